This design comes from an exercise in tuning for small area on the open sky130 flow, not from production work.
At most, simulation tests tie the RTL to the original design; equivalence was not proved.
The runs stand in the order in which they began. Some may have run side by side, so a run need not build on the results above it, and the first need not be the original design.
The series may have gaps, and a smaller design here may also do less where the tests do not look.
For runs 1, 4 and 5, only the layout was checked, not whether the RTL still works.
Power figures rest on the tool's default switching activity, not on a simulated workload.

==> design.v <==
module conv1 (
input clock,
input reset,
input vld_in,
input [5:0][15:0] in,
output vld_out,
output [63:0][15:0] out
);
reg [4:0] vld_reg;
wire [4:0] resets;
reg [3:0] rst_reg;
assign resets = { rst_reg, reset };
assign vld_out = vld_reg[4];
always @( posedge clock ) begin
vld_reg <= reset ? 5'b0 : { vld_reg[3:0], vld_in };
rst_reg <= resets[3:0];
end
reg [15:0] tree_0;
always @( posedge clock ) begin
tree_0 <= ( $signed( in[3] ) ) - ( $signed( in[4] ) ) - ( $signed( 16'h0 ) );
end
reg [15:0] tree_1;
always @( posedge clock ) begin
tree_1 <= ( $signed( in[1] ) ) + ( $signed( in[5] ) ) - ( $signed( 16'h0 ) );
end
reg [15:0] tree_2;
always @( posedge clock ) begin
tree_2 <= ( $signed( in[0] ) ) - ( $signed( in[5] ) ) - ( $signed( 16'h0 ) );
end
reg [15:0] tree_3;
always @( posedge clock ) begin
tree_3 <= ( $signed( in[1] ) ) - ( $signed( in[2] ) ) - ( $signed( 16'h0 ) );
end
reg [15:0] tree_4;
always @( posedge clock ) begin
tree_4 <= ( $signed( tree_0 ) ) - ( $signed( tree_2 ) ) - ( $signed( 16'h0 ) );
end
reg [15:0] tree_5;
always @( posedge clock ) begin
tree_5 <= ( $signed( in[1] ) ) - ( $signed( in[4] ) ) - ( $signed( 16'h0 ) );
end
reg [15:0] tree_6;
always @( posedge clock ) begin
tree_6 <= ( $signed( in[0] ) ) + ( $signed( in[2] ) ) - ( $signed( 16'h0 ) );
end
reg [15:0] tree_7;
always @( posedge clock ) begin
tree_7 <= ( $signed( in[4] ) ) + ( $signed( in[5] ) ) - ( $signed( 16'h0 ) );
end
reg [15:0] tree_8;
always @( posedge clock ) begin
tree_8 <= ( $signed( in[3] ) ) + ( $signed( in[5] ) ) + ( $signed( 16'h0 ) );
end
reg [15:0] tree_9;
always @( posedge clock ) begin
tree_9 <= ( $signed( tree_1 ) ) + ( $signed( 16'h0 ) ) + ( $signed( 16'h0 ) );
end
reg [15:0] tree_10;
always @( posedge clock ) begin
tree_10 <= ( $signed( in[2] ) ) - ( $signed( 16'h0 ) ) - ( $signed( 16'h0 ) );
end
reg [15:0] tree_11;
always @( posedge clock ) begin
tree_11 <= ( $signed( tree_10 ) ) + ( $signed( tree_1 ) ) - ( $signed( 16'h0 ) );
end
reg [15:0] tree_12;
always @( posedge clock ) begin
tree_12 <= ( $signed( in[3] ) ) + ( $signed( in[4] ) ) - ( $signed( 16'h0 ) );
end
reg [15:0] tree_13;
always @( posedge clock ) begin
tree_13 <= ( $signed( in[0] ) ) - ( $signed( 16'h0 ) ) - ( $signed( 16'h0 ) );
end
reg [15:0] tree_14;
always @( posedge clock ) begin
tree_14 <= ( $signed( tree_13 ) ) - ( $signed( tree_1 ) ) - ( $signed( 16'h0 ) );
end
reg [15:0] tree_15;
always @( posedge clock ) begin
tree_15 <= ( $signed( in[2] ) ) + ( $signed( 16'h0 ) ) + ( $signed( 16'h0 ) );
end
reg [15:0] tree_16;
always @( posedge clock ) begin
tree_16 <= ( $signed( tree_15 ) ) + ( $signed( tree_0 ) ) + ( $signed( 16'h0 ) );
end
reg [15:0] tree_17;
always @( posedge clock ) begin
tree_17 <=  - ( $signed( tree_16 ) ) + ( $signed( tree_14 ) ) - ( $signed( 16'h0 ) );
end
reg [15:0] tree_18;
always @( posedge clock ) begin
tree_18 <= ( $signed( tree_0 ) ) + ( $signed( tree_6 ) ) + ( $signed( 16'h0 ) );
end
reg [15:0] tree_19;
always @( posedge clock ) begin
tree_19 <= ( $signed( in[2] ) ) + ( $signed( in[4] ) ) - ( $signed( 16'h0 ) );
end
reg [15:0] tree_20;
always @( posedge clock ) begin
tree_20 <= ( $signed( in[1] ) ) - ( $signed( 16'h0 ) ) - ( $signed( 16'h0 ) );
end
reg [15:0] tree_21;
always @( posedge clock ) begin
tree_21 <= ( $signed( tree_0 ) ) + ( $signed( tree_3 ) ) - ( $signed( 16'h0 ) );
end
reg [15:0] tree_22;
always @( posedge clock ) begin
tree_22 <= ( $signed( tree_6 ) ) + ( $signed( tree_7 ) ) - ( $signed( 16'h0 ) );
end
reg [15:0] tree_23;
always @( posedge clock ) begin
tree_23 <= ( $signed( in[3] ) ) + ( $signed( 16'h0 ) ) + ( $signed( 16'h0 ) );
end
reg [15:0] tree_24;
always @( posedge clock ) begin
tree_24 <= ( $signed( tree_23 ) ) + ( $signed( 16'h0 ) ) + ( $signed( 16'h0 ) );
end
reg [15:0] tree_25;
always @( posedge clock ) begin
tree_25 <= ( $signed( tree_24 ) ) + ( $signed( tree_14 ) ) + ( $signed( 16'h0 ) );
end
reg [15:0] tree_26;
always @( posedge clock ) begin
tree_26 <= ( $signed( in[5] ) ) + ( $signed( 16'h0 ) ) + ( $signed( 16'h0 ) );
end
reg [15:0] tree_27;
always @( posedge clock ) begin
tree_27 <= ( $signed( in[3] ) ) - ( $signed( 16'h0 ) ) - ( $signed( 16'h0 ) );
end
reg [15:0] tree_28;
always @( posedge clock ) begin
tree_28 <= ( $signed( tree_27 ) ) - ( $signed( tree_2 ) ) - ( $signed( 16'h0 ) );
end
reg [15:0] tree_29;
always @( posedge clock ) begin
tree_29 <= ( $signed( tree_0 ) ) + ( $signed( 16'h0 ) ) + ( $signed( 16'h0 ) );
end
reg [15:0] tree_30;
always @( posedge clock ) begin
tree_30 <=  - ( $signed( tree_29 ) ) + ( $signed( tree_14 ) ) - ( $signed( 16'h0 ) );
end
reg [15:0] tree_31;
always @( posedge clock ) begin
tree_31 <=  - ( $signed( in[1] ) ) + ( $signed( in[5] ) ) - ( $signed( 16'h0 ) );
end
reg [15:0] tree_32;
always @( posedge clock ) begin
tree_32 <= ( $signed( tree_2 ) ) + ( $signed( tree_5 ) ) - ( $signed( 16'h0 ) );
end
reg [15:0] tree_33;
always @( posedge clock ) begin
tree_33 <= ( $signed( in[1] ) ) - ( $signed( 16'h0 ) ) - ( $signed( 16'h0 ) );
end
reg [15:0] tree_34;
always @( posedge clock ) begin
tree_34 <= ( $signed( tree_33 ) ) + ( $signed( tree_2 ) ) - ( $signed( 16'h0 ) );
end
reg [15:0] tree_35;
always @( posedge clock ) begin
tree_35 <= ( $signed( tree_2 ) ) - ( $signed( 16'h0 ) ) - ( $signed( 16'h0 ) );
end
reg [15:0] tree_36;
always @( posedge clock ) begin
tree_36 <= ( $signed( in[2] ) ) - ( $signed( 16'h0 ) ) - ( $signed( 16'h0 ) );
end
reg [15:0] tree_37;
always @( posedge clock ) begin
tree_37 <= ( $signed( tree_36 ) ) - ( $signed( tree_12 ) ) - ( $signed( 16'h0 ) );
end
reg [15:0] tree_38;
always @( posedge clock ) begin
tree_38 <= ( $signed( in[4] ) ) + ( $signed( 16'h0 ) ) + ( $signed( 16'h0 ) );
end
reg [15:0] tree_39;
always @( posedge clock ) begin
tree_39 <= ( $signed( tree_38 ) ) + ( $signed( tree_1 ) ) + ( $signed( 16'h0 ) );
end
reg [15:0] tree_40;
always @( posedge clock ) begin
tree_40 <= ( $signed( in[5] ) ) - ( $signed( 16'h0 ) ) - ( $signed( 16'h0 ) );
end
reg [15:0] tree_41;
always @( posedge clock ) begin
tree_41 <= ( $signed( tree_40 ) ) + ( $signed( tree_0 ) ) - ( $signed( 16'h0 ) );
end
reg [15:0] tree_42;
always @( posedge clock ) begin
tree_42 <= ( $signed( tree_6 ) ) + ( $signed( 16'h0 ) ) + ( $signed( 16'h0 ) );
end
reg [15:0] tree_43;
always @( posedge clock ) begin
tree_43 <= ( $signed( tree_42 ) ) + ( $signed( tree_41 ) ) + ( $signed( 16'h0 ) );
end
reg [15:0] tree_44;
always @( posedge clock ) begin
tree_44 <= ( $signed( in[0] ) ) + ( $signed( in[3] ) ) - ( $signed( 16'h0 ) );
end
reg [15:0] tree_45;
always @( posedge clock ) begin
tree_45 <= ( $signed( in[2] ) ) - ( $signed( 16'h0 ) ) - ( $signed( 16'h0 ) );
end
reg [15:0] tree_46;
always @( posedge clock ) begin
tree_46 <= ( $signed( tree_45 ) ) - ( $signed( 16'h0 ) ) - ( $signed( 16'h0 ) );
end
reg [15:0] tree_47;
always @( posedge clock ) begin
tree_47 <= ( $signed( tree_46 ) ) + ( $signed( tree_4 ) ) - ( $signed( 16'h0 ) );
end
reg [15:0] tree_48;
always @( posedge clock ) begin
tree_48 <= ( $signed( in[1] ) ) + ( $signed( in[2] ) ) + ( $signed( 16'h0 ) );
end
reg [15:0] tree_49;
always @( posedge clock ) begin
tree_49 <= ( $signed( tree_48 ) ) + ( $signed( 16'h0 ) ) + ( $signed( 16'h0 ) );
end
reg [15:0] tree_50;
always @( posedge clock ) begin
tree_50 <=  - ( $signed( tree_49 ) ) + ( $signed( tree_28 ) ) - ( $signed( 16'h0 ) );
end
reg [15:0] tree_51;
always @( posedge clock ) begin
tree_51 <= ( $signed( tree_2 ) ) + ( $signed( 16'h0 ) ) + ( $signed( 16'h0 ) );
end
reg [15:0] tree_52;
always @( posedge clock ) begin
tree_52 <=  - ( $signed( tree_51 ) ) + ( $signed( tree_37 ) ) - ( $signed( 16'h0 ) );
end
reg [15:0] tree_53;
always @( posedge clock ) begin
tree_53 <= ( $signed( in[2] ) ) - ( $signed( 16'h0 ) ) - ( $signed( 16'h0 ) );
end
reg [15:0] tree_54;
always @( posedge clock ) begin
tree_54 <= ( $signed( tree_53 ) ) - ( $signed( 16'h0 ) ) - ( $signed( 16'h0 ) );
end
reg [15:0] tree_55;
always @( posedge clock ) begin
tree_55 <= ( $signed( tree_54 ) ) - ( $signed( tree_28 ) ) - ( $signed( 16'h0 ) );
end
reg [15:0] tree_56;
always @( posedge clock ) begin
tree_56 <= ( $signed( tree_19 ) ) + ( $signed( 16'h0 ) ) + ( $signed( 16'h0 ) );
end
reg [15:0] tree_57;
always @( posedge clock ) begin
tree_57 <= ( $signed( tree_56 ) ) + ( $signed( tree_14 ) ) + ( $signed( 16'h0 ) );
end
reg [15:0] tree_58;
always @( posedge clock ) begin
tree_58 <= ( $signed( tree_21 ) ) - ( $signed( 16'h0 ) ) - ( $signed( 16'h0 ) );
end
reg [15:0] tree_59;
always @( posedge clock ) begin
tree_59 <= ( $signed( in[3] ) ) - ( $signed( 16'h0 ) ) - ( $signed( 16'h0 ) );
end
reg [15:0] tree_60;
always @( posedge clock ) begin
tree_60 <= ( $signed( tree_59 ) ) + ( $signed( tree_1 ) ) - ( $signed( 16'h0 ) );
end
reg [15:0] tree_61;
always @( posedge clock ) begin
tree_61 <= ( $signed( tree_1 ) ) - ( $signed( 16'h0 ) ) - ( $signed( 16'h0 ) );
end
reg [15:0] tree_62;
always @( posedge clock ) begin
tree_62 <= ( $signed( tree_61 ) ) + ( $signed( tree_37 ) ) - ( $signed( 16'h0 ) );
end
reg [15:0] tree_63;
always @( posedge clock ) begin
tree_63 <= ( $signed( tree_11 ) ) - ( $signed( 16'h0 ) ) - ( $signed( 16'h0 ) );
end
reg [15:0] tree_64;
always @( posedge clock ) begin
tree_64 <= ( $signed( tree_3 ) ) - ( $signed( 16'h0 ) ) - ( $signed( 16'h0 ) );
end
reg [15:0] tree_65;
always @( posedge clock ) begin
tree_65 <= ( $signed( tree_64 ) ) - ( $signed( tree_4 ) ) - ( $signed( 16'h0 ) );
end
reg [15:0] tree_66;
always @( posedge clock ) begin
tree_66 <= ( $signed( in[2] ) ) - ( $signed( 16'h0 ) ) - ( $signed( 16'h0 ) );
end
reg [15:0] tree_67;
always @( posedge clock ) begin
tree_67 <= ( $signed( tree_66 ) ) + ( $signed( tree_12 ) ) - ( $signed( 16'h0 ) );
end
reg [15:0] tree_68;
always @( posedge clock ) begin
tree_68 <= ( $signed( in[5] ) ) - ( $signed( 16'h0 ) ) - ( $signed( 16'h0 ) );
end
reg [15:0] tree_69;
always @( posedge clock ) begin
tree_69 <= ( $signed( tree_68 ) ) - ( $signed( tree_0 ) ) - ( $signed( 16'h0 ) );
end
reg [15:0] tree_70;
always @( posedge clock ) begin
tree_70 <= ( $signed( in[2] ) ) - ( $signed( 16'h0 ) ) - ( $signed( 16'h0 ) );
end
reg [15:0] tree_71;
always @( posedge clock ) begin
tree_71 <= ( $signed( tree_70 ) ) - ( $signed( 16'h0 ) ) - ( $signed( 16'h0 ) );
end
reg [15:0] tree_72;
always @( posedge clock ) begin
tree_72 <= ( $signed( tree_71 ) ) + ( $signed( tree_41 ) ) - ( $signed( 16'h0 ) );
end
reg [15:0] tree_73;
always @( posedge clock ) begin
tree_73 <= ( $signed( tree_37 ) ) + ( $signed( 16'h0 ) ) + ( $signed( 16'h0 ) );
end
reg [15:0] tree_74;
always @( posedge clock ) begin
tree_74 <= ( $signed( tree_60 ) ) + ( $signed( 16'h0 ) ) + ( $signed( 16'h0 ) );
end
reg [15:0] tree_75;
always @( posedge clock ) begin
tree_75 <= ( $signed( tree_1 ) ) + ( $signed( tree_0 ) ) + ( $signed( 16'h0 ) );
end
reg [15:0] tree_76;
always @( posedge clock ) begin
tree_76 <=  - ( $signed( in[0] ) ) + ( $signed( in[1] ) ) - ( $signed( 16'h0 ) );
end
reg [15:0] tree_77;
always @( posedge clock ) begin
tree_77 <= ( $signed( tree_76 ) ) - ( $signed( tree_12 ) ) - ( $signed( 16'h0 ) );
end
reg [15:0] tree_78;
always @( posedge clock ) begin
tree_78 <= ( $signed( tree_2 ) ) - ( $signed( 16'h0 ) ) - ( $signed( 16'h0 ) );
end
reg [15:0] tree_79;
always @( posedge clock ) begin
tree_79 <= ( $signed( tree_78 ) ) - ( $signed( tree_67 ) ) - ( $signed( 16'h0 ) );
end
reg [15:0] tree_80;
always @( posedge clock ) begin
tree_80 <=  - ( $signed( tree_3 ) ) + ( $signed( tree_12 ) ) - ( $signed( 16'h0 ) );
end
reg [15:0] tree_81;
always @( posedge clock ) begin
tree_81 <= ( $signed( in[5] ) ) + ( $signed( 16'h0 ) ) + ( $signed( 16'h0 ) );
end
reg [15:0] tree_82;
always @( posedge clock ) begin
tree_82 <=  - ( $signed( tree_81 ) ) + ( $signed( tree_5 ) ) - ( $signed( 16'h0 ) );
end
reg [15:0] tree_83;
always @( posedge clock ) begin
tree_83 <= ( $signed( in[2] ) ) - ( $signed( 16'h0 ) ) - ( $signed( 16'h0 ) );
end
reg [15:0] tree_84;
always @( posedge clock ) begin
tree_84 <= ( $signed( tree_83 ) ) - ( $signed( tree_0 ) ) - ( $signed( 16'h0 ) );
end
reg [15:0] tree_85;
always @( posedge clock ) begin
tree_85 <= ( $signed( in[0] ) ) - ( $signed( 16'h0 ) ) - ( $signed( 16'h0 ) );
end
reg [15:0] tree_86;
always @( posedge clock ) begin
tree_86 <= ( $signed( tree_85 ) ) + ( $signed( tree_1 ) ) - ( $signed( 16'h0 ) );
end
reg [15:0] tree_87;
always @( posedge clock ) begin
tree_87 <= ( $signed( in[2] ) ) - ( $signed( 16'h0 ) ) - ( $signed( 16'h0 ) );
end
reg [15:0] tree_88;
always @( posedge clock ) begin
tree_88 <= ( $signed( tree_87 ) ) + ( $signed( tree_2 ) ) - ( $signed( 16'h0 ) );
end
reg [15:0] tree_89;
always @( posedge clock ) begin
tree_89 <= ( $signed( in[0] ) ) - ( $signed( 16'h0 ) ) - ( $signed( 16'h0 ) );
end
reg [15:0] tree_90;
always @( posedge clock ) begin
tree_90 <= ( $signed( tree_89 ) ) - ( $signed( tree_3 ) ) - ( $signed( 16'h0 ) );
end
reg [15:0] tree_91;
always @( posedge clock ) begin
tree_91 <= ( $signed( tree_4 ) ) + ( $signed( 16'h0 ) ) + ( $signed( 16'h0 ) );
end
reg [15:0] tree_92;
always @( posedge clock ) begin
tree_92 <= ( $signed( tree_5 ) ) + ( $signed( tree_6 ) ) + ( $signed( 16'h0 ) );
end
reg [15:0] tree_93;
always @( posedge clock ) begin
tree_93 <= ( $signed( in[4] ) ) - ( $signed( 16'h0 ) ) - ( $signed( 16'h0 ) );
end
reg [15:0] tree_94;
always @( posedge clock ) begin
tree_94 <= ( $signed( tree_93 ) ) - ( $signed( 16'h0 ) ) - ( $signed( 16'h0 ) );
end
reg [15:0] tree_95;
always @( posedge clock ) begin
tree_95 <= ( $signed( tree_94 ) ) - ( $signed( tree_86 ) ) - ( $signed( 16'h0 ) );
end
reg [15:0] tree_96;
always @( posedge clock ) begin
tree_96 <= ( $signed( tree_3 ) ) - ( $signed( tree_7 ) ) - ( $signed( 16'h0 ) );
end
reg [15:0] tree_97;
always @( posedge clock ) begin
tree_97 <= ( $signed( in[4] ) ) + ( $signed( 16'h0 ) ) + ( $signed( 16'h0 ) );
end
reg [15:0] tree_98;
always @( posedge clock ) begin
tree_98 <= ( $signed( tree_97 ) ) + ( $signed( 16'h0 ) ) + ( $signed( 16'h0 ) );
end
reg [15:0] tree_99;
always @( posedge clock ) begin
tree_99 <=  - ( $signed( tree_98 ) ) + ( $signed( tree_11 ) ) - ( $signed( 16'h0 ) );
end
reg [15:0] tree_100;
always @( posedge clock ) begin
tree_100 <= ( $signed( tree_2 ) ) + ( $signed( 16'h0 ) ) + ( $signed( 16'h0 ) );
end
reg [15:0] tree_101;
always @( posedge clock ) begin
tree_101 <= ( $signed( tree_100 ) ) + ( $signed( tree_84 ) ) + ( $signed( 16'h0 ) );
end
reg [15:0] tree_102;
always @( posedge clock ) begin
tree_102 <= ( $signed( tree_12 ) ) + ( $signed( 16'h0 ) ) + ( $signed( 16'h0 ) );
end
reg [15:0] tree_103;
always @( posedge clock ) begin
tree_103 <=  - ( $signed( tree_102 ) ) + ( $signed( tree_14 ) ) - ( $signed( 16'h0 ) );
end
reg [15:0] tree_104;
always @( posedge clock ) begin
tree_104 <= ( $signed( tree_14 ) ) + ( $signed( tree_84 ) ) + ( $signed( 16'h0 ) );
end
reg [15:0] tree_105;
always @( posedge clock ) begin
tree_105 <= ( $signed( tree_7 ) ) - ( $signed( 16'h0 ) ) - ( $signed( 16'h0 ) );
end
reg [15:0] tree_106;
always @( posedge clock ) begin
tree_106 <= ( $signed( tree_105 ) ) + ( $signed( tree_90 ) ) - ( $signed( 16'h0 ) );
end
reg [15:0] tree_107;
always @( posedge clock ) begin
tree_107 <= ( $signed( in[5] ) ) + ( $signed( 16'h0 ) ) + ( $signed( 16'h0 ) );
end
reg [15:0] tree_108;
always @( posedge clock ) begin
tree_108 <=  - ( $signed( tree_107 ) ) + ( $signed( tree_19 ) ) - ( $signed( 16'h0 ) );
end
reg [15:0] tree_109;
always @( posedge clock ) begin
tree_109 <= ( $signed( tree_2 ) ) + ( $signed( 16'h0 ) ) + ( $signed( 16'h0 ) );
end
reg [15:0] tree_110;
always @( posedge clock ) begin
tree_110 <= ( $signed( tree_109 ) ) + ( $signed( tree_21 ) ) + ( $signed( 16'h0 ) );
end
reg [15:0] tree_111;
always @( posedge clock ) begin
tree_111 <= ( $signed( tree_19 ) ) - ( $signed( 16'h0 ) ) - ( $signed( 16'h0 ) );
end
reg [15:0] tree_112;
always @( posedge clock ) begin
tree_112 <= ( $signed( tree_111 ) ) + ( $signed( tree_86 ) ) - ( $signed( 16'h0 ) );
end
reg [15:0] tree_113;
always @( posedge clock ) begin
tree_113 <= ( $signed( in[0] ) ) + ( $signed( 16'h0 ) ) + ( $signed( 16'h0 ) );
end
reg [15:0] tree_114;
always @( posedge clock ) begin
tree_114 <= ( $signed( tree_113 ) ) + ( $signed( 16'h0 ) ) + ( $signed( 16'h0 ) );
end
reg [15:0] tree_115;
always @( posedge clock ) begin
tree_115 <=  - ( $signed( tree_114 ) ) + ( $signed( tree_84 ) ) - ( $signed( 16'h0 ) );
end
reg [15:0] tree_116;
always @( posedge clock ) begin
tree_116 <= ( $signed( tree_28 ) ) + ( $signed( 16'h0 ) ) + ( $signed( 16'h0 ) );
end
reg [15:0] tree_117;
always @( posedge clock ) begin
tree_117 <= ( $signed( tree_12 ) ) + ( $signed( 16'h0 ) ) + ( $signed( 16'h0 ) );
end
reg [15:0] tree_118;
always @( posedge clock ) begin
tree_118 <= ( $signed( tree_117 ) ) + ( $signed( tree_90 ) ) + ( $signed( 16'h0 ) );
end
reg [15:0] tree_119;
always @( posedge clock ) begin
tree_119 <=  - ( $signed( tree_37 ) ) + ( $signed( tree_86 ) ) - ( $signed( 16'h0 ) );
end
reg [15:0] tree_120;
always @( posedge clock ) begin
tree_120 <= ( $signed( in[0] ) ) - ( $signed( in[1] ) ) - ( $signed( 16'h0 ) );
end
reg [15:0] tree_121;
always @( posedge clock ) begin
tree_121 <= ( $signed( tree_120 ) ) - ( $signed( 16'h0 ) ) - ( $signed( 16'h0 ) );
end
reg [15:0] tree_122;
always @( posedge clock ) begin
tree_122 <= ( $signed( tree_121 ) ) + ( $signed( tree_41 ) ) - ( $signed( 16'h0 ) );
end
reg [15:0] tree_123;
always @( posedge clock ) begin
tree_123 <= ( $signed( tree_3 ) ) + ( $signed( tree_44 ) ) - ( $signed( 16'h0 ) );
end
reg [15:0] tree_124;
always @( posedge clock ) begin
tree_124 <= ( $signed( tree_60 ) ) + ( $signed( 16'h0 ) ) + ( $signed( 16'h0 ) );
end
reg [15:0] tree_125;
always @( posedge clock ) begin
tree_125 <= ( $signed( tree_123 ) ) - ( $signed( 16'h0 ) ) - ( $signed( 16'h0 ) );
end
reg [15:0] tree_126;
always @( posedge clock ) begin
tree_126 <= ( $signed( tree_37 ) ) + ( $signed( tree_86 ) ) + ( $signed( 16'h0 ) );
end
reg [15:0] tree_127;
always @( posedge clock ) begin
tree_127 <= ( $signed( tree_86 ) ) - ( $signed( tree_67 ) ) - ( $signed( 16'h0 ) );
end
reg [15:0] tree_128;
always @( posedge clock ) begin
tree_128 <= ( $signed( in[1] ) ) - ( $signed( 16'h0 ) ) - ( $signed( 16'h0 ) );
end
reg [15:0] tree_129;
always @( posedge clock ) begin
tree_129 <= ( $signed( tree_128 ) ) - ( $signed( 16'h0 ) ) - ( $signed( 16'h0 ) );
end
reg [15:0] tree_130;
always @( posedge clock ) begin
tree_130 <= ( $signed( tree_129 ) ) + ( $signed( tree_88 ) ) - ( $signed( 16'h0 ) );
end
reg [15:0] tree_131;
always @( posedge clock ) begin
tree_131 <= ( $signed( in[3] ) ) + ( $signed( 16'h0 ) ) + ( $signed( 16'h0 ) );
end
reg [15:0] tree_132;
always @( posedge clock ) begin
tree_132 <= ( $signed( tree_131 ) ) + ( $signed( 16'h0 ) ) + ( $signed( 16'h0 ) );
end
reg [15:0] tree_133;
always @( posedge clock ) begin
tree_133 <= ( $signed( tree_132 ) ) + ( $signed( 16'h0 ) ) + ( $signed( 16'h0 ) );
end
reg [15:0] tree_134;
always @( posedge clock ) begin
tree_134 <= ( $signed( tree_133 ) ) + ( $signed( tree_130 ) ) + ( $signed( 16'h0 ) );
end
reg [15:0] tree_135;
always @( posedge clock ) begin
tree_135 <= ( $signed( tree_5 ) ) - ( $signed( 16'h0 ) ) - ( $signed( 16'h0 ) );
end
reg [15:0] tree_136;
always @( posedge clock ) begin
tree_136 <= ( $signed( tree_135 ) ) + ( $signed( tree_88 ) ) - ( $signed( 16'h0 ) );
end
reg [15:0] tree_137;
always @( posedge clock ) begin
tree_137 <= ( $signed( in[1] ) ) - ( $signed( 16'h0 ) ) - ( $signed( 16'h0 ) );
end
reg [15:0] tree_138;
always @( posedge clock ) begin
tree_138 <= ( $signed( tree_137 ) ) - ( $signed( 16'h0 ) ) - ( $signed( 16'h0 ) );
end
reg [15:0] tree_139;
always @( posedge clock ) begin
tree_139 <= ( $signed( tree_138 ) ) + ( $signed( tree_84 ) ) - ( $signed( 16'h0 ) );
end
reg [15:0] tree_140;
always @( posedge clock ) begin
tree_140 <= ( $signed( tree_86 ) ) + ( $signed( tree_67 ) ) - ( $signed( 16'h0 ) );
end
reg [15:0] tree_141;
always @( posedge clock ) begin
tree_141 <= ( $signed( tree_84 ) ) + ( $signed( tree_86 ) ) - ( $signed( 16'h0 ) );
end
reg [15:0] tree_142;
always @( posedge clock ) begin
tree_142 <= ( $signed( tree_88 ) ) - ( $signed( 16'h0 ) ) - ( $signed( 16'h0 ) );
end
reg [15:0] tree_143;
always @( posedge clock ) begin
tree_143 <=  - ( $signed( in[4] ) ) + ( $signed( in[5] ) ) - ( $signed( 16'h0 ) );
end
reg [15:0] tree_144;
always @( posedge clock ) begin
tree_144 <= ( $signed( tree_143 ) ) - ( $signed( 16'h0 ) ) - ( $signed( 16'h0 ) );
end
reg [15:0] tree_145;
always @( posedge clock ) begin
tree_145 <= ( $signed( tree_144 ) ) + ( $signed( tree_90 ) ) - ( $signed( 16'h0 ) );
end
reg [15:0] tree_146;
always @( posedge clock ) begin
tree_146 <= ( $signed( tree_123 ) ) - ( $signed( 16'h0 ) ) - ( $signed( 16'h0 ) );
end
reg [15:0] tree_147;
always @( posedge clock ) begin
tree_147 <= ( $signed( tree_12 ) ) + ( $signed( 16'h0 ) ) + ( $signed( 16'h0 ) );
end
reg [15:0] tree_148;
always @( posedge clock ) begin
tree_148 <= ( $signed( tree_147 ) ) + ( $signed( 16'h0 ) ) + ( $signed( 16'h0 ) );
end
reg [15:0] tree_149;
always @( posedge clock ) begin
tree_149 <= ( $signed( tree_148 ) ) + ( $signed( tree_130 ) ) + ( $signed( 16'h0 ) );
end
reg [15:0] tree_150;
always @( posedge clock ) begin
tree_150 <=  - ( $signed( tree_8 ) ) - ( $signed( 16'h0 ) ) - ( $signed( 16'h0 ) );
end
reg [15:0] tree_151;
always @( posedge clock ) begin
tree_151 <=  - ( $signed( tree_9 ) ) - ( $signed( 16'h0 ) ) - ( $signed( 16'h0 ) );
end
reg [15:0] tree_152;
always @( posedge clock ) begin
tree_152 <=  - ( $signed( tree_18 ) ) - ( $signed( 16'h0 ) ) - ( $signed( 16'h0 ) );
end
reg [15:0] tree_153;
always @( posedge clock ) begin
tree_153 <=  - ( $signed( tree_25 ) ) - ( $signed( 16'h0 ) ) - ( $signed( 16'h0 ) );
end
reg [15:0] tree_154;
always @( posedge clock ) begin
tree_154 <=  - ( $signed( tree_26 ) ) - ( $signed( 16'h0 ) ) - ( $signed( 16'h0 ) );
end
reg [15:0] tree_155;
always @( posedge clock ) begin
tree_155 <=  - ( $signed( tree_39 ) ) - ( $signed( 16'h0 ) ) - ( $signed( 16'h0 ) );
end
reg [15:0] tree_156;
always @( posedge clock ) begin
tree_156 <=  - ( $signed( tree_43 ) ) - ( $signed( 16'h0 ) ) - ( $signed( 16'h0 ) );
end
reg [15:0] tree_157;
always @( posedge clock ) begin
tree_157 <=  - ( $signed( tree_57 ) ) - ( $signed( 16'h0 ) ) - ( $signed( 16'h0 ) );
end
reg [15:0] tree_158;
always @( posedge clock ) begin
tree_158 <=  - ( $signed( tree_73 ) ) - ( $signed( 16'h0 ) ) - ( $signed( 16'h0 ) );
end
reg [15:0] tree_159;
always @( posedge clock ) begin
tree_159 <=  - ( $signed( tree_74 ) ) - ( $signed( 16'h0 ) ) - ( $signed( 16'h0 ) );
end
reg [15:0] tree_160;
always @( posedge clock ) begin
tree_160 <=  - ( $signed( tree_75 ) ) - ( $signed( 16'h0 ) ) - ( $signed( 16'h0 ) );
end
reg [15:0] tree_161;
always @( posedge clock ) begin
tree_161 <=  - ( $signed( tree_91 ) ) - ( $signed( 16'h0 ) ) - ( $signed( 16'h0 ) );
end
reg [15:0] tree_162;
always @( posedge clock ) begin
tree_162 <=  - ( $signed( tree_92 ) ) - ( $signed( 16'h0 ) ) - ( $signed( 16'h0 ) );
end
reg [15:0] tree_163;
always @( posedge clock ) begin
tree_163 <=  - ( $signed( tree_101 ) ) - ( $signed( 16'h0 ) ) - ( $signed( 16'h0 ) );
end
reg [15:0] tree_164;
always @( posedge clock ) begin
tree_164 <=  - ( $signed( tree_104 ) ) - ( $signed( 16'h0 ) ) - ( $signed( 16'h0 ) );
end
reg [15:0] tree_165;
always @( posedge clock ) begin
tree_165 <=  - ( $signed( tree_110 ) ) - ( $signed( 16'h0 ) ) - ( $signed( 16'h0 ) );
end
reg [15:0] tree_166;
always @( posedge clock ) begin
tree_166 <=  - ( $signed( tree_116 ) ) - ( $signed( 16'h0 ) ) - ( $signed( 16'h0 ) );
end
reg [15:0] tree_167;
always @( posedge clock ) begin
tree_167 <=  - ( $signed( tree_118 ) ) - ( $signed( 16'h0 ) ) - ( $signed( 16'h0 ) );
end
reg [15:0] tree_168;
always @( posedge clock ) begin
tree_168 <=  - ( $signed( tree_124 ) ) - ( $signed( 16'h0 ) ) - ( $signed( 16'h0 ) );
end
reg [15:0] tree_169;
always @( posedge clock ) begin
tree_169 <=  - ( $signed( tree_126 ) ) - ( $signed( 16'h0 ) ) - ( $signed( 16'h0 ) );
end
reg [15:0] tree_170;
always @( posedge clock ) begin
tree_170 <=  - ( $signed( tree_134 ) ) - ( $signed( 16'h0 ) ) - ( $signed( 16'h0 ) );
end
reg [15:0] tree_171;
always @( posedge clock ) begin
tree_171 <=  - ( $signed( tree_149 ) ) - ( $signed( 16'h0 ) ) - ( $signed( 16'h0 ) );
end
reg [1:0][15:0] out_0;
assign out[0] = out_0[1];
reg [1:0][15:0] out_1;
assign out[1] = out_1[1];
reg [1:0][15:0] out_2;
assign out[2] = out_2[1];
reg [15:0] out_3;
assign out[3] = out_3;
reg [1:0][15:0] out_4;
assign out[4] = out_4[1];
reg [1:0][15:0] out_5;
assign out[5] = out_5[1];
reg [2:0][15:0] out_6;
assign out[6] = out_6[2];
reg [2:0][15:0] out_7;
assign out[7] = out_7[2];
reg [1:0][15:0] out_8;
assign out[8] = out_8[1];
reg [1:0][15:0] out_9;
assign out[9] = out_9[1];
reg [15:0] out_10;
assign out[10] = out_10;
reg [1:0][15:0] out_11;
assign out[11] = out_11[1];
reg [15:0] out_12;
assign out[12] = out_12;
reg [1:0][15:0] out_13;
assign out[13] = out_13[1];
reg [1:0][15:0] out_14;
assign out[14] = out_14[1];
reg [1:0][15:0] out_15;
assign out[15] = out_15[1];
reg [2:0][15:0] out_16;
assign out[16] = out_16[2];
reg [3:0][15:0] out_17;
assign out[17] = out_17[3];
reg [15:0] out_18;
assign out[18] = out_18;
reg [2:0][15:0] out_19;
assign out[19] = out_19[2];
reg [15:0] out_20;
assign out[20] = out_20;
reg [2:0][15:0] out_21;
assign out[21] = out_21[2];
reg [1:0][15:0] out_22;
assign out[22] = out_22[1];
reg [1:0][15:0] out_23;
assign out[23] = out_23[1];
reg [15:0] out_24;
assign out[24] = out_24;
reg [1:0][15:0] out_25;
assign out[25] = out_25[1];
reg [3:0][15:0] out_26;
assign out[26] = out_26[3];
reg [2:0][15:0] out_27;
assign out[27] = out_27[2];
reg [2:0][15:0] out_28;
assign out[28] = out_28[2];
reg [15:0] out_29;
assign out[29] = out_29;
reg [2:0][15:0] out_30;
assign out[30] = out_30[2];
reg [1:0][15:0] out_31;
assign out[31] = out_31[1];
reg [1:0][15:0] out_32;
assign out[32] = out_32[1];
reg [1:0][15:0] out_33;
assign out[33] = out_33[1];
reg [15:0] out_34;
assign out[34] = out_34;
reg [1:0][15:0] out_35;
assign out[35] = out_35[1];
reg [1:0][15:0] out_36;
assign out[36] = out_36[1];
reg [1:0][15:0] out_37;
assign out[37] = out_37[1];
reg [1:0][15:0] out_38;
assign out[38] = out_38[1];
reg [1:0][15:0] out_39;
assign out[39] = out_39[1];
reg [15:0] out_40;
assign out[40] = out_40;
reg [1:0][15:0] out_41;
assign out[41] = out_41[1];
reg [15:0] out_42;
assign out[42] = out_42;
reg [1:0][15:0] out_43;
assign out[43] = out_43[1];
reg [1:0][15:0] out_44;
assign out[44] = out_44[1];
reg [1:0][15:0] out_45;
assign out[45] = out_45[1];
reg [15:0] out_46;
assign out[46] = out_46;
reg [1:0][15:0] out_47;
assign out[47] = out_47[1];
reg [1:0][15:0] out_48;
assign out[48] = out_48[1];
assign out[49] = tree_171;
assign out[50] = 16'h0;
reg [2:0][15:0] out_51;
assign out[51] = out_51[2];
assign out[52] = tree_170;
reg [1:0][15:0] out_53;
assign out[53] = out_53[1];
reg [1:0][15:0] out_54;
assign out[54] = out_54[1];
reg [15:0] out_55;
assign out[55] = out_55;
reg [15:0] out_56;
assign out[56] = out_56;
reg [1:0][15:0] out_57;
assign out[57] = out_57[1];
reg [1:0][15:0] out_58;
assign out[58] = out_58[1];
reg [1:0][15:0] out_59;
assign out[59] = out_59[1];
reg [2:0][15:0] out_60;
assign out[60] = out_60[2];
reg [1:0][15:0] out_61;
assign out[61] = out_61[1];
reg [2:0][15:0] out_62;
assign out[62] = out_62[2];
reg [2:0][15:0] out_63;
assign out[63] = out_63[2];
always @( posedge clock ) begin
out_0 <= { out_0[0:0], tree_141};
out_1 <= { out_1[0:0], tree_142};
out_2 <= { out_2[0:0], tree_145};
out_3 <= tree_161;
out_4 <= { out_4[0:0], tree_162};
out_5 <= { out_5[0:0], tree_95};
out_6 <= { out_6[1:0], tree_96};
out_7 <= { out_7[1:0], tree_150};
out_8 <= { out_8[0:0], tree_151};
out_9 <= { out_9[0:0], tree_99};
out_10 <= tree_163;
out_11 <= { out_11[0:0], tree_103};
out_12 <= tree_164;
out_13 <= { out_13[0:0], tree_106};
out_14 <= { out_14[0:0], tree_17};
out_15 <= { out_15[0:0], tree_152};
out_16 <= { out_16[1:0], tree_108};
out_17 <= { out_17[2:0], tree_20};
out_18 <= tree_165;
out_19 <= { out_19[1:0], tree_22};
out_20 <= tree_153;
out_21 <= { out_21[1:0], tree_154};
out_22 <= { out_22[0:0], tree_112};
out_23 <= { out_23[0:0], tree_115};
out_24 <= tree_166;
out_25 <= { out_25[0:0], tree_30};
out_26 <= { out_26[2:0], tree_31};
out_27 <= { out_27[1:0], tree_32};
out_28 <= { out_28[1:0], tree_34};
out_29 <= tree_167;
out_30 <= { out_30[1:0], tree_35};
out_31 <= { out_31[0:0], tree_119};
out_32 <= { out_32[0:0], tree_155};
out_33 <= { out_33[0:0], tree_122};
out_34 <= tree_156;
out_35 <= { out_35[0:0], tree_146};
out_36 <= { out_36[0:0], tree_47};
out_37 <= { out_37[0:0], tree_50};
out_38 <= { out_38[0:0], tree_52};
out_39 <= { out_39[0:0], tree_55};
out_40 <= tree_157;
out_41 <= { out_41[0:0], tree_58};
out_42 <= tree_168;
out_43 <= { out_43[0:0], tree_62};
out_44 <= { out_44[0:0], tree_125};
out_45 <= { out_45[0:0], tree_63};
out_46 <= tree_169;
out_47 <= { out_47[0:0], tree_65};
out_48 <= { out_48[0:0], tree_127};
out_51 <= { out_51[1:0], tree_69};
out_53 <= { out_53[0:0], tree_72};
out_54 <= { out_54[0:0], tree_136};
out_55 <= tree_158;
out_56 <= tree_159;
out_57 <= { out_57[0:0], tree_139};
out_58 <= { out_58[0:0], tree_160};
out_59 <= { out_59[0:0], tree_140};
out_60 <= { out_60[1:0], tree_77};
out_61 <= { out_61[0:0], tree_79};
out_62 <= { out_62[1:0], tree_80};
out_63 <= { out_63[1:0], tree_82};
end
endmodule
==> run.sh <==
#!/bin/bash
# synth_recipe.tcl (not shown) runs the flow's synth.tcl, then flattens the netlist and writes it again
# the make line also repeats each setting of config.mk as NAME=value (left out here)
make -C /OpenROAD-flow-scripts/flow DESIGN_CONFIG=/design/flow/config.mk WORK_HOME=/design/flow/orfs CLKGATE_MAP_FILE= SYNTH_SCRIPT=/design/flow/synth_recipe.tcl finish
==> config.mk <==
export PLATFORM = sky130hd
export DESIGN_NAME = conv1
export DESIGN_NICKNAME = conv1
export VERILOG_FILES = /design/flow/design.v
export SDC_FILE = /design/flow/constraint.sdc
export NUM_CORES = 8
export LEC_CHECK = 0
export CAP_MARGIN = 20
export CORE_MARGIN = 2
export CORE_UTILIZATION = 40
export SLEW_MARGIN = 20
==> constraint.sdc <==
create_clock -name core_clock -period 6.0 [get_ports {clock}]
set_input_delay 1.2000 -clock core_clock [delete_from_list [all_inputs] [get_ports {clock}]]
set_output_delay 1.2000 -clock core_clock [all_outputs]
set_load 0.01 [all_outputs]
==> results.txt, run 1 <==
Place
The congestion estimate from routability-driven global placement came to 0.942. The total of buffers placed on input and output ports is 1107. Detailed placement ended at an HPWL of 404000 um.

Logic synthesis
The post-synthesis cell type with the largest combined area is sky130_fd_sc_hd__dfxtp_1. By area, the combinational part of the netlist is dominated by adder cells. For this run, asynchronously set or reset flops after synthesis account for 0.

The multiplexer share of the synthesized area is 0.00227. Of the total synthesized cell area, the portion taken by full adders, half adders and majority gates is 0.113. The synthesized cell area is 0.147 sq mm.

The post-synthesis area per instance is 10.9 sq um. For this run, the number of Yosys warnings is 1. The number of instances in the synthesized netlist is 13600. The total of flip-flops plus latches after synthesis is 4015. The compound-cell area share of the yosys netlist is 0.110. Of the total synthesized cell area, the portion taken by XOR and XNOR cells is 0.0691. The most frequent cell after synthesis is sky130_fd_sc_hd__dfxtp_1. The count of flip-flops with a built-in enable after synthesis is 0. The leading register cell type out of synthesis is sky130_fd_sc_hd__dfxtp_1.

The portion of the post-synthesis area used by sequential elements is 0.546. The commonest cells after synthesis are sky130_fd_sc_hd__dfxtp_1, sky130_fd_sc_hd__ha_1, sky130_fd_sc_hd__inv_1. The area share of the largest cell type after synthesis is 0.546. Sorting the synthesized cells by area gives the leading types as sky130_fd_sc_hd__dfxtp_1, sky130_fd_sc_hd__ha_1, sky130_fd_sc_hd__xnor2_1.

Synthesis instantiated 82 different standard cells from the library. Of the total synthesized cell area, the portion taken by AND, OR, NAND and NOR gates is 0.0925.

Power
The worst-case IR drop observed on VDD is 0.410 mV. The share of total power dissipated in combinational logic is 0.348. For this design the ratio of total power to cell area is 644 mW/mm^2. The share of total power in the clock network is 0.238. The switching power total is 39800 uW. The net switching fraction of the power is 0.356. Summed over all cells, the static leakage comes to 0.0741 uW. The share of power burned in registers is 0.414. The internal power of the cells totals 71900 uW.

Floorplanning
Row generation in the floorplan step produced 222 rows. In this run the count of I/O pins placed on the die edge is 1124. The standard cell core area is 0.366 sq mm. The die height is 611 um. For this configuration, the core starts out at a cell density of 0.402.

The area enclosed by the die boundary is 0.373 sq mm. The floorplan step set the die width to 611 um.

Global route
The largest net degree at the start of global routing is 17. The global route total overflow is 0. The first-pass GRT wire length is 695000 um. The total track usage is 0.267. The number of global-route vias before repair is 91800. The initial antenna violation count is 169.

Drt
The final route contains 98100 vias. The initial detailed-routing violation count is 8602. The number of iterations in the first detailed-routing pass is 6. The count of antenna-violating nets left after detailed routing is 0. The routed length per placed instance is 26.4 um. The DRC violation count after routing is 0. The aggregate routed wire length is 516000 um.

The via density per instance is 5.02.

Critical path
STA classifies the critical path endpoint as a flop. The register-to-register setup slack is 2090 ps. The startpoint of the most critical register-to-register path is tree_3[0].

The critical path is of the in2reg type. The critical path data arrival time is 5020 ps. STA puts the critical path data required time at 6880 ps. The critical path starts at in[17]. The startpoint type of the worst setup path is an input port. In this run the worst path has a maximum fanout of 9. The number of cells on the worst reg-to-reg path is 11. The critical register-to-register path endpoint is tree_123[14].

Cells and area
The number of flip-flops under the largest register name is 62. The fraction of layout cells with a size suffix above 1 is 0.0627. Ranked by flip-flop count, first place goes to out_26.

After the last flow step, the layout net total stands at 15700. Counting the fill cells in the layout gives 33400. The multi-input combinational cells in the finished layout cover a total of 0.0570 sq mm.

The post-synthesis to final-layout area growth is 17.9%. The final core area utilization is 0.474. In the final layout, the registers with the most flip-flops are out_26: 62 flops, out_17: 49 flops. Across the whole layout, storage elements account for 0.0804 sq mm.

Hold path
The classification of the worst-slack hold path is reg2reg. The instance count along the most critical hold path is 0. The worst hold endpoint is out_2[24]. In this run the most critical hold path is launched from out_2[8].

Timing
The hold violation total from the final report is 0. The final total negative setup slack is 0 ps. The count of final max-slew check failures is 0. The routed design could run at a clock period as short as 4140 ps. Setup violations remaining at the end of the flow were counted as 0. For the pin with the worst max-slew slack, the measured transition is 1180 ps. Setup repair after global routing left no endpoint under its margin. Final hold analysis gives a worst-case slack of 268 ps. Dividing the final minimum period by the clock period gives 0.690. The post-route clock skew is 84.1 ps.

The upper clock frequency limit is 0.241 GHz. The normalized max-slew margin is 0.211.

CTS
The number of gates resized after CTS was 0. In this run, CTS created clock tree buffers numbering 400. The H-tree depth reported by CTS is 5. The tree is rooted in a sky130_fd_sc_hd__clkbuf_16. Counting along the longest clock path gives a buffer depth of 4. After clock tree synthesis, the clock-pin slew on the worst setup and hold paths is 60 ps. The clock net sink count is 4015. The clock latency at the later pin of the worst-skew pair is 1000 ps. The post-CTS setup repair buffer count is 0. The number of hold buffers added after CTS was 0. The TritonCTS clock tree is done.

Status
The flow ran to the end and the layout has no timing, DRC or antenna violations.

Flow run
The max-cap violation count is 0.
routing by layer:
layer | wire, um | GRT usage
met5 | 414 | 0
met4 | 32700 | 0.157
met2 | 223000 | 0.410
met1 | 223000 | 0.351
met3 | 36100 | 0.0491
area by class of cell:
class / instances / area share
well taps: 4816 / 0.0347
clock inverters: 203 / 0.0172
multi-input cells: 7721 / 0.328
clock buffers: 540 / 0.0655
inverters: 932 / 0.0202
flip-flops and latches: 4015 / 0.463
repair buffers: 1241 / 0.0698
diodes: 71 / 0.00102
power by group through the flow:
stage | registers [uW] | clock network (uW) | logic, uW
2_1_floorplan | 42400 | 0 | 26400
3_3_place_gp | 46700 | 0 | 38500
3_5_place_dp | 46700 | 0 | 38500
4_1_cts | 46400 | 27100 | 38800
5_1_grt | 47100 | 28100 | 42200
6_report | 46300 | 26600 | 38800
worst max-delay path by stage:
stage                             to  slack, ps  cells past startpoint
after floorplan           tree_7[15]       2740                     10
after global placement    tree_5[14]       1050                     10
after detailed placement  tree_5[14]       1030                     10
after CTS                 tree_5[14]       2060                     10
after global routing      tree_5[14]       1780                     10
final                     tree_5[14]       1860                     10
metrics by stage:
step / total power (uW) / cell area, sq um / instances / setup slack [ps]
2_1_floorplan: 68900 / 147000 / 13600 / 2740
3_3_place_gp: 85300 / 159000 / 18700 / 1050
3_5_place_dp: 85200 / 159000 / 18700 / 1030
4_1_cts: 112000 / 173000 / 19500 / 2060
5_1_grt: 117000 / 173000 / 19500 / 1780
6_report: 112000 / 173000 / 19500 / 1860
logic make-up (layout without fill, tap and decap cells):
group | after synthesis | in the layout
AO/OA/AOI/OAI | 2482 | 2482
adder cells (fa/ha/maj) | 1281 | 1281
other | 1 | 87
XOR/XNOR | 1162 | 1162
buffers and inverters | 1838 | 2916
multiplexers | 33 | 33
AND/OR/NAND/NOR | 2747 | 2747
flip-flops | 4015 | 4015
worst max-delay path: stages:
cell and delay (ps):
sky130_fd_sc_hd__clkdlybuf4s50_1 850, sky130_fd_sc_hd__inv_1 680, sky130_fd_sc_hd__fa_1 320, sky130_fd_sc_hd__nor2b_1 50, sky130_fd_sc_hd__o21ai_0 430, sky130_fd_sc_hd__a21boi_0 280, sky130_fd_sc_hd__o31ai_1 410, sky130_fd_sc_hd__a21oi_1 160
sky130_fd_sc_hd__or4_1 520, sky130_fd_sc_hd__o211ai_1 100
layout by cell type, fill, tap and decap left out, drive strengths merged, types with 54 or more instances in the layout:
cell	netlist	layout
clkbuf	91	540
nand2	451	451
xnor2	860	860
ha	1202	1202
clkinv	1	102
xor2	302	302
or3	72	72
buf	815	135
or4	54	54
fa	79	79
o211ai	62	62
o21bai	88	88
a21boi	62	62
nor2b	240	240
o31ai	64	64
nor4	78	78
a21oi	658	658
clkdlybuf4s50	0	1106
and3	82	82
a211oi	122	122
nor2	884	884
o21a	203	203
o21ai	591	591
inv	931	956
nor3	340	340
nand2b	175	175
a21o	170	170
diode	0	71
nand3	113	113
dfxtp	4015	4015
==> run 2, diff against run 1 <==
==> design.v (replaced) <==
module conv1 (
  input clock,
  input reset,
  input vld_in,
  input [5:0][15:0] in,
  output vld_out,
  output [63:0][15:0] out
);
  reg [1:0] vld_r;
  always @(posedge clock) vld_r <= reset ? 2'd0 : {vld_r, vld_in};
  assign vld_out = vld_r[1];
  reg [5:0][15:0] in_r;
  always @(posedge clock) in_r <= in;
  wire [15:0] x0 = in_r[0];
  wire [15:0] x1 = in_r[1];
  wire [15:0] x2 = in_r[2];
  wire [15:0] x3 = in_r[3];
  wire [15:0] x4 = in_r[4];
  wire [15:0] x5 = in_r[5];
  wire [15:0] n0 = x3 - x4;   
  wire [15:0] n1 = x5 + x3;   
  wire [15:0] n2 = x4 + x3;   
  wire [15:0] n3 = x1 - x2;   
  wire [15:0] n4 = x1 - x5;   
  wire [15:0] n5 = x5 + x1;   
  wire [15:0] n6 = x0 - x5;   
  wire [15:0] n7 = x3 + x0;   
  wire [15:0] n8 = n0 - x5;   
  wire [15:0] n9 = x2 - n2;   
  wire [15:0] n10 = x2 - n0;   
  wire [15:0] n11 = n2 + x2;   
  wire [15:0] n12 = n3 - n2;   
  wire [15:0] n13 = n0 + n3;   
  wire [15:0] n14 = n4 - x4;   
  wire [15:0] n15 = x4 + n5;   
  wire [15:0] n16 = n0 + n5;   
  wire [15:0] n17 = x3 + n5;   
  wire [15:0] n18 = x2 + n5;   
  wire [15:0] n19 = n7 - n5;   
  wire [15:0] n20 = n7 - n4;   
  wire [15:0] n21 = n6 - x3;   
  wire [15:0] n22 = n6 - n0;   
  wire [15:0] n23 = x2 + n6;   
  wire [15:0] n24 = n3 + n7;   
  wire [15:0] n25 = n4 + x0;   
  wire [15:0] n26 = n5 + x0;   
  reg [15:0] n1_s2;
  always @(posedge clock) n1_s2 <= n1;
  reg [15:0] n11_s2;
  always @(posedge clock) n11_s2 <= n11;
  wire [15:0] n27 = n11_s2 - n1_s2;   
  reg [15:0] n3_s2;
  always @(posedge clock) n3_s2 <= n3;
  reg [15:0] n16_s2;
  always @(posedge clock) n16_s2 <= n16;
  wire [15:0] n28 = n16_s2 - n3_s2;   
  reg [15:0] n13_s2;
  always @(posedge clock) n13_s2 <= n13;
  wire [15:0] n29 = n13_s2 - n1_s2;   
  reg [15:0] n2_s2;
  always @(posedge clock) n2_s2 <= n2;
  reg [15:0] n18_s2;
  always @(posedge clock) n18_s2 <= n18;
  wire [15:0] n30 = n18_s2 - n2_s2;   
  reg [15:0] n10_s2;
  always @(posedge clock) n10_s2 <= n10;
  reg [15:0] x1_s2;
  always @(posedge clock) x1_s2 <= x1;
  wire [15:0] n31 = n10_s2 + x1_s2;   
  reg [15:0] x4_s2;
  always @(posedge clock) x4_s2 <= x4;
  wire [15:0] n32 = n18_s2 - x4_s2;   
  reg [15:0] n22_s2;
  always @(posedge clock) n22_s2 <= n22;
  wire [15:0] n33 = n22_s2 - x1_s2;   
  reg [15:0] n20_s2;
  always @(posedge clock) n20_s2 <= n20;
  wire [15:0] n34 = n20_s2 - x4_s2;   
  wire [15:0] n35 = n22_s2 - n3_s2;   
  reg [15:0] n9_s2;
  always @(posedge clock) n9_s2 <= n9;
  wire [15:0] n36 = n9_s2 + n20_s2;   
  reg [15:0] n19_s2;
  always @(posedge clock) n19_s2 <= n19;
  wire [15:0] n37 = n10_s2 + n19_s2;   
  wire [15:0] n38 = n10_s2 + n20_s2;   
  reg [15:0] n12_s2;
  always @(posedge clock) n12_s2 <= n12;
  reg [15:0] x0_s2;
  always @(posedge clock) x0_s2 <= x0;
  wire [15:0] n39 = x0_s2 - n12_s2;   
  reg [15:0] n6_s2;
  always @(posedge clock) n6_s2 <= n6;
  wire [15:0] n40 = n6_s2 - n11_s2;   
  reg [15:0] x2_s2;
  always @(posedge clock) x2_s2 <= x2;
  wire [15:0] n41 = n22_s2 - x2_s2;   
  wire [15:0] n42 = x0_s2 - n10_s2;   
  wire [15:0] n43 = n6_s2 - n9_s2;   
  reg [15:0] x3_s2;
  always @(posedge clock) x3_s2 <= x3;
  reg [15:0] n23_s2;
  always @(posedge clock) n23_s2 <= n23;
  wire [15:0] n44 = n23_s2 - x3_s2;   
  reg [15:0] n0_s2;
  always @(posedge clock) n0_s2 <= n0;
  wire [15:0] n45 = n23_s2 - n0_s2;   
  reg [15:0] n26_s2;
  always @(posedge clock) n26_s2 <= n26;
  wire [15:0] n46 = n26_s2 - n11_s2;   
  wire [15:0] n47 = n3_s2 + n22_s2;   
  reg [15:0] n25_s2;
  always @(posedge clock) n25_s2 <= n25;
  wire [15:0] n48 = n25_s2 - n10_s2;   
  wire [15:0] n49 = n26_s2 - n9_s2;   
  wire [15:0] n50 = n25_s2 - x4_s2;   
  wire [15:0] n51 = n26_s2 - x4_s2;   
  wire [15:0] n52 = n9_s2 + n26_s2;   
  wire [15:0] n53 = n10_s2 + n26_s2;   
  wire [15:0] n54 = n11_s2 + n25_s2;   
  wire [15:0] n55 = n11_s2 + n26_s2;   
  wire [15:0] n56 = n33 - x2_s2;   
  wire [15:0] n57 = n40 - n3_s2;   
  wire [15:0] n58 = n39 - x2_s2;   
  wire [15:0] n59 = x1_s2 + n38;   
  wire [15:0] n60 = n28 + n6_s2;   
  wire [15:0] n61 = n28 + x0_s2;   
  wire [15:0] n62 = n10_s2 + n50;   
  wire [15:0] n63 = x2_s2 + n50;   
  wire [15:0] n64 = n16_s2 + n44;   
  wire [15:0] n65 = x3_s2 + n53;   
  wire [15:0] n66 = n54 - x4_s2;   
  assign out[0] = n53;
  assign out[1] = n23_s2;
  assign out[2] = n36;
  assign out[3] = n22_s2;
  assign out[4] = -n64;
  assign out[5] = -n51;
  assign out[6] = n29;
  assign out[7] = -n1_s2;
  reg [15:0] n5_s2;
  always @(posedge clock) n5_s2 <= n5;
  assign out[8] = -n5_s2;
  assign out[9] = n32;
  assign out[10] = -n45;
  assign out[11] = n57;
  assign out[12] = -n35;
  assign out[13] = n38;
  assign out[14] = n56;
  assign out[15] = -n60;
  assign out[16] = n27;
  assign out[17] = x1_s2;
  assign out[18] = -n48;
  assign out[19] = n59;
  assign out[20] = -n19_s2;
  reg [15:0] x5_s2;
  always @(posedge clock) x5_s2 <= x5;
  assign out[21] = -x5_s2;
  assign out[22] = n65;
  assign out[23] = -n42;
  reg [15:0] n21_s2;
  always @(posedge clock) n21_s2 <= n21;
  assign out[24] = n21_s2;
  assign out[25] = n33;
  reg [15:0] n4_s2;
  always @(posedge clock) n4_s2 <= n4;
  assign out[26] = -n4_s2;
  assign out[27] = n50;
  assign out[28] = n25_s2;
  assign out[29] = -n39;
  assign out[30] = n6_s2;
  assign out[31] = n49;
  reg [15:0] n15_s2;
  always @(posedge clock) n15_s2 <= n15;
  assign out[32] = -n15_s2;
  assign out[33] = n34;
  assign out[34] = -n61;
  reg [15:0] n24_s2;
  always @(posedge clock) n24_s2 <= n24;
  assign out[35] = n24_s2;
  assign out[36] = -n41;
  assign out[37] = -n62;
  assign out[38] = -n43;
  assign out[39] = n44;
  assign out[40] = -n37;
  assign out[41] = n13_s2;
  reg [15:0] n17_s2;
  always @(posedge clock) n17_s2 <= n17;
  assign out[42] = -n17_s2;
  assign out[43] = n30;
  assign out[44] = n24_s2;
  assign out[45] = n18_s2;
  assign out[46] = -n52;
  assign out[47] = n47;
  assign out[48] = n46;
  assign out[49] = -n54;
  assign out[50] = 16'd0;
  reg [15:0] n8_s2;
  always @(posedge clock) n8_s2 <= n8;
  assign out[51] = -n8_s2;
  assign out[52] = -n66;
  assign out[53] = n28;
  assign out[54] = n63;
  assign out[55] = -n9_s2;
  assign out[56] = -n17_s2;
  assign out[57] = n31;
  assign out[58] = -n16_s2;
  assign out[59] = n55;
  assign out[60] = -n58;
  assign out[61] = n40;
  assign out[62] = -n12_s2;
  reg [15:0] n14_s2;
  always @(posedge clock) n14_s2 <= n14;
  assign out[63] = n14_s2;
endmodule
==> run 2 against run 1 <==
Net effect:
- now fails the layout checks on setup timing
- maximum frequency decreased by 34%
- critical endpoint is now out[79]
- hold slack better by 160 ps
- non-clock buffer count up 880
==> results.txt, run 2 <==
Critical path
STA classifies the critical path startpoint as a flop. Data on the critical path is required at its endpoint by 4800 ps. Among cell families on the critical path, the largest total delay comes from compound AO/OA/AOI/OAI gates. In this run the critical register-to-register path is launched from in_r[18]. Across all register-to-register paths, the minimum setup slack is 360 ps.

The cell count of the worst reg-to-reg path is 18. The total buffers and inverters traversed by the critical path is 3. The critical path goes through inv_2 -> ha_4 -> fa_2 -> nor2b_2 -> o21ai_2 -> a21boi_2 -> o21ai_2 -> a21boi_2 -> o21ai_4 -> a21oi_4 -> nor2_2 -> xor2_2 -> ha_1 -> ha_4 -> buf_4 -> a22o_4 -> a311oi_4 -> o41ai_4 -> a21oi_2 -> xnor2_2 -> xnor2_1 -> buf_2. Data arrives at the worst endpoint at 5090 ps. The worst setup path is of the reg2out kind. For this design, the slowest cell found on the critical path is sky130_fd_sc_hd__fa_2. Following the worst setup path forward leads to its endpoint at out[79]. The depth of the critical timing path with buffers and inverters included is 22. The worst setup path is captured at a primary output. In this run the worst setup path begins at n23_s2[0]. The peak per-stage delay on the critical path is 380 ps. Along the worst path, the maximum fanout reaches 3.

The critical register-to-register path endpoint is n17_s2[15].

Global route
The first global-routing pass estimated 465000 um of wire. The number of global-route vias before repair is 65300. The initial antenna violation count is 52. For this run, the total global-route usage over all layers was measured as 0.423. Entering global routing, the biggest net connects 15 pins.

Global routing finished with a remaining overflow of 0.

Floorplanning
The die covers 0.156 sq mm. 1124 I/O pins were placed. After floorplanning, the core was sized to cover 0.152 sq mm. The die height is 395 um. In this run the core area contains 143 standard-cell rows. The width of the die is 395 um.

The effective utilization at floorplan is 0.402.

Cells and area
After filler insertion, the fill cell instance count of the layout stands at 14000. The number of nets in the layout is 10800. The fraction of layout cells with a size suffix above 1 is 0.188. Leaving out fill and tap cells, the most frequent cell in the layout is sky130_fd_sc_hd__ha_1. The area of the multi-input gates is 0.0481 sq mm. The post-synthesis to final-layout area growth is 43.6%.

The library cells used most frequently in the layout, excluding fill and tap cells, are sky130_fd_sc_hd__ha_1, sky130_fd_sc_hd__clkdlybuf4s50_1, sky130_fd_sc_hd__buf_4. The register ranked first by flip-flop count is in_r. The number of flip-flops under the largest register name is 96. Summing all flip-flop and latch instances after layout gives 0.0122 sq mm.

Logic synthesis
Counting flops with an async set or reset pin after synthesis yields a share of 0. The area share of the largest cell type after synthesis is 0.221. sky130_fd_sc_hd__ha_1 takes more of the synthesized area than any other cell.

For this run, the number of Yosys warnings is 1. The total of flip-flops plus latches after synthesis is 607. The synthesized design contains 0 enable-type register cells. The mapped netlist covers 0.0611 sq mm. The portion of the post-synthesis area used by sequential elements is 0.199. For this run, the leading register cell type out of synthesis is sky130_fd_sc_hd__dfxtp_1.

In the synthesized netlist, the number of instances is 7469. The unique cell type count in the Yosys netlist is 96. The post-synthesis area per instance is 8.18 sq um. After synthesis, the cell types taking the most area are sky130_fd_sc_hd__ha_1, sky130_fd_sc_hd__dfxtp_1, sky130_fd_sc_hd__xnor2_1. Sorting the synthesized cells by how often they occur yields sky130_fd_sc_hd__ha_1, sky130_fd_sc_hd__inv_1, sky130_fd_sc_hd__xnor2_1. In the post-synthesis netlist, the cell with the most instances is sky130_fd_sc_hd__ha_1.

Drt
In this run the remaining antenna-violating nets after routing total 0. The DRC violation count after routing is 0. The via density per instance is 5.68.

The initial detailed-routing violation count is 5848. The via count is 66400. The first detailed-routing pass took 5 iterations. The routed design has 346000 um of wire. The routed length per placed instance is 29.6 um.

CTS
The clock reaches the later pin of the worst-skew pair after 720 ps. The clock tree synthesis step divided the H-tree into 3 levels. The root buffer cell chosen for the clock tree is sky130_fd_sc_hd__clkbuf_16.

The TritonCTS buffer count is 81. The tree built by TritonCTS fans out to 607 sinks. The TritonCTS clock tree is done. Clock-pin slew was measured on the worst setup and hold paths at 60 ps. The cts-stage hold buffer count is 0. The deepest clock path buffer count is 3.

Timing
The final worst-path cycle share is 1.05. The normalized max-slew margin is 0.0923. The hold violation total from the final report was 0.

Static timing analysis puts the maximum clock frequency at 0.159 GHz. The post-route minimum period is 6290 ps. The slack of the critical path is -291 ps.

The post-route clock skew is 47.3 ps. The slew of the pin with the lowest slew margin is 1340 ps. Setup repair after global routing could not meet its margin everywhere. The count of final max-slew check failures is 0. Final hold analysis gives a worst-case slack of 429 ps. The setup violation total in the final timing report is 10.

Hold path
The worst hold path begins at in_r[90]. The worst hold path belongs to the class reg2reg.

Place
The detailed placer's ending HPWL is 301000 um. In this run the tool buffered the top-level ports with 1107 buffer cells. The final weighted congestion in routability-driven placement is 1.05.

Status
The run did not pass the layout checks because of setup timing. The flow ran to the end, but the layout failed its checks.

Flow run
The max-cap violation count is 0.
## run 2: how the worst min path moves through the flow
| stage | endpoint | slack (ps) | cells past startpoint |
|---|---|---|---|
| after floorplan | x2_s2[15] | 330 | 0 |
| final | x5_s2[10] | 430 | 0 |
| after global routing | x5_s2[14] | 450 | 0 |
| after CTS | x5_s2[14] | 430 | 0 |
| after global placement | x5_s2[14] | 410 | 0 |
| after detailed placement | x5_s2[14] | 420 | 0 |
## run 2: final cells by class
class / count / share of cell area
Multi-Input combinational cell: 5854 / 0.548
Clock inverter: 37 / 0.00518
Inverter: 921 / 0.0395
Tap cell: 2030 / 0.0290
Sequential cell: 607 / 0.139
Clock buffer: 106 / 0.0256
Timing Repair Buffer: 2121 / 0.213
Antenna cell: 11 / 0.000314
## run 2: through the flow
stage / area, sq um / cells / setup slack [ps] / TNS (ps) / utilization
after detailed placement: 81000 / 11400 / -1170 / -10310 / 0.534
after CTS: 86300 / 11600 / -488 / -2700 / 0.569
after global placement: 81000 / 11400 / -1140 / -8750 / 0.534
final: 87700 / 11700 / -291 / -1390 / 0.578
after global routing: 87700 / 11700 / -437 / -3340 / 0.578
after floorplan: 61100 / 7484 / 370 / 0 / -
## run 2: cell families after synthesis
| kind of cell | share of synthesized area |
|---|---|
| fa+ha+maj | 0.245 |
| flops | 0.199 |
| simple gates | 0.155 |
| compound gates | 0.179 |
| buf+inv | 0.0672 |
| mux | 0.00172 |
| other cells | 0.0000614 |
| xor+xnor | 0.153 |
## run 2: timing repair
item,in CTS,in global routing
gates resized for setup,692,282
endpoints found under the setup margin,163,129
cloned,0,0
buffers inserted,83,41
pin swaps,223,220
## run 2: worst reg2reg max path, delay by kind of cell (launching register included)
kind	cells	cell delay, ps
flops	1	810
buf+inv	1	420
fa+ha+maj	2	780
simple gates	2	530
xor+xnor	2	600
compound gates	11	2420
## run 2: routing by layer
layer  wire, um  up-vias  GRT usage
li1           -    30200          -
met2     160000     3364      0.719
met1     128000    32100      0.478
met5         69        -          0
met4      28700       12      0.292
met3      29500      833     0.0801
Power of run 2 is left out: the tool's default activity adds up to more than one toggle a clock period on the data nets, which glitch-free logic cannot reach.
==> run 3, diff against run 2 <==
==> design.v (replaced) <==
module conv1 (
  input clock,
  input reset,
  input vld_in,
  input [5:0][15:0] in,
  output vld_out,
  output [63:0][15:0] out
);
  reg [2:0] vld_r;
  always @(posedge clock) vld_r <= reset ? 3'd0 : {vld_r, vld_in};
  assign vld_out = vld_r[2];
  reg [5:0][15:0] in_r;
  always @(posedge clock) in_r <= in;
  wire [15:0] x0 = in_r[0];
  wire [15:0] x1 = in_r[1];
  wire [15:0] x2 = in_r[2];
  wire [15:0] x3 = in_r[3];
  wire [15:0] x4 = in_r[4];
  wire [15:0] x5 = in_r[5];
  wire [15:0] n0 = x3 - x4;   
  wire [15:0] n1 = x5 + x3;   
  wire [15:0] n2 = x4 + x3;   
  wire [15:0] n3 = x1 - x2;   
  wire [15:0] n4 = x1 - x5;   
  wire [15:0] n5 = x5 + x1;   
  wire [15:0] n6 = x0 - x5;   
  wire [15:0] n7 = x3 + x0;   
  reg [15:0] x5_s2;
  always @(posedge clock) x5_s2 <= x5;
  reg [15:0] n0_s2;
  always @(posedge clock) n0_s2 <= n0;
  wire [15:0] n8 = n0_s2 - x5_s2;   
  reg [15:0] n2_s2;
  always @(posedge clock) n2_s2 <= n2;
  reg [15:0] x2_s2;
  always @(posedge clock) x2_s2 <= x2;
  wire [15:0] n9 = x2_s2 - n2_s2;   
  wire [15:0] n10 = x2_s2 - n0_s2;   
  wire [15:0] n11 = n2_s2 + x2_s2;   
  reg [15:0] n3_s2;
  always @(posedge clock) n3_s2 <= n3;
  wire [15:0] n12 = n3_s2 - n2_s2;   
  wire [15:0] n13 = n0_s2 + n3_s2;   
  reg [15:0] x4_s2;
  always @(posedge clock) x4_s2 <= x4;
  reg [15:0] n4_s2;
  always @(posedge clock) n4_s2 <= n4;
  wire [15:0] n14 = n4_s2 - x4_s2;   
  reg [15:0] n5_s2;
  always @(posedge clock) n5_s2 <= n5;
  wire [15:0] n15 = x4_s2 + n5_s2;   
  wire [15:0] n16 = n0_s2 + n5_s2;   
  reg [15:0] x3_s2;
  always @(posedge clock) x3_s2 <= x3;
  wire [15:0] n17 = x3_s2 + n5_s2;   
  wire [15:0] n18 = x2_s2 + n5_s2;   
  reg [15:0] n7_s2;
  always @(posedge clock) n7_s2 <= n7;
  wire [15:0] n19 = n7_s2 - n5_s2;   
  wire [15:0] n20 = n7_s2 - n4_s2;   
  reg [15:0] n6_s2;
  always @(posedge clock) n6_s2 <= n6;
  wire [15:0] n21 = n6_s2 - x3_s2;   
  wire [15:0] n22 = n6_s2 - n0_s2;   
  wire [15:0] n23 = x2_s2 + n6_s2;   
  wire [15:0] n24 = n3_s2 + n7_s2;   
  reg [15:0] x0_s2;
  always @(posedge clock) x0_s2 <= x0;
  wire [15:0] n25 = n4_s2 + x0_s2;   
  wire [15:0] n26 = n5_s2 + x0_s2;   
  reg [15:0] n1_s2;
  always @(posedge clock) n1_s2 <= n1;
  wire [15:0] n27 = n11 - n1_s2;   
  wire [15:0] n28 = n16 - n3_s2;   
  wire [15:0] n29 = n13 - n1_s2;   
  wire [15:0] n30 = n18 - n2_s2;   
  reg [15:0] x1_s2;
  always @(posedge clock) x1_s2 <= x1;
  wire [15:0] n31 = n10 + x1_s2;   
  wire [15:0] n32 = n18 - x4_s2;   
  wire [15:0] n33 = n22 - x1_s2;   
  wire [15:0] n34 = n20 - x4_s2;   
  wire [15:0] n35 = n22 - n3_s2;   
  wire [15:0] n36 = n9 + n20;   
  wire [15:0] n37 = n10 + n19;   
  wire [15:0] n38 = n10 + n20;   
  wire [15:0] n39 = x0_s2 - n12;   
  wire [15:0] n40 = n6_s2 - n11;   
  wire [15:0] n41 = n22 - x2_s2;   
  wire [15:0] n42 = x0_s2 - n10;   
  wire [15:0] n43 = n6_s2 - n9;   
  wire [15:0] n44 = n23 - x3_s2;   
  wire [15:0] n45 = n23 - n0_s2;   
  wire [15:0] n46 = n26 - n11;   
  wire [15:0] n47 = n3_s2 + n22;   
  wire [15:0] n48 = n25 - n10;   
  wire [15:0] n49 = n26 - n9;   
  wire [15:0] n50 = n25 - x4_s2;   
  wire [15:0] n51 = n26 - x4_s2;   
  wire [15:0] n52 = n9 + n26;   
  wire [15:0] n53 = n10 + n26;   
  wire [15:0] n54 = n11 + n25;   
  wire [15:0] n55 = n11 + n26;   
  reg [15:0] x2_s3;
  always @(posedge clock) x2_s3 <= x2_s2;
  reg [15:0] n33_s3;
  always @(posedge clock) n33_s3 <= n33;
  wire [15:0] n56 = n33_s3 - x2_s3;   
  reg [15:0] n3_s3;
  always @(posedge clock) n3_s3 <= n3_s2;
  reg [15:0] n40_s3;
  always @(posedge clock) n40_s3 <= n40;
  wire [15:0] n57 = n40_s3 - n3_s3;   
  reg [15:0] n39_s3;
  always @(posedge clock) n39_s3 <= n39;
  wire [15:0] n58 = n39_s3 - x2_s3;   
  reg [15:0] x1_s3;
  always @(posedge clock) x1_s3 <= x1_s2;
  reg [15:0] n38_s3;
  always @(posedge clock) n38_s3 <= n38;
  wire [15:0] n59 = x1_s3 + n38_s3;   
  reg [15:0] n28_s3;
  always @(posedge clock) n28_s3 <= n28;
  reg [15:0] n6_s3;
  always @(posedge clock) n6_s3 <= n6_s2;
  wire [15:0] n60 = n28_s3 + n6_s3;   
  reg [15:0] x0_s3;
  always @(posedge clock) x0_s3 <= x0_s2;
  wire [15:0] n61 = n28_s3 + x0_s3;   
  reg [15:0] n10_s3;
  always @(posedge clock) n10_s3 <= n10;
  reg [15:0] n50_s3;
  always @(posedge clock) n50_s3 <= n50;
  wire [15:0] n62 = n10_s3 + n50_s3;   
  wire [15:0] n63 = x2_s3 + n50_s3;   
  reg [15:0] n16_s3;
  always @(posedge clock) n16_s3 <= n16;
  reg [15:0] n44_s3;
  always @(posedge clock) n44_s3 <= n44;
  wire [15:0] n64 = n16_s3 + n44_s3;   
  reg [15:0] x3_s3;
  always @(posedge clock) x3_s3 <= x3_s2;
  reg [15:0] n53_s3;
  always @(posedge clock) n53_s3 <= n53;
  wire [15:0] n65 = x3_s3 + n53_s3;   
  reg [15:0] x4_s3;
  always @(posedge clock) x4_s3 <= x4_s2;
  reg [15:0] n54_s3;
  always @(posedge clock) n54_s3 <= n54;
  wire [15:0] n66 = n54_s3 - x4_s3;   
  assign out[0] = n53_s3;
  reg [15:0] n23_s3;
  always @(posedge clock) n23_s3 <= n23;
  assign out[1] = n23_s3;
  reg [15:0] n36_s3;
  always @(posedge clock) n36_s3 <= n36;
  assign out[2] = n36_s3;
  reg [15:0] n22_s3;
  always @(posedge clock) n22_s3 <= n22;
  assign out[3] = n22_s3;
  assign out[4] = -n64;
  reg [15:0] n51_s3;
  always @(posedge clock) n51_s3 <= n51;
  assign out[5] = -n51_s3;
  reg [15:0] n29_s3;
  always @(posedge clock) n29_s3 <= n29;
  assign out[6] = n29_s3;
  reg [15:0] n1_s3;
  always @(posedge clock) n1_s3 <= n1_s2;
  assign out[7] = -n1_s3;
  reg [15:0] n5_s3;
  always @(posedge clock) n5_s3 <= n5_s2;
  assign out[8] = -n5_s3;
  reg [15:0] n32_s3;
  always @(posedge clock) n32_s3 <= n32;
  assign out[9] = n32_s3;
  reg [15:0] n45_s3;
  always @(posedge clock) n45_s3 <= n45;
  assign out[10] = -n45_s3;
  assign out[11] = n57;
  reg [15:0] n35_s3;
  always @(posedge clock) n35_s3 <= n35;
  assign out[12] = -n35_s3;
  assign out[13] = n38_s3;
  assign out[14] = n56;
  assign out[15] = -n60;
  reg [15:0] n27_s3;
  always @(posedge clock) n27_s3 <= n27;
  assign out[16] = n27_s3;
  assign out[17] = x1_s3;
  reg [15:0] n48_s3;
  always @(posedge clock) n48_s3 <= n48;
  assign out[18] = -n48_s3;
  assign out[19] = n59;
  reg [15:0] n19_s3;
  always @(posedge clock) n19_s3 <= n19;
  assign out[20] = -n19_s3;
  reg [15:0] x5_s3;
  always @(posedge clock) x5_s3 <= x5_s2;
  assign out[21] = -x5_s3;
  assign out[22] = n65;
  reg [15:0] n42_s3;
  always @(posedge clock) n42_s3 <= n42;
  assign out[23] = -n42_s3;
  reg [15:0] n21_s3;
  always @(posedge clock) n21_s3 <= n21;
  assign out[24] = n21_s3;
  assign out[25] = n33_s3;
  reg [15:0] n4_s3;
  always @(posedge clock) n4_s3 <= n4_s2;
  assign out[26] = -n4_s3;
  assign out[27] = n50_s3;
  reg [15:0] n25_s3;
  always @(posedge clock) n25_s3 <= n25;
  assign out[28] = n25_s3;
  assign out[29] = -n39_s3;
  assign out[30] = n6_s3;
  reg [15:0] n49_s3;
  always @(posedge clock) n49_s3 <= n49;
  assign out[31] = n49_s3;
  reg [15:0] n15_s3;
  always @(posedge clock) n15_s3 <= n15;
  assign out[32] = -n15_s3;
  reg [15:0] n34_s3;
  always @(posedge clock) n34_s3 <= n34;
  assign out[33] = n34_s3;
  assign out[34] = -n61;
  reg [15:0] n24_s3;
  always @(posedge clock) n24_s3 <= n24;
  assign out[35] = n24_s3;
  reg [15:0] n41_s3;
  always @(posedge clock) n41_s3 <= n41;
  assign out[36] = -n41_s3;
  assign out[37] = -n62;
  reg [15:0] n43_s3;
  always @(posedge clock) n43_s3 <= n43;
  assign out[38] = -n43_s3;
  assign out[39] = n44_s3;
  reg [15:0] n37_s3;
  always @(posedge clock) n37_s3 <= n37;
  assign out[40] = -n37_s3;
  reg [15:0] n13_s3;
  always @(posedge clock) n13_s3 <= n13;
  assign out[41] = n13_s3;
  reg [15:0] n17_s3;
  always @(posedge clock) n17_s3 <= n17;
  assign out[42] = -n17_s3;
  reg [15:0] n30_s3;
  always @(posedge clock) n30_s3 <= n30;
  assign out[43] = n30_s3;
  assign out[44] = n24_s3;
  reg [15:0] n18_s3;
  always @(posedge clock) n18_s3 <= n18;
  assign out[45] = n18_s3;
  reg [15:0] n52_s3;
  always @(posedge clock) n52_s3 <= n52;
  assign out[46] = -n52_s3;
  reg [15:0] n47_s3;
  always @(posedge clock) n47_s3 <= n47;
  assign out[47] = n47_s3;
  reg [15:0] n46_s3;
  always @(posedge clock) n46_s3 <= n46;
  assign out[48] = n46_s3;
  assign out[49] = -n54_s3;
  assign out[50] = 16'd0;
  reg [15:0] n8_s3;
  always @(posedge clock) n8_s3 <= n8;
  assign out[51] = -n8_s3;
  assign out[52] = -n66;
  assign out[53] = n28_s3;
  assign out[54] = n63;
  reg [15:0] n9_s3;
  always @(posedge clock) n9_s3 <= n9;
  assign out[55] = -n9_s3;
  assign out[56] = -n17_s3;
  reg [15:0] n31_s3;
  always @(posedge clock) n31_s3 <= n31;
  assign out[57] = n31_s3;
  assign out[58] = -n16_s3;
  reg [15:0] n55_s3;
  always @(posedge clock) n55_s3 <= n55;
  assign out[59] = n55_s3;
  assign out[60] = -n58;
  assign out[61] = n40_s3;
  reg [15:0] n12_s3;
  always @(posedge clock) n12_s3 <= n12;
  assign out[62] = -n12_s3;
  reg [15:0] n14_s3;
  always @(posedge clock) n14_s3 <= n14;
  assign out[63] = n14_s3;
endmodule
==> run 3 against run 2 <==
Net effect:
- now clean on timing, DRC and antenna
- core utilization down 6.2 points
- final area grew 10%
- clock skew shrank 14 ps
- global-route usage is 4.3 points lower
- critical path depth fell by 8
- worst setup slack improved by 460 ps
- via count is 4.0% higher
- register-to-register slack gained 240 ps
- sequential share of layout area up 11 points
- critical endpoint is now out[879]
- area after synthesis rose by 23%
- flip-flop and latch count up 600
==> results.txt, run 3 <==
CTS
TritonCTS built the clock tree. The cts-stage hold buffer count is 0. The deepest clock path buffer count is 3. The cell sitting at the root of the clock tree is a sky130_fd_sc_hd__clkbuf_16.

Clock tree synthesis inserted a total of 147 buffers. The H-tree depth reported by CTS is 4. After clock tree synthesis, the clock-pin slew on the worst setup and hold paths is 60 ps. The clock drives 1207 sinks. At the later pin of the worst-skew pair, clock insertion delay measures 840 ps.

Floorplanning
The standard cell core area is 0.188 sq mm. The die height is 438 um. The width of the die is 438 um. The number of placement rows is 159. The floorplan step defined a die boundary enclosing 0.192 sq mm. For this configuration, the core starts out at a cell density of 0.402.

The I/O pin count is 1124.

Logic synthesis
Of the post-synthesis cell area, the dominant cell type holds 0.321. Counting instances in the post-synthesis netlist gives the leading cell types as sky130_fd_sc_hd__dfxtp_1, sky130_fd_sc_hd__inv_1, sky130_fd_sc_hd__ha_1. For this run, the leading register cell type out of synthesis is sky130_fd_sc_hd__dfxtp_1. Synthesis handed over a netlist of 8578 instances.

In the synthesized netlist the async set-or-reset flop fraction comes to 0. For this run, the number of Yosys warnings is 1. The most frequent cell after synthesis is sky130_fd_sc_hd__dfxtp_1. The total of flip-flops plus latches after synthesis is 1207.

Dividing the synthesized area by the synthesized cell count gives 8.79 sq um. The largest total area in the synthesized netlist belongs to sky130_fd_sc_hd__dfxtp_1. After synthesis the cells add up to 0.0754 sq mm. Of the synthesized area, sequential elements account for 0.321.

The netlist uses 108 different library cells. The count of flip-flops with a built-in enable after synthesis is 0. After synthesis, the cell types taking the most area are sky130_fd_sc_hd__dfxtp_1, sky130_fd_sc_hd__ha_1, sky130_fd_sc_hd__xnor2_1.

Cells and area
The number of nets in the layout is 11300. The post-synthesis to final-layout area growth is 28.5%. For this run, the share of the core covered by cells in the final layout is 0.516. The register with the most flip-flops in the layout has 96 of them. Leaving out filler cells and counting taps, the final layout contains 12700. The fraction of layout cells with a size suffix above 1 is 0.0697. The most common cell after layout, fill and taps aside is sky130_fd_sc_hd__dfxtp_1. The register ranked first by flip-flop count is in_r. The top cell types in the final layout, fill and taps aside, are sky130_fd_sc_hd__dfxtp_1, sky130_fd_sc_hd__clkdlybuf4s50_1, sky130_fd_sc_hd__inv_1. The post-route cell area is 0.0969 sq mm.

Critical path
The kind of cell with the highest combined delay along the critical path is compound AO/OA/AOI/OAI gates. The worst setup path is captured at a primary output. The maximum fanout encountered on the critical timing path is 4. The startpoint type of the worst setup path is a flop. Data on the critical path is required at its endpoint by 4800 ps.

The startpoint of the most critical register-to-register path is n0_s2[0]. The total buffers and inverters traversed by the critical path is 2. The critical-path cell with the highest stage delay is sky130_fd_sc_hd__clkdlybuf4s50_1. The critical register-to-register path endpoint is n39_s3[15]. The cell count of the worst reg-to-reg path is 19. The worst setup path category is reg2out. Traced cell by cell, the critical path runs through ha_1 -> a21o_1 -> a21oi_1 -> o21ai_0 -> a21oi_1 -> o21ai_0 -> a21oi_2 -> o21ai_0 -> o41ai_2 -> buf_4 -> o2111ai_1 -> a21oi_1 -> xnor2_1 -> clkdlybuf4s50_1. For this run, the slowest stage of the critical path takes 560 ps. Data arrives at the worst endpoint at 4630 ps.

Across all register-to-register paths, the minimum setup slack is 600 ps.

Global route
The global routing stage identified its most utilized layer as met2. The initial antenna violation count is 35. For this run, global-route usage on met3 was measured as 0.0674. For met2 alone, demand over resource in global routing was 0.651.

For this run the aggregate overflow at the end of global routing stands at 0. The number of global-route vias before repair is 69700. The total track usage is 0.380. The global-route met1 utilization is 0.421.

The first-pass GRT wire length is 509000 um. Entering global routing, the biggest net connects 19 pins.

Timing
Setup violations remaining at the end of the flow were counted as 0. For the pin with the worst max-slew slack, the measured transition is 1290 ps. Across the routed clock network, the largest skew measured is 33.7 ps. The hold violation total from the final report is 0. Dividing the final minimum period by the clock period gives 0.972. Headroom to the max-slew limit came out at 0.134. The count of final max-slew check failures is 0. The final total negative setup slack is 0 ps. The post-route minimum period is 5830 ps. The upper clock frequency limit is 0.171 GHz.

Flow run
The max-cap violation count is 0.

Place
The total of buffers placed on input and output ports is 1107. The number of cells in the design after placement is 12400. At the end of routability-driven placement, the weighted congestion stood at 1.00. Summing all placed instances gives a cell area of 0.0913 sq mm. Once detailed placement completed, the half-perimeter wirelength came to 324000 um.

Drt
Dividing the detail-routed via count by the number of cells gives 5.45. Summing over every cut layer, the via total after detailed routing is 69100. The aggregate routed wire length is 377000 um.

The initial detailed-routing violation count is 5220. After detailed routing, the average wire length per cell comes to 29.7 um. In the routed design, unresolved DRC markers number 0. The number of iterations in the first detailed-routing pass is 8. The count of antenna-violating nets left after detailed routing is 0.

Hold path
For hold timing, the worst endpoint is x5_s3[3]. The classification of the worst-slack hold path is reg2reg. The instance count along the most critical hold path is 0. The launch instance of the worst min-delay path is x5_s2[3].

Status
The run finished with no timing, DRC or antenna violations.
==> run 3: cell count changes in the layout (fill, tap and decap cells not counted), sizes merged, moves of 45 or more <==
cell           before   now
clkdlybuf4s50    1019  1094
nand2b             51    98
or4                23    68
dfxtp             607  1207
clkbuf            114   200
inv               925  1071
a21boi             78   128
xor2              245   290
nand2             278   467
buf              1054   320
==> run 3: logic make-up after synthesis <==
| group | Yosys count | synth area share |
|---|---|---|
| DFF | 1207 | 0.321 |
| buffers and inverters | 1188 | 0.0635 |
| other | 1 | 0.0000497 |
| AOI/OAI and AO/OA | 1696 | 0.147 |
| muxes | 10 | 0.00134 |
| adders and majority gates | 1125 | 0.193 |
| xor gates and xnor gates | 1083 | 0.127 |
| and+or+nand+nor | 2268 | 0.147 |
==> run 3: repair_timing <==
action,CTS,global route
pin swaps,4,15
setup endpoints to repair,37,37
resized for setup,51,58
buffers inserted,3,4
==> run 3: area by class of cell <==
class	count	area [sq um]
Fill cell	17400	90700
Antenna cell	14	35.0
Sequential cell	1207	24200
Multi-Input combinational cell	6198	46700
Timing Repair Buffer	1425	13500
Clock inverter	70	1020
Clock buffer	200	4280
Tap cell	2495	3120
Inverter	1068	4010
==> run 3: layer usage <==
layer / up-vias / share of wire
met5: - / 0.00012
met4: 8 / 0.087
met3: 739 / 0.064
met2: 2646 / 0.47
met1: 33300 / 0.38
li1: 32400 / -
==> run 3: worst max-delay path by stage <==
stage | from | cells after the start | slack (ps) | end
final | x2_s3[1] | 14 | 170 | out[879]
after global routing | n50_s3[2] | 15 | -30 | out[606]
after CTS | n38_s3[1] | 13 | -40 | out[319]
after detailed placement | n28_s3[1] | 17 | 310 | out[559]
after floorplan | n5_s2[1] | 18 | 1650 | n49_s3[15]
after global placement | n38_s3[1] | 13 | 310 | out[319]
==> run 3: per-stage QoR <==
step | hold slack [ps] | setup slack (ps)
global route | 353 | -30.3
floorplan | 329 | 1650
detailed placement | 337 | 307
global placement | 336 | 308
CTS | 351 | -35.3
finish | 348 | 168
Power of run 3 is not shown: the default activity estimate is doubtful for this run.
==> run 4, diff against run 3 <==
==> design.v (replaced) <==
module conv1 (
  input clock,
  input reset,
  input vld_in,
  input [5:0][15:0] in,
  output vld_out,
  output [63:0][15:0] out
);
  reg vld_r;
  always @(posedge clock) vld_r <= vld_in & ~reset;
  assign vld_out = vld_r;
  wire [15:0] i0 = in[0];
  wire [15:0] i1 = in[1];
  wire [15:0] i2 = in[2];
  wire [15:0] i3 = in[3];
  wire [15:0] i4 = in[4];
  wire [15:0] i5 = in[5];
  wire [15:0] a0 = i1 + i5;
  wire [15:0] a1 = i2 + i4;
  wire [15:0] a2 = i2 + ~i4 + 16'd1;
  wire [15:0] a3 = i0 + i3;
  wire [15:0] a4 = i3 + i5;
  wire [15:0] a5 = ~i1 + i5 + 16'd1;
  wire [15:0] a6 = i3 + ~a2 + 16'd1;
  wire [15:0] a7 = i0 + ~a4 + 16'd1;
  wire [15:0] a8 = ~i5 + a1 + 16'd1;
  wire [15:0] a9 = ~a1 + ~a5 + 16'd1;
  wire [15:0] a10 = i0 + ~a8 + 16'd1;
  wire [15:0] a11 = i0 + ~a9;
  reg [15:0] r0;
  always @(posedge clock) r0 <= a11;
  reg [15:0] r1;
  always @(posedge clock) r1 <= a0;
  reg [15:0] r2;
  always @(posedge clock) r2 <= a6;
  reg [15:0] r3;
  always @(posedge clock) r3 <= a1;
  reg [15:0] r4;
  always @(posedge clock) r4 <= a2;
  reg [15:0] r5;
  always @(posedge clock) r5 <= a7;
  reg [15:0] r6;
  always @(posedge clock) r6 <= a3;
  reg [15:0] r7;
  always @(posedge clock) r7 <= a4;
  reg [15:0] r8;
  always @(posedge clock) r8 <= i2;
  reg [15:0] r9;
  always @(posedge clock) r9 <= i1;
  reg [15:0] r10;
  always @(posedge clock) r10 <= a5;
  reg [15:0] r11;
  always @(posedge clock) r11 <= a9;
  reg [15:0] r12;
  always @(posedge clock) r12 <= a10;
  reg [15:0] r13;
  always @(posedge clock) r13 <= i0;
  reg [15:0] r14;
  always @(posedge clock) r14 <= a8;
  wire [15:0] b0 = r4 + r7;
  wire [15:0] b1 = r7 + r11 + 16'd1;
  wire [15:0] b2 = r8 + r11 + 16'd1;
  wire [15:0] b3 = r7 + r9;
  wire [15:0] b3_inc = ~b3 + 16'd1;
  wire [15:0] b4 = r1 + ~r2 + 16'd1;
  wire [15:0] b5 = r1 + r4;
  wire [15:0] b6 = r1 + r8;
  wire [15:0] b7 = r1 + ~r6 + 16'd1;
  wire [15:0] b8 = ~r3 + r5 + 16'd1;
  wire [15:0] b9 = r4 + ~r5 + 16'd1;
  wire [15:0] b10 = r3 + ~r6 + 16'd1;
  wire [15:0] b11 = r6 + ~r7 + 16'd1;
  wire [15:0] b12 = r5 + r8;
  wire [15:0] b13 = r3 + r5;
  wire [15:0] b13_inc = ~b13 + 16'd1;
  wire [15:0] b14 = r0 + r9;
  wire [15:0] b15 = r4 + r6;
  wire [15:0] b15_inc = ~b15 + 16'd1;
  wire [15:0] b16 = ~r6 + ~r11 + 16'd1;
  wire [15:0] b17 = ~r10 + r13 + 16'd1;
  wire [15:0] b18 = r1 + ~r7 + 16'd1;
  wire [15:0] b19 = ~r8 + r9;
  wire [15:0] b20 = r3 + r6;
  wire [15:0] b21 = r8 + r12;
  wire [15:0] b22 = ~r4 + r6;
  wire [15:0] b56 = ~r3 + r14 + 16'd1;
  wire [15:0] b23 = ~b2 + b18 + 16'd1;
  wire [15:0] b24 = r3 + ~b18 + 16'd1;
  wire [15:0] b25 = r4 + ~b6 + 16'd1;
  wire [15:0] b26 = ~b0 + ~b19 + 16'd1;
  wire [15:0] b27 = r3 + b18;
  wire [15:0] b28 = ~r9 + ~b9 + 16'd1;
  wire [15:0] b28_inc = b28 + 16'd1;
  wire [15:0] b29 = b8 + ~b19;
  wire [15:0] b30 = ~b9 + ~b19 + 16'd1;
  wire [15:0] b31 = ~b18 + b21 + 16'd1;
  wire [15:0] b32 = b19 + ~b22 + 16'd1;
  wire [15:0] b33 = r9 + ~b13 + 16'd1;
  wire [15:0] b34 = ~b19 + b21;
  wire [15:0] b35 = ~b13 + b18 + 16'd1;
  wire [15:0] b36 = r9 + ~b20 + 16'd1;
  wire [15:0] b37 = ~b22 + ~b56 + 16'd1;
  wire [15:0] b38 = r8 + ~b9 + 16'd1;
  wire [15:0] b39 = b17 + ~b19;
  wire [15:0] b40 = ~b15 + b56 + 16'd1;
  wire [15:0] b41 = r12 + b18;
  wire [15:0] b42 = r9 + ~b9 + 16'd1;
  wire [15:0] b43 = r6 + b19 + 16'd1;
  wire [15:0] b44 = r1 + b22 + 16'd1;
  wire [15:0] b45 = r13 + b2;
  wire [15:0] b46 = r9 + b21;
  wire [15:0] b46_inc = ~b46 + 16'd1;
  wire [15:0] b47 = r13 + b4;
  wire [15:0] b47_inc = ~b47 + 16'd1;
  wire [15:0] b48 = r9 + b12;
  wire [15:0] b48_inc = ~b48 + 16'd1;
  wire [15:0] b49 = b14 + b18;
  wire [15:0] b50 = r4 + b17;
  wire [15:0] b51 = b15 + b18;
  wire [15:0] b51_inc = ~b51 + 16'd1;
  wire [15:0] b52 = r9 + b14;
  wire [15:0] b53 = b2 + b20;
  wire [15:0] b53_inc = ~b53 + 16'd1;
  wire [15:0] b54 = r10 + ~b20 + 16'd1;
  wire [15:0] b55 = r1 + b20;
  wire [15:0] a0_inc = ~r1 + 16'd1;
  wire [15:0] a4_inc = ~r7 + 16'd1;
  wire [15:0] a9_inc = r11 + 16'd1;
  assign out[0] = b49;
  assign out[1] = b39;
  assign out[2] = b34;
  assign out[3] = b38;
  assign out[4] = b51_inc;
  assign out[5] = b46_inc;
  assign out[6] = a9_inc;
  assign out[7] = a4_inc;
  assign out[8] = a0_inc;
  assign out[9] = b5;
  assign out[10] = b13_inc;
  assign out[11] = b29;
  assign out[12] = b33;
  assign out[13] = r0;
  assign out[14] = b28_inc;
  assign out[15] = b15_inc;
  assign out[16] = r14;
  assign out[17] = r9;
  assign out[18] = b16;
  assign out[19] = b14;
  assign out[20] = b7;
  assign out[21] = b56;
  assign out[22] = b52;
  assign out[23] = b10;
  assign out[24] = r5;
  assign out[25] = b30;
  assign out[26] = r10;
  assign out[27] = b45;
  assign out[28] = b17;
  assign out[29] = b36;
  assign out[30] = b11;
  assign out[31] = b44;
  assign out[32] = b25;
  assign out[33] = b31;
  assign out[34] = b40;
  assign out[35] = b43;
  assign out[36] = b9;
  assign out[37] = b48_inc;
  assign out[38] = b37;
  assign out[39] = b12;
  assign out[40] = b35;
  assign out[41] = b1;
  assign out[42] = b3_inc;
  assign out[43] = b4;
  assign out[44] = b43;
  assign out[45] = b6;
  assign out[46] = b47_inc;
  assign out[47] = b42;
  assign out[48] = b41;
  assign out[49] = b54;
  assign out[50] = 16'd0;
  assign out[51] = b23;
  assign out[52] = b53_inc;
  assign out[53] = b0;
  assign out[54] = b50;
  assign out[55] = r2;
  assign out[56] = b3_inc;
  assign out[57] = b27;
  assign out[58] = b26;
  assign out[59] = b55;
  assign out[60] = b32;
  assign out[61] = b8;
  assign out[62] = b24;
  assign out[63] = b2;
endmodule
==> flow/run.sh (new file) <==
#!/bin/bash
# Layout flow: standard synthesis (for the register list), then the hand-mapped
# adder netlist generated by flow/gen.py from flow/plan.json replaces the
# synthesized netlist; the rest is the standard ORFS flow, with port buffers
# of the smallest buffer cell.
set -eo pipefail
R=orfs/results/sky130hd/conv1/base
bash standard.sh synth > std_synth.log 2>&1
cp $R/1_2_yosys.v std_1_2_yosys.v
python3 flow/gen.py flow/plan.json std_1_2_yosys.v hand_netlist.v > gen.log 2>&1
cp hand_netlist.v $R/1_2_yosys.v
rm -f $R/1_synth.odb
bash standard.sh BUFFER_PORTS_ARGS="-buffer_cell sky130_fd_sc_hd__buf_1" finish > std_finish.log 2>&1
==> flow/gen.py (new file) <==
# Generates the hand-mapped gate netlist for conv1 from plan.json.
# usage: python3 gen.py plan.json std_netlist.v out_netlist.v
import json, sys, re, random, os
sys.path.insert(0, os.path.dirname(os.path.abspath(__file__)))
from nlgen2 import generate, write
plan = json.load(open(sys.argv[1]))
std = open(sys.argv[2]).read()
ffs = re.findall(r"sky130_fd_sc_hd__(dfxtp_\d)\s+(\\\S+|\S+)\s*\(", std)
stdnames = set(n for t, n in ffs)
# register-bit signatures from random simulation of the plan
M = 0xFFFF
rnd = random.Random(1)
N = 256
sigs = {}
vals = []
for t in range(N):
    x = [rnd.randrange(65536) for _ in range(6)]
    v = {f"i{j}": x[j] for j in range(6)}
    for nd in plan['nodes']:
        if nd['stage'] != 'A': continue
        op = lambda n, i: (~v[n]) & M if i else v[n]
        if nd.get('type') == 'inc': v[nd['name']] = (op(nd['a'], nd['inva']) + 1) & M
        else: v[nd['name']] = (op(nd['a'], nd['inva']) + op(nd['b'], nd['invb']) + nd['c0']) & M
    vals.append({r['name']: v[r['src']] for r in plan['regs']})
def sig(r, i): return tuple((vals[t][r] >> i) & 1 for t in range(N))
def ffn(r, i): return f"\\{r}[{i}]$_DFF_P_"
alias = {}
present = {}
for r in plan['regs']:
    for i in range(16):
        s = sig(r['name'], i)
        if ffn(r['name'], i) in stdnames: present.setdefault(s, (r['name'], i))
for r in plan['regs']:
    for i in range(16):
        if ffn(r['name'], i) not in stdnames:
            s = sig(r['name'], i)
            assert s in present, ('missing reg bit', r['name'], i)
            alias[(r['name'], i)] = present[s]
def ffname(r, i):
    if r == 'vld_r': return "\\vld_r$_DFF_P_ "
    return ffn(r, i) + " "
nl, assigns = generate(plan, ffname=ffname, alias=alias)
mine = len(re.findall(r"dfxtp_1", "\n".join(nl.lines)))
print('std ffs', len(ffs), 'mine', mine, 'aliases', alias)
assert mine == len(ffs)
write(nl, assigns, sys.argv[3])
print('area', round(nl.area, 1))
==> flow/nlgen2.py (new file) <==
# generic hand-mapped netlist generator: nodes list from plan (A nodes, regs, B nodes, inc nodes)
import json, sys, re
P='sky130_fd_sc_hd__'
AREA={'inv_1':3.7536,'xor2_1':8.7584,'xnor2_1':8.7584,'nand2_1':3.7536,'nor2_1':3.7536,'and2_0':6.256,'or2_0':6.256,
      'nor2b_1':6.256,'nand2b_1':6.256,'a21oi_1':5.0048,'o21ai_1':5.0048,'fa_1':20.0192,'dfxtp_1':20.0192,'conb_1':3.7536}
class NL:
    def __init__(s): s.lines=[]; s.n=0; s.area=0.0; s.cnt={}; s.nets=set()
    def net(s,hint=None):
        s.n+=1; nm=f"{hint}_{s.n}" if hint else f"_w{s.n}_"; s.nets.add(nm); return nm
    def cell(s,typ,pins,name=None):
        s.n+=1; nm=name or f"_c{s.n}_"
        s.lines.append(f"  {P}{typ} {nm} ("+", ".join(f".{k}({v})" for k,v in pins.items())+");")
        s.area+=AREA[typ]; s.cnt[typ]=s.cnt.get(typ,0)+1
    def g(s,typ,ins,outpin='Y',hint=None):
        o=s.net(hint); d=dict(ins); d[outpin]=o; s.cell(typ,d); return o
def inv(nl,x): return (nl.g('inv_1',{'A':x[0]}),x[1]^1)
def xor_sig(nl,x,y,want,hint=None):
    par=x[1]^y[1]^want
    if par==0: return (nl.g('xor2_1',{'A':x[0],'B':y[0]},'X',hint),want)
    return (nl.g('xnor2_1',{'A':x[0],'B':y[0]},'Y',hint),want)
def and_sig(nl,x,y,want):
    (nx,px),(ny,py)=x,y
    if want==0:
        if px and py: return (nl.g('nor2_1',{'A':nx,'B':ny}),0)
        if not px and not py: return (nl.g('and2_0',{'A':nx,'B':ny},'X'),0)
        if px: return (nl.g('nor2b_1',{'A':nx,'B_N':ny}),0)
        return (nl.g('nor2b_1',{'A':ny,'B_N':nx}),0)
    else:
        if not px and not py: return (nl.g('nand2_1',{'A':nx,'B':ny}),1)
        if px and py: return (nl.g('or2_0',{'A':nx,'B':ny},'X'),1)
        if px: return (nl.g('nand2b_1',{'A_N':nx,'B':ny}),1)
        return (nl.g('nand2b_1',{'A_N':ny,'B':nx}),1)
def or_sig(nl,x,y,want):
    r=and_sig(nl,(x[0],x[1]^1),(y[0],y[1]^1),want^1); return (r[0],want)
def pref(i,kf):
    if i==0: return 1
    if i<kf: return 0
    if i==15: return None
    return 1 if (i-kf)%2==0 else 0
def generate(plan, ffname=None, kfdef=1, alias=None):
    """plan: dict with 'nodes' (ordered list: {name,stage,a,inva,b,invb,c0,kf} or {name,type:'inc',a,inva}),
       'regs': [{name,src}], 'outs': [name or None]"""
    nl=NL()
    sig={}
    for j in range(6): sig[f"i{j}"]=[(f"in[{16*j+i}]",0) for i in range(16)]
    nodes=plan['nodes']; regs=plan['regs']; outs=plan['outs']
    regnames={r['name'] for r in regs}
    forced0=set(r['src'] for r in regs)|set(o for o in outs if o)
    # consumer preferences
    cons={}
    for nd in nodes:
        for side in ('a','b'):
            src=nd.get(side)
            if src is None: continue
            inv_=nd.get('inv'+side,False)
            cons.setdefault(src,[]).append((nd.get('kf',kfdef),inv_,nd.get('type','add')))
    def want_pol(name,i):
        if name in forced0: return 0
        votes=[0,0]
        for kf,inv_,typ in cons.get(name,[]):
            if typ=='inc': continue
            p=pref(i,kf)
            if p is None: continue
            votes[p^int(inv_)]+=1
        return 1 if votes[1]>votes[0] else 0
    def emit_regs(stage_done):
        pass
    ffcount=0
    # vld
    vd=nl.g('nor2b_1',{'A':'reset','B_N':'vld_in'})
    nl.cell('dfxtp_1',{'CLK':'clock','D':vd,'Q':'vld_q'},name=ffname('vld_r',None) if ffname else "\\vld_r$_DFF_P_ ")
    nl.nets.add('vld_q')
    regs_emitted=False
    def do_regs():
        for r in regs:
            bits=[]
            for i in range(16):
                s=sig[r['src']][i]
                if s[1]!=0: s=inv(nl,s)
                if alias and (r['name'],i) in alias:
                    r2,i2=alias[(r['name'],i)]
                    bits.append((f"{r2}_q{i2}",0)); continue
                q=f"{r['name']}_q{i}"; nl.nets.add(q)
                nm=ffname(r['name'],i) if ffname else f"\\{r['name']}[{i}]$_DFF_P_ "
                nl.cell('dfxtp_1',{'CLK':'clock','D':s[0],'Q':q},name=nm)
                bits.append((q,0))
            sig[r['name']]=bits
    for nd in nodes:
        if nd.get('stage')=='B' and not regs_emitted:
            do_regs(); regs_emitted=True
        nm=nd['name']; kf=nd.get('kf',kfdef)
        if nd.get('type')=='inc':
            A=[(s[0],s[1]^int(nd['inva'])) for s in sig[nd['a']]]
            bits=[]; c=None
            for i in range(16):
                a=A[i]; w=want_pol(nm,i)
                if i==0:
                    bits.append((a[0],a[1]^1) if w==(a[1]^1) else inv(nl,(a[0],a[1]^1)))
                    c=a
                else:
                    bits.append(xor_sig(nl,a,c,w))
                    if i<15: c=and_sig(nl,a,c,c[1]^1)
            sig[nm]=bits; continue
        A=[(s[0],s[1]^int(nd['inva'])) for s in sig[nd['a']]]
        B=[(s[0],s[1]^int(nd['invb'])) for s in sig[nd['b']]]
        c0=nd['c0']; bits=[]; c=None
        for i in range(16):
            a=A[i]; b=B[i]; w=want_pol(nm,i)
            if i==0:
                s=xor_sig(nl,a,b,w^c0); s=(s[0],s[1]^c0); bits.append(s)
                if kf>1: cw=0
                else: cw=0 if (a[1] and b[1]) else 1 if (not a[1] and not b[1]) else 0
                if c0: cw=0 if (a[1] and b[1]) else 1 if (not a[1] and not b[1]) else 0
                if kf>1: cw=0
                c=or_sig(nl,a,b,cw) if c0 else and_sig(nl,a,b,cw)
            elif i<kf and i<15:
                P0=1 if (a[1]+b[1]+c[1])>=2 else 0
                ins=[x if x[1]==P0 else inv(nl,x) for x in (a,b,c)]
                so=nl.net(); co=nl.net()
                nl.cell('fa_1',{'A':ins[0][0],'B':ins[1][0],'CIN':ins[2][0],'COUT':co,'SUM':so})
                s=(so,P0)
                if w!=P0 and nm in forced0: s=inv(nl,s)
                bits.append(s); c=(co,P0)
            elif i<15:
                if c[1]==0:
                    t=xor_sig(nl,a,b,0); gg=and_sig(nl,a,b,0)
                    cn=(nl.g('a21oi_1',{'A1':t[0],'A2':c[0],'B1':gg[0]}),1)
                else:
                    t=xor_sig(nl,a,b,1); gg=and_sig(nl,a,b,1)
                    cn=(nl.g('o21ai_1',{'A1':t[0],'A2':c[0],'B1':gg[0]}),0)
                bits.append(xor_sig(nl,t,c,w)); c=cn
            else:
                t=xor_sig(nl,a,b,0); bits.append(xor_sig(nl,t,c,w,hint=f"{nm}_msb"))
        sig[nm]=bits
    if not regs_emitted: do_regs()
    assigns=[]
    for k,o in enumerate(outs):
        for i in range(16):
            port=f"out[{16*k+i}]"
            if o is None: assigns.append((port,None)); continue
            s=sig[o][i]
            if s[1]!=0: s=inv(nl,s)
            assigns.append((port,s[0]))
    return nl,assigns
def write(nl,assigns,fn):
    L=["module conv1 (clock, reset, vld_in, in, vld_out, out);","  input clock;","  input reset;","  input vld_in;","  input [95:0] in;","  output vld_out;","  output [1023:0] out;"]
    if any(s is None for _,s in assigns):
        nl.cell('conb_1',{'LO':'zlo','HI':'zhi'}); nl.nets|={'zlo','zhi'}
    for n in sorted(nl.nets): L.append(f"  wire {n};")
    L+=nl.lines
    L.append("  assign vld_out = vld_q;")
    for p,s in assigns: L.append(f"  assign {p} = {s if s else 'zlo'};")
    L.append("endmodule")
    open(fn,'w').write("\n".join(L)+"\n")
==> flow/plan.json (new file) <==
{"nodes": [{"name": "a0", "stage": "A", "a": "i1", "inva": false, "b": "i5", "invb": false, "c0": 0, "lvl": 1, "kf": 6}, {"name": "a1", "stage": "A", "a": "i2", "inva": false, "b": "i4", "invb": false, "c0": 0, "lvl": 1, "kf": 6}, {"name": "a2", "stage": "A", "a": "i2", "inva": false, "b": "i4", "invb": true, "c0": 1, "lvl": 1, "kf": 6}, {"name": "a3", "stage": "A", "a": "i0", "inva": false, "b": "i3", "invb": false, "c0": 0, "lvl": 1, "kf": 6}, {"name": "a4", "stage": "A", "a": "i3", "inva": false, "b": "i5", "invb": false, "c0": 0, "lvl": 1, "kf": 6}, {"name": "a5", "stage": "A", "a": "i1", "inva": true, "b": "i5", "invb": false, "c0": 1, "lvl": 1, "kf": 6}, {"name": "a6", "stage": "A", "a": "i3", "inva": false, "b": "a2", "invb": true, "c0": 1, "lvl": 2, "kf": 6}, {"name": "a7", "stage": "A", "a": "i0", "inva": false, "b": "a4", "invb": true, "c0": 1, "lvl": 2, "kf": 6}, {"name": "a8", "stage": "A", "a": "i5", "inva": true, "b": "a1", "invb": false, "c0": 1, "lvl": 2, "kf": 6}, {"name": "a9", "stage": "A", "a": "a1", "inva": true, "b": "a5", "invb": true, "c0": 1, "lvl": 2, "kf": 6}, {"name": "a10", "stage": "A", "a": "i0", "inva": false, "b": "a8", "invb": true, "c0": 1, "lvl": 3, "kf": 6}, {"name": "a11", "stage": "A", "a": "i0", "inva": false, "b": "a9", "invb": true, "c0": 0, "lvl": 3, "kf": 6}, {"name": "b0", "stage": "B", "a": "r4", "inva": false, "b": "r7", "invb": false, "c0": 0, "lvl": 1, "kf": 1}, {"name": "b1", "stage": "B", "a": "r7", "inva": false, "b": "r11", "invb": false, "c0": 1, "lvl": 1, "kf": 1}, {"name": "b2", "stage": "B", "a": "r8", "inva": false, "b": "r11", "invb": false, "c0": 1, "lvl": 1, "kf": 1}, {"name": "b3", "stage": "B", "a": "r7", "inva": false, "b": "r9", "invb": false, "c0": 0, "lvl": 1, "kf": 1}, {"name": "b3_inc", "stage": "B", "type": "inc", "a": "b3", "inva": true, "lvl": 2, "kf": 1}, {"name": "b4", "stage": "B", "a": "r1", "inva": false, "b": "r2", "invb": true, "c0": 1, "lvl": 1, "kf": 1}, {"name": "b5", "stage": "B", "a": "r1", "inva": false, "b": "r4", "invb": false, "c0": 0, "lvl": 1, "kf": 1}, {"name": "b6", "stage": "B", "a": "r1", "inva": false, "b": "r8", "invb": false, "c0": 0, "lvl": 1, "kf": 1}, {"name": "b7", "stage": "B", "a": "r1", "inva": false, "b": "r6", "invb": true, "c0": 1, "lvl": 1, "kf": 1}, {"name": "b8", "stage": "B", "a": "r3", "inva": true, "b": "r5", "invb": false, "c0": 1, "lvl": 1, "kf": 1}, {"name": "b9", "stage": "B", "a": "r4", "inva": false, "b": "r5", "invb": true, "c0": 1, "lvl": 1, "kf": 1}, {"name": "b10", "stage": "B", "a": "r3", "inva": false, "b": "r6", "invb": true, "c0": 1, "lvl": 1, "kf": 1}, {"name": "b11", "stage": "B", "a": "r6", "inva": false, "b": "r7", "invb": true, "c0": 1, "lvl": 1, "kf": 1}, {"name": "b12", "stage": "B", "a": "r5", "inva": false, "b": "r8", "invb": false, "c0": 0, "lvl": 1, "kf": 1}, {"name": "b13", "stage": "B", "a": "r3", "inva": false, "b": "r5", "invb": false, "c0": 0, "lvl": 1, "kf": 1}, {"name": "b13_inc", "stage": "B", "type": "inc", "a": "b13", "inva": true, "lvl": 2, "kf": 1}, {"name": "b14", "stage": "B", "a": "r0", "inva": false, "b": "r9", "invb": false, "c0": 0, "lvl": 1, "kf": 1}, {"name": "b15", "stage": "B", "a": "r4", "inva": false, "b": "r6", "invb": false, "c0": 0, "lvl": 1, "kf": 1}, {"name": "b15_inc", "stage": "B", "type": "inc", "a": "b15", "inva": true, "lvl": 2, "kf": 1}, {"name": "b16", "stage": "B", "a": "r6", "inva": true, "b": "r11", "invb": true, "c0": 1, "lvl": 1, "kf": 1}, {"name": "b17", "stage": "B", "a": "r10", "inva": true, "b": "r13", "invb": false, "c0": 1, "lvl": 1, "kf": 1}, {"name": "b18", "stage": "B", "a": "r1", "inva": false, "b": "r7", "invb": true, "c0": 1, "lvl": 1, "kf": 1}, {"name": "b19", "stage": "B", "a": "r8", "inva": true, "b": "r9", "invb": false, "c0": 0, "lvl": 1, "kf": 1}, {"name": "b20", "stage": "B", "a": "r3", "inva": false, "b": "r6", "invb": false, "c0": 0, "lvl": 1, "kf": 1}, {"name": "b21", "stage": "B", "a": "r8", "inva": false, "b": "r12", "invb": false, "c0": 0, "lvl": 1, "kf": 1}, {"name": "b22", "stage": "B", "a": "r4", "inva": true, "b": "r6", "invb": false, "c0": 0, "lvl": 1, "kf": 1}, {"name": "b56", "stage": "B", "a": "r3", "inva": true, "b": "r14", "invb": false, "c0": 1, "lvl": 1, "kf": 1}, {"name": "b23", "stage": "B", "a": "b2", "inva": true, "b": "b18", "invb": false, "c0": 1, "lvl": 2, "kf": 1}, {"name": "b24", "stage": "B", "a": "r3", "inva": false, "b": "b18", "invb": true, "c0": 1, "lvl": 2, "kf": 1}, {"name": "b25", "stage": "B", "a": "r4", "inva": false, "b": "b6", "invb": true, "c0": 1, "lvl": 2, "kf": 1}, {"name": "b26", "stage": "B", "a": "b0", "inva": true, "b": "b19", "invb": true, "c0": 1, "lvl": 2, "kf": 1}, {"name": "b27", "stage": "B", "a": "r3", "inva": false, "b": "b18", "invb": false, "c0": 0, "lvl": 2, "kf": 1}, {"name": "b28", "stage": "B", "a": "r9", "inva": true, "b": "b9", "invb": true, "c0": 1, "lvl": 2, "kf": 1}, {"name": "b28_inc", "stage": "B", "type": "inc", "a": "b28", "inva": false, "lvl": 3, "kf": 1}, {"name": "b29", "stage": "B", "a": "b8", "inva": false, "b": "b19", "invb": true, "c0": 0, "lvl": 2, "kf": 1}, {"name": "b30", "stage": "B", "a": "b9", "inva": true, "b": "b19", "invb": true, "c0": 1, "lvl": 2, "kf": 1}, {"name": "b31", "stage": "B", "a": "b18", "inva": true, "b": "b21", "invb": false, "c0": 1, "lvl": 2, "kf": 1}, {"name": "b32", "stage": "B", "a": "b19", "inva": false, "b": "b22", "invb": true, "c0": 1, "lvl": 2, "kf": 1}, {"name": "b33", "stage": "B", "a": "r9", "inva": false, "b": "b13", "invb": true, "c0": 1, "lvl": 2, "kf": 1}, {"name": "b34", "stage": "B", "a": "b19", "inva": true, "b": "b21", "invb": false, "c0": 0, "lvl": 2, "kf": 1}, {"name": "b35", "stage": "B", "a": "b13", "inva": true, "b": "b18", "invb": false, "c0": 1, "lvl": 2, "kf": 1}, {"name": "b36", "stage": "B", "a": "r9", "inva": false, "b": "b20", "invb": true, "c0": 1, "lvl": 2, "kf": 1}, {"name": "b37", "stage": "B", "a": "b22", "inva": true, "b": "b56", "invb": true, "c0": 1, "lvl": 2, "kf": 1}, {"name": "b38", "stage": "B", "a": "r8", "inva": false, "b": "b9", "invb": true, "c0": 1, "lvl": 2, "kf": 1}, {"name": "b39", "stage": "B", "a": "b17", "inva": false, "b": "b19", "invb": true, "c0": 0, "lvl": 2, "kf": 1}, {"name": "b40", "stage": "B", "a": "b15", "inva": true, "b": "b56", "invb": false, "c0": 1, "lvl": 2, "kf": 1}, {"name": "b41", "stage": "B", "a": "r12", "inva": false, "b": "b18", "invb": false, "c0": 0, "lvl": 2, "kf": 1}, {"name": "b42", "stage": "B", "a": "r9", "inva": false, "b": "b9", "invb": true, "c0": 1, "lvl": 2, "kf": 1}, {"name": "b43", "stage": "B", "a": "r6", "inva": false, "b": "b19", "invb": false, "c0": 1, "lvl": 2, "kf": 1}, {"name": "b44", "stage": "B", "a": "r1", "inva": false, "b": "b22", "invb": false, "c0": 1, "lvl": 2, "kf": 1}, {"name": "b45", "stage": "B", "a": "r13", "inva": false, "b": "b2", "invb": false, "c0": 0, "lvl": 2, "kf": 1}, {"name": "b46", "stage": "B", "a": "r9", "inva": false, "b": "b21", "invb": false, "c0": 0, "lvl": 2, "kf": 1}, {"name": "b46_inc", "stage": "B", "type": "inc", "a": "b46", "inva": true, "lvl": 3, "kf": 1}, {"name": "b47", "stage": "B", "a": "r13", "inva": false, "b": "b4", "invb": false, "c0": 0, "lvl": 2, "kf": 1}, {"name": "b47_inc", "stage": "B", "type": "inc", "a": "b47", "inva": true, "lvl": 3, "kf": 1}, {"name": "b48", "stage": "B", "a": "r9", "inva": false, "b": "b12", "invb": false, "c0": 0, "lvl": 2, "kf": 1}, {"name": "b48_inc", "stage": "B", "type": "inc", "a": "b48", "inva": true, "lvl": 3, "kf": 1}, {"name": "b49", "stage": "B", "a": "b14", "inva": false, "b": "b18", "invb": false, "c0": 0, "lvl": 2, "kf": 1}, {"name": "b50", "stage": "B", "a": "r4", "inva": false, "b": "b17", "invb": false, "c0": 0, "lvl": 2, "kf": 1}, {"name": "b51", "stage": "B", "a": "b15", "inva": false, "b": "b18", "invb": false, "c0": 0, "lvl": 2, "kf": 1}, {"name": "b51_inc", "stage": "B", "type": "inc", "a": "b51", "inva": true, "lvl": 3, "kf": 1}, {"name": "b52", "stage": "B", "a": "r9", "inva": false, "b": "b14", "invb": false, "c0": 0, "lvl": 2, "kf": 1}, {"name": "b53", "stage": "B", "a": "b2", "inva": false, "b": "b20", "invb": false, "c0": 0, "lvl": 2, "kf": 1}, {"name": "b53_inc", "stage": "B", "type": "inc", "a": "b53", "inva": true, "lvl": 3, "kf": 1}, {"name": "b54", "stage": "B", "a": "r10", "inva": false, "b": "b20", "invb": true, "c0": 1, "lvl": 2, "kf": 1}, {"name": "b55", "stage": "B", "a": "r1", "inva": false, "b": "b20", "invb": false, "c0": 0, "lvl": 2, "kf": 1}, {"name": "a0_inc", "stage": "B", "type": "inc", "a": "r1", "inva": true, "lvl": 1, "kf": 1}, {"name": "a4_inc", "stage": "B", "type": "inc", "a": "r7", "inva": true, "lvl": 1, "kf": 1}, {"name": "a9_inc", "stage": "B", "type": "inc", "a": "r11", "inva": false, "lvl": 1, "kf": 1}], "regs": [{"name": "r0", "src": "a11"}, {"name": "r1", "src": "a0"}, {"name": "r2", "src": "a6"}, {"name": "r3", "src": "a1"}, {"name": "r4", "src": "a2"}, {"name": "r5", "src": "a7"}, {"name": "r6", "src": "a3"}, {"name": "r7", "src": "a4"}, {"name": "r8", "src": "i2"}, {"name": "r9", "src": "i1"}, {"name": "r10", "src": "a5"}, {"name": "r11", "src": "a9"}, {"name": "r12", "src": "a10"}, {"name": "r13", "src": "i0"}, {"name": "r14", "src": "a8"}], "outs": ["b49", "b39", "b34", "b38", "b51_inc", "b46_inc", "a9_inc", "a4_inc", "a0_inc", "b5", "b13_inc", "b29", "b33", "r0", "b28_inc", "b15_inc", "r14", "r9", "b16", "b14", "b7", "b56", "b52", "b10", "r5", "b30", "r10", "b45", "b17", "b36", "b11", "b44", "b25", "b31", "b40", "b43", "b9", "b48_inc", "b37", "b12", "b35", "b1", "b3_inc", "b4", "b43", "b6", "b47_inc", "b42", "b41", "b54", null, "b23", "b53_inc", "b0", "b50", "r2", "b3_inc", "b27", "b26", "b55", "b32", "b8", "b24", "b2"], "conflicts": 12}
==> standard.sh (new file) <==
#!/bin/bash
# synth_recipe.tcl (not shown) runs the flow's synth.tcl, then flattens the netlist and writes it again
# the make line also repeats each setting of config.mk as NAME=value (left out here)
make -C /OpenROAD-flow-scripts/flow DESIGN_CONFIG=/design/flow/config.mk WORK_HOME=/design/flow/orfs CLKGATE_MAP_FILE= SYNTH_SCRIPT=/design/flow/synth_recipe.tcl "${@:-finish}"
removed: run.sh
==> run 4 against run 3 <==
Net effect:
- synthesized cell count fell by 46%
- the run now fails in I/O pin placement
- area after synthesis fell by 52%
==> results.txt, run 4 <==
Status
The run stopped with a tool error. Progress stopped at I/O pin placement. The first error in the log reads "[ERROR PPL-0024] Number of IO pins (1124) exceeds maximum number of available positions (1098). Increase the die perimeter from 1216.76um to 1528.64um".

Logic synthesis
Summing every instance area after synthesis gives 0.0360 sq mm. After synthesis, the mean cell area works out to 7.85 sq um. For this run, the number of Yosys warnings is 1. The number of instances in the synthesized netlist is 4592.

Floorplanning
The die height is 304 um. The effective utilization at floorplan is 0.402. The floorplan has 110 rows. The die is 304 um wide.
==> run 5, diff against run 4 <==
--- a/flow/run.sh
+++ b/flow/run.sh
@@ -10,4 +10,4 @@
 python3 flow/gen.py flow/plan.json std_1_2_yosys.v hand_netlist.v > gen.log 2>&1
 cp hand_netlist.v $R/1_2_yosys.v
 rm -f $R/1_synth.odb
-bash standard.sh BUFFER_PORTS_ARGS="-buffer_cell sky130_fd_sc_hd__buf_1" finish > std_finish.log 2>&1
+bash standard.sh BUFFER_PORTS_ARGS="-buffer_cell sky130_fd_sc_hd__buf_1" PLACE_PINS_ARGS="-min_distance 1 -min_distance_in_tracks" finish > std_finish.log 2>&1
--- a/config.mk
+++ b/config.mk
@@ -7,5 +7,5 @@
 export LEC_CHECK = 0
 export CAP_MARGIN = 20
 export CORE_MARGIN = 2
-export CORE_UTILIZATION = 40
+export CORE_UTILIZATION = 35
 export SLEW_MARGIN = 20
==> run 5 against run 4 <==
Net effect:
- now fails the layout checks on setup timing
- area after synthesis is the same
- synthesized cell count is the same
==> results.txt, run 5 <==
Critical path
The critical-path cell with the highest stage delay is sky130_fd_sc_hd__dfxtp_4. The worst setup path category is reg2out. The maximum fanout encountered on the critical timing path is 6. Data arrives at the worst endpoint at 4880 ps. The worst setup path is captured at a primary output. For this run, the slowest stage of the critical path takes 360 ps. The worst setup path endpoint is out[942]. For the worst setup path, the data required time is 4800 ps. The critical path starts at r8[1].

The cell that appears most often on the critical path is sky130_fd_sc_hd__buf_4. The worst setup path is launched from a flop.

CTS
The TritonCTS buffer count is 34. The clock net sink count is 239. The H-tree was split into 2 levels.

After clock tree synthesis, the clock-pin slew on the worst setup and hold paths is 60 ps. CTS placed an instance of sky130_fd_sc_hd__clkbuf_16 at the clock tree root. The clock passes through at most 3 buffers. The cts-stage hold buffer count is 0. The TritonCTS clock tree is done.

Cells and area
In the layout the commonest cells are sky130_fd_sc_hd__buf_4, sky130_fd_sc_hd__xor2_1, sky130_fd_sc_hd__buf_1. The fraction of layout cells with a size suffix above 1 is 0.389. The area used by sequential logic in the layout is 0.00483 sq mm.

The final core area utilization is 0.621. The number of nets in the layout is 7393. The number of fill cells is 8775. The area of the multi-input gates is 0.0393 sq mm. The post-route cell area is 0.0632 sq mm. The post-synthesis to final-layout area growth is 75.4%. Leaving out fill and tap cells, the most frequent cell in the layout is sky130_fd_sc_hd__buf_4.

Floorplanning
The die is 325 um tall. The floorplan has 117 rows. 1124 I/O pins were placed. The initial utilization of the core area, before any placement, comes to 0.354. The region available for standard cell placement spans 0.102 sq mm.

The area enclosed by the die boundary is 0.106 sq mm. The width of the die is 325 um.

Place
Summing all placed instances gives a cell area of 0.0517 sq mm. Routability-driven placement finished with a final weighted congestion of 1.15. The setup slack after placement is -820 ps. The detailed placer's ending HPWL is 169000 um.

The total of buffers placed on input and output ports is 1107.

Timing
For this run, the top clock speed supported by timing is 0.164 GHz. The setup violation total in the final timing report is 7. The hold violation total from the final report is 0. Setup repair after global routing could not meet its margin everywhere. The worst path in the final design needs a cycle of 6080 ps, including I/O delays and setup. The final worst-path cycle share is 1.01. The normalized max-slew margin is 0.254. The slack of the critical path is -79.4 ps. The count of final max-slew check failures is 0. The slew of the pin with the lowest slew margin is 1120 ps. The final total negative setup slack is -249 ps.

Global route
The largest net degree at the start of global routing is 22. The total track usage is 0.364. The number of global-route vias before repair is 41200. The global route total overflow is 0.

The initial antenna violation count is 24. The first global-routing pass estimated 281000 um of wire.

Drt
The number of iterations in the first detailed-routing pass is 10. The count of nets left with antenna violations once routing finished came out at 0. The routed length per placed instance is 24.4 um. For this block, the routed nets add up to 211000 um of wire. The DRC violation count after routing is 0. The initial detailed-routing violation count is 3000. The via density per instance is 5.10.

Summing over every cut layer, the via total after detailed routing is 44100.

Logic synthesis
The post-synthesis area per instance is 7.85 sq um. The number of instances in the synthesized netlist is 4592. The synthesized netlist occupies a cell area of 0.0360 sq mm. The count of warnings emitted by yosys is 1.

Status
In this run the layout check failures are setup timing. The run finished, with violations left.

Hold path
The path class of the tightest hold or removal check is in2reg.

Flow run
The tool flagged a number of max-cap violations equal to 0.
run 5: worst min path at each step:
stage	startpoint	end	cells past startpoint
final	reset	vld_r	2
after global routing	reset	vld_r	2
after CTS	reset	vld_r	2
after global placement	reset	vld_r	2
after floorplan	in[0]	r13[0]	0
after detailed placement	reset	vld_r	2
run 5: final cells by class:
cell class,count,share of cell area
Clock buffer,42,0.0142
Inverter,43,0.00255
Tap cell,1368,0.0271
Clock inverter,18,0.00419
Sequential cell,239,0.0763
Timing Repair Buffer,2591,0.254
Antenna cell,22,0.000871
Multi-Input combinational cell,4325,0.621
run 5: per-layer routing:
| layer | wire length (um) | global-route usage | vias up |
|---|---|---|---|
| met2 | 95600 | 0.584 | 2043 |
| met3 | 15900 | 0.0810 | 784 |
| met1 | 77900 | 0.413 | 21400 |
| li1 | - | - | 19900 |
| met4 | 21500 | 0.302 | 16 |
| met5 | 109 | 0.00136 | - |
run 5: critical path, delay by kind of cell (launching register included):
family / cells / cell delay (ps)
XOR/XNOR: 4 / 830
buffers and inverters: 8 / 1370
AO/OA/AOI/OAI: 13 / 1740
flip-flops: 1 / 360
run 5: per-stage QoR:
step,cells,hold slack [ps]
floorplan,4607,1230
global placement,8340,1350
detailed placement,8340,1360
CTS,8476,763
global route,8640,785
finish,8648,775
run 5: repair_timing:
action / in CTS / in global routing
pin swaps: 136 / 364
resized for setup: 738 / 902
setup buffers: 78 / 153
endpoints found under the setup margin: 216 / 172
cloned: 0 / 2
Power of run 5 is left out: the tool's default activity adds up to more than one toggle a clock period on the data nets, which glitch-free logic cannot reach.

separate check: timing with driven ports:
How much do the figures lean on ideal ports? The routed layouts below were timed once more, with nothing changed but the port constraints.
Step 1: set_driving_cell puts a clkbuf_16 on clock and a buf_2 on each other input, an assumption about the parent block.
Step 2 times the ports against the registers' clock, not the clock port: input delays grow and output delays shrink by t, the midpoint of the rising clock arrivals with the driver on.
a / b / c = ideal / step 1 / step 2; a / b = the first two.
run	shift t [ns]	slack for setup (ns)	hold WS [ns]	slew at the worst register clock pin (ns)	pins driven straight from the clock port
run 1	1.074	1.858 / 1.856 / 0.782	0.268 / 0.268 / 0.268	0.07 / 0.07	1
run 2	0.791	-0.291 / -0.382 / 0.358	0.429 / 0.429 / 0.429	0.07 / 0.07	1
run 3	0.925	0.168 / 0.067 / 0.600	0.348 / 0.348 / 0.348	0.07 / 0.07	1
run 5	0.644	-0.079 / -0.155 / -0.467	0.775 / 0.724 / 1.368	0.07 / 0.07	1
The setup slack of run 1, which loses most, moves by -0.002 ns with the drivers and by -1.076 ns with both steps.
